What follows belongs to an exercise in optimizing a design on an open flow for small area; a production flow would make more cautious choices.
The RTL was checked by simulation tests, not by an equivalence proof against the original design.
Runs are listed by start time; runs that overlapped did not see each other's results, and the first one shown may already differ from the original design.
Some runs may be left out. An edit can pass the tests and still lose a function that they never use.
No activity file was given, so power comes from the tool's default toggle rates.

`flow/config.mk`:
```
export PLATFORM = sky130hd
export DESIGN_NAME = fbga_pl
export DESIGN_NICKNAME = fbga_pl
export VERILOG_FILES = /design/flow/design.v
export SDC_FILE = /design/flow/constraint.sdc
export NUM_CORES = 4
export LEC_CHECK = 0
export CAP_MARGIN = 20
export CORE_AREA = 2.3 2.72 221.26 220.32
export CTS_BUF_LIST = sky130_fd_sc_hd__clkbuf_8
export DIE_AREA = 0 0 223.465 223.465
export SLEW_MARGIN = 20
```
`flow/constraint.sdc`:
```
create_clock -name core_clock -period 10.0 [get_ports {clk}]
set_input_delay 2.0000 -clock core_clock [delete_from_list [all_inputs] [get_ports {clk}]]
set_output_delay 2.0000 -clock core_clock [all_outputs]
set_load 0.01 [all_outputs]
```
`flow/design.v`:
```
`timescale 1ns/1ps
module adc9826_cfg (
    input             clk,
    input             rst_n,
    output            cfg_done_o,
    input             cfg_start_in,
    input      [8:0]  cfg_data_in,
    input             cfg_wr_in,
    input      [2:0]  cfg_addr_in,
    input             cfg_rd_in,
    output reg [8:0]  cfg_rd_data_o,
    output reg        cfg_rd_valid_o,
    input             sdata_i,
    output            sdata_o,
    output            tri_en,
    output            sload_o
);
reg [8:0] ram [0:7];
always @(posedge clk) begin
    if (cfg_wr_in) ram[cfg_addr_in] <= cfg_data_in;
    cfg_rd_data_o  <= ram[cfg_addr_in];
    cfg_rd_valid_o <= cfg_rd_in;
end
reg  [3:0] cs;
reg        cfg_start;
wire       e_idle = ~cs[3];
wire       e_wr   = cs[3] & ~cs[2];
wire       e_rd   = cs[3] & cs[2];
wire [2:0] addr   = {cs[1] & cs[0], cs[1] & ~cs[0], cs[0]};
wire [8:0] entry  = cs[1] ? (cs[0] ? ram[5] : ram[2]) : (cs[0] ? ram[1] : ram[0]);
localparam S_IDLE  = 3'b000,    
           S_IDLEW = 3'b010,    
           S_IDLER = 3'b011,    
           S_WR    = 3'b100,
           S_RDC   = 3'b101,
           S_RDD   = 3'b110,
           S_END   = 3'b111;
reg  [2:0]  st;
reg  [3:0]  cnt;
reg  [1:0]  code;       
reg  [8:0]  sh;         
wire ready    = ~st[2];
wire done     = (st == S_IDLEW);
wire rd_valid = st[1] & st[0];
wire match    = (sh == entry);
wire step = e_idle ? (~cfg_start & cfg_start_in & ready) :
            e_wr   ? done : (rd_valid & match);
always @(posedge clk) begin
    cfg_start <= cfg_start_in;
    if (~rst_n) cs <= 4'd0;
    else if (step) cs <= e_idle ? 4'b1000 : cs + 1'b1;
end
assign cfg_done_o = &cs;
wire cnt_nz = |cnt;
wire cnt9   = (st == S_RDD) & cnt[3] & cnt[0];
wire cmd    = (st == S_WR || st == S_RDC);
wire cmd_sh = cmd & cnt_nz;
always @(posedge clk) begin
    if (~rst_n) begin
        st <= S_IDLE;
    end else begin
        case (st)
            S_WR:    if (cnt == 4'hf) st <= S_IDLEW;
            S_RDC:   if (cnt == 4'h7) st <= S_RDD;
            S_RDD:   if (cnt9) st <= S_END;
            S_END:   st <= S_IDLER;
            default: st <= e_wr ? S_WR : e_rd ? S_RDC : S_IDLE;
        endcase
    end
end
always @(posedge clk) begin
    if (ready | (st == S_RDC && cnt == 4'h7) | cnt9) cnt <= 4'd0;
    else cnt <= cnt + 1'b1;
end
always @(posedge clk) begin
    if (ready) begin
        code <= cs[1:0];
        sh   <= {entry[8] & e_wr, entry[7:0]};
    end else if ((st == S_WR & cnt[3]) | ((st == S_RDD) & ~cnt9)) begin
        sh   <= {sh[7:0], sdata_i};
    end
end
reg hdr;
always @* begin
    case (cnt[2:0])
        3'd1:    hdr = st[0];                  
        3'd2:    hdr = code[1] & code[0];
        3'd3:    hdr = code[1] & ~code[0];
        3'd4:    hdr = code[0];
        default: hdr = 1'b0;
    endcase
end
assign sdata_o = (cmd & ~cnt[3]) ? hdr : sh[8];
assign tri_en  = ~(cmd_sh | (st == S_IDLEW) | ((st == S_RDD) & ~cnt_nz));
assign sload_o = ~(cmd_sh | (st == S_IDLEW) | ((st == S_RDD) & ~cnt9));
endmodule
`timescale 1ns/1ps
module adc9826 (
    input             clk,
    input             rst_n,
    input      [7:0]  adc_data_in,       
    input      [7:0]  adc_data_fall_in,  
    output            adc_oeb,
    input             adc_start_in,
    output reg        adc_done_out,
    output     [12:0] ram_addr_o,
    output     [31:0] ram_data_o,        
    output            ram_wr_o
);
reg  [9:0]  cnt;
reg         tail;           
reg  [10:0] waddr;          
reg  [7:0]  r1, r2, r3;     
reg  [7:0]  f1, f2, f3, f4; 
wire idle = (cnt == 10'd0);
wire last = &cnt;
always @(posedge clk) begin
    if (~rst_n) cnt <= 10'd0;
    else if (idle) cnt <= adc_start_in ? 10'd506 : 10'd0;
    else cnt <= cnt + 1'b1;
    adc_done_out <= last;
    tail <= adc_done_out;
end
assign ram_wr_o = (cnt[9] & cnt[0] & (|cnt[8:1])) | tail;
always @(posedge clk) begin
    if (~rst_n) waddr <= 11'd0;
    else if (ram_wr_o) waddr <= waddr + 1'b1;
end
always @(posedge clk) begin
    r1 <= adc_data_in;
    if (~adc_done_out) r2 <= r1;
    r3 <= r2;
    f1 <= cnt[9] ? adc_data_fall_in : 8'h00;
    f2 <= f1;
    f3 <= f2;
    f4 <= f3;
end
assign adc_oeb    = 1'b0;
assign ram_addr_o = {waddr, 2'b00};
assign ram_data_o = {f4, r3, f3, r2};
endmodule
`timescale 1ns/1ps
module g11620 (
    input             clk,
    input             rst_n,
    output reg        reset_o,
    input             ad_sp,
    input             start_in,
    input             soft_reset_in,
    output reg        done_o,
    output            cfg_ram_rd_o,
    output [7:0]      cfg_ram_addr_o,
    input  [31:0]     cfg_ram_din
);
localparam IDLE  = 3'd0,
           GET_I = 3'd1,
           GET_C = 3'd2,
           INTEG = 3'd3,
           NOP   = 3'd4,
           DATA  = 3'd5,
           BLANK = 3'd6,
           DONE  = 3'd7;
reg [2:0]  state;
reg        start_r;
reg [31:0] integ;     
reg [31:0] frames;    
reg        borrow;    
reg        nz;        
reg [31:0] cnt;
wire s_idle  = (state == IDLE);
wire s_integ = (state == INTEG);
wire s_data  = (state == DATA);
wire s_blank = (state == BLANK);
wire s_done  = (state == DONE);
wire integ_end = (&cnt[31:1]) & ~cnt[0];
wire data_end  = cnt[9];
wire blank_end = cnt[4] & cnt[3];
wire done_end  = cnt[5] & cnt[0];
wire last_frame = ~nz;
wire fbit = frames[0] ^ borrow;
wire enter_integ = (state == GET_C) | (s_blank & blank_end & ~last_frame);
wire cnt_run = (s_integ & ~integ_end) | (s_data & ~data_end) |
               (s_blank & ~blank_end) | s_done;
always @(posedge clk) begin
    start_r <= start_in;
    if (enter_integ) cnt <= ~integ;
    else cnt <= cnt_run ? cnt + 1'b1 : 32'd1;
    if (state == GET_I) integ <= cfg_ram_din;
    if (state == GET_C) frames <= cfg_ram_din;
    else if (s_data) frames <= {fbit, frames[31:1]};
    borrow <= ~s_data | (borrow & ~frames[0] & ~cnt[5]);
    nz <= (s_data & fbit) | ((s_data | s_blank) & nz);
    done_o <= s_done;
end
always @(posedge clk) begin
    if (~rst_n) begin
        state <= IDLE;
        reset_o <= 1'b0;
    end else begin
        reset_o <= s_integ;
        case (state)
            IDLE:  if (start_in & ~start_r) state <= GET_I;
            GET_I: state <= GET_C;
            GET_C: state <= INTEG;
            INTEG: if (soft_reset_in) state <= IDLE;
                   else if (integ_end) state <= NOP;
            NOP:   if (ad_sp) state <= DATA;
                   else if (soft_reset_in) state <= IDLE;
            DATA:  if (soft_reset_in) state <= IDLE;
                   else if (data_end) state <= BLANK;
            BLANK: if (soft_reset_in) state <= IDLE;
                   else if (blank_end) state <= last_frame ? DONE : INTEG;
            DONE:  if (done_end) state <= IDLE;
        endcase
    end
end
assign cfg_ram_rd_o   = (state[2:1] == 2'b00);
assign cfg_ram_addr_o = {4'b0000, state[0], ~state[0], 2'b00};
endmodule
`timescale 1ns/1ps
module data_gen (
    input             clk,
    input             rst_n,
    input             data_gen_in,
    input      [7:0]  data_gen_num_in,
    output     [31:0] data_gen_o,
    output            data_gen_valid_o
);
reg        data_gen_r, data_gen_p;
reg [7:0]  num;
reg        run;
reg        valid;
reg [29:0] word;      
wire [7:0] steps = {~word[7], word[6], word[5:0]};
always @(posedge clk) begin
    data_gen_r <= data_gen_in;
    data_gen_p <= ~data_gen_r & data_gen_in;
    if (data_gen_p) num <= data_gen_num_in;
end
always @(posedge clk) begin
    if (~rst_n) begin
        run <= 1'b0;
        valid <= 1'b0;
    end else begin
        valid <= run;
        if (run) begin
            if (steps == num) run <= 1'b0;
        end else begin
            run <= data_gen_p;
        end
    end
    if (run) word <= word + 30'h01010101;
    else word <= 30'h00004080;    
end
assign data_gen_o       = {word, 2'b11};
assign data_gen_valid_o = valid;
endmodule
`timescale 1ns/1ps
module fbga_pl (
    input           clk,
    input           rst_n,
    input           g11620_start_in,
    input           g11620_soft_reset_in,
    input           ad_sp_in,
    output          g11620_reset_o,
    output          g11620_done_o,
    output          param_ram_rd_o,
    output [7:0]    param_ram_addr_o,
    input  [31:0]   param_ram_din,
    input           adc_start_in,
    input  [7:0]    adc_data_rise_in,
    input  [7:0]    adc_data_fall_in,
    output          adc_oeb_o,
    output          adc_done_o,
    input           data_source_in,
    input           pldata_gen_in,
    input  [7:0]    pldata_gen_num_in,
    output [12:0]   pldata_ram_addr_o,
    output [31:0]   pldata_ram_din_o,
    output          pldata_ram_wr_o,
    input           cfg_start_in,
    input  [8:0]    cfg_data_in,
    input           cfg_wr_in,
    input  [2:0]    cfg_addr_in,
    input           cfg_rd_in,
    output [8:0]    cfg_rd_data_o,
    output          cfg_rd_valid_o,
    output          cfg_done_o,
    input           sdata_i,
    output          sdata_o,
    output          tri_en_o,
    output          sload_o
);
wire [12:0]  ad9826_ram_addr;
wire [31:0]  ad9826_ram_dout;
wire         ad9826_ram_wr;
wire [31:0]  pldata_gen;
wire         pldata_gen_valid;
reg  [7:0]   pldata_gen_addr;    
g11620 g11620_inst (
    .clk            (clk),
    .rst_n          (rst_n),
    .reset_o        (g11620_reset_o),
    .ad_sp          (ad_sp_in),
    .start_in       (g11620_start_in),
    .soft_reset_in  (g11620_soft_reset_in),
    .done_o         (g11620_done_o),
    .cfg_ram_rd_o   (param_ram_rd_o),
    .cfg_ram_addr_o (param_ram_addr_o),
    .cfg_ram_din    (param_ram_din)
);
adc9826 adc9826_inst (
    .clk             (clk),
    .rst_n           (rst_n),
    .adc_data_in     (adc_data_rise_in),
    .adc_data_fall_in(adc_data_fall_in),
    .adc_oeb         (adc_oeb_o),
    .adc_start_in    (ad_sp_in | adc_start_in),
    .adc_done_out    (adc_done_o),
    .ram_addr_o      (ad9826_ram_addr),
    .ram_data_o      (ad9826_ram_dout),
    .ram_wr_o        (ad9826_ram_wr)
);
adc9826_cfg adc9826_cfg_inst (
    .clk           (clk),
    .rst_n         (rst_n),
    .cfg_done_o    (cfg_done_o),
    .cfg_start_in  (cfg_start_in),
    .cfg_data_in   (cfg_data_in),
    .cfg_wr_in     (cfg_wr_in),
    .cfg_addr_in   (cfg_addr_in),
    .cfg_rd_in     (cfg_rd_in),
    .cfg_rd_data_o (cfg_rd_data_o),
    .cfg_rd_valid_o(cfg_rd_valid_o),
    .sdata_i       (sdata_i),
    .sdata_o       (sdata_o),
    .tri_en        (tri_en_o),
    .sload_o       (sload_o)
);
data_gen pldata_gen_inst (
    .clk             (clk),
    .rst_n           (rst_n),
    .data_gen_in     (pldata_gen_in),
    .data_gen_num_in (pldata_gen_num_in),
    .data_gen_o      (pldata_gen),
    .data_gen_valid_o(pldata_gen_valid)
);
always @(posedge clk) begin
    if (~rst_n) pldata_gen_addr <= 8'h0;
    else if (pldata_gen_valid) pldata_gen_addr <= pldata_gen_addr + 1'b1;
end
assign pldata_ram_din_o  = data_source_in ? pldata_gen : ad9826_ram_dout;
assign pldata_ram_wr_o   = data_source_in ? pldata_gen_valid : ad9826_ram_wr;
assign pldata_ram_addr_o = data_source_in ? {3'h0, pldata_gen_addr, 2'b00} : ad9826_ram_addr;
endmodule
```
`flow/run.sh`:
```
#!/bin/bash
# synth_recipe.tcl (not shown) runs the flow's synth.tcl, then flattens the netlist and writes it again
# the make line also repeats each setting of config.mk as NAME=value (left out here)
make -C /OpenROAD-flow-scripts/flow DESIGN_CONFIG=/design/flow/config.mk WORK_HOME=/design/flow/orfs CLKGATE_MAP_FILE= SYNTH_SCRIPT=/design/flow/synth_recipe.tcl finish
```
==> results of run 1 <==
-- synth_stat cells, types with 2 or more instances --
cell type / instances
dfxtp_1: 175
edfxtp_1: 163
nor2_1: 75
nand2_1: 71
mux2_1: 66
xor2_1: 62
clkbuf_1: 37
o22ai_1: 33
xnor2_1: 32
nand3_1: 31
nand4_1: 26
mux4_2: 25
and2_1: 21
a21oi_1: 19
inv_1: 19
and3_1: 18
ha_1: 13
mux2_2: 13
o21ai_1: 13
o21ai_0: 12
buf_4: 10
and4_1: 9
nand2b_1: 8
nor3_1: 7
or3_1: 7
a31oi_1: 6
buf_2: 6
nor2b_1: 6
nor4_1: 6
mux2i_1: 5
a311oi_1: 3
buf_1: 3
or2_1: 3
a21o_1: 2
inv_2: 2
mux4_1: 2
nand3b_1: 2
nand4b_1: 2
nor3b_1: 2
o21ai_2: 2
-- power by group --
part           internal, W  switching (W)
Combinational     0.000133       0.000140
Sequential         0.00155      0.0000581
Clock             0.000736       0.000572
-- cells by family after synthesis --
kind of cell,after synthesis,synth area share
AO/OA/AOI/OAI,108,0.0524
XOR/XNOR,94,0.0611
adder cells (fa/ha/maj),13,0.0121
buffers and inverters,78,0.0256
flip-flops,338,0.623
multiplexers,111,0.115
other,1,0.000278
AND/OR/NAND/NOR,297,0.110
-- layer usage --
metal	vias to the layer above	part of all wire	GRT usage
li1	4117	-	-
met1	4177	0.46	0.158
met2	207	0.45	0.192
met3	80	0.061	0.0346
met4	2	0.027	0.0460
met5	-	0.00043	0
-- cell type report --
cell class              instances  area, sq um  area share
repair buffers                152         1490      0.0892
clock buffers                  66          908      0.0542
diodes                          2         5.00    0.000299
clock inverters                40          318      0.0190
inverters                      21         78.8     0.00471
well taps                     615          769      0.0459
multi-input cells             632         4780       0.285
flip-flops and latches        338         8400       0.501
-- final timing paths --
check                           endpoint                   start
setup / recovery     pldata_ram_din_o[2]          data_source_in
hold / removal        adc9826_inst.f2[0]      adc9826_inst.f1[0]
setup reg to reg  adc9826_cfg_inst.cs[3]  adc9826_cfg_inst.cs[0]
hold reg to reg       adc9826_inst.f2[0]      adc9826_inst.f1[0]
-- registers in the layout, indices dropped and copies added (netlist names), 2 cells and up --
signal	count
adc9826_cfg_inst.cfg_rd_data_o	9
adc9826_cfg_inst.cnt	4
adc9826_cfg_inst.code	2
adc9826_cfg_inst.cs	4
adc9826_cfg_inst.ram	72
adc9826_cfg_inst.sh	9
adc9826_cfg_inst.st	3
adc9826_inst.cnt	10
adc9826_inst.f1	8
adc9826_inst.f2	8
adc9826_inst.f3	8
adc9826_inst.f4	8
adc9826_inst.r1	8
adc9826_inst.r2	8
adc9826_inst.r3	8
adc9826_inst.waddr	11
g11620_inst.cnt	32
g11620_inst.frames	32
g11620_inst.integ	32
g11620_inst.state	3
pldata_gen_addr	8
pldata_gen_inst.num	8
pldata_gen_inst.word	30
-- placed cells by master, fill, tap and decap left out, drive strengths merged, types with 13 or more instances in the layout --
| cell type | n |
|---|---|
| mux4 | 27 |
| dfxtp | 175 |
| o21ai | 27 |
| clkinv | 13 |
| nand4 | 26 |
| xnor2 | 32 |
| nor2 | 75 |
| and2 | 21 |
| clkbuf | 66 |
| a21oi | 19 |
| clkdlybuf4s50 | 142 |
| nand2 | 71 |
| o22ai | 33 |
| mux2 | 79 |
| edfxtp | 163 |
| xor2 | 62 |
| inv | 41 |
| and3 | 18 |
| nand3 | 31 |
| ha | 13 |
-- stage by stage --
| stage | util | hold slack (ns) | power (W) | cells | area, sq um |
|---|---|---|---|---|---|
| final | 0.352 | 0.321 | 0.00319 | 1866 | 16700 |
| after global routing | 0.351 | 0.325 | 0.00334 | 1864 | 16700 |
| after CTS | 0.351 | 0.323 | 0.00325 | 1864 | 16700 |
| after detailed placement | 0.326 | 0.313 | 0.00191 | 1758 | 15500 |
| after global placement | 0.326 | 0.317 | 0.00191 | 1758 | 15500 |
| after floorplan | - | 0.310 | 0.00179 | 1048 | 13500 |
==> run notes, run 1 <==
Run status:
- The flow ran to the end and the layout has no timing, DRC or antenna violations.

Power and ir drop:
- The maximum vdd ir drop is approximately 0.1 mV.
- The cell leakage power is 5.93 nW.
- In this run the power density over the cells is 190 nW/um^2.

Clocking:
- CTS saw ~340 sinks.
- The level count of the clock H-tree is 2.
- The clock passes through at most 3 buffers.
- After clock tree synthesis, the repair step resized 0 gates.
- The number of buffers inserted during clock tree synthesis is 57.
- The clock transition at the registers of the reported paths is ~0.060 ns.
- Post-CTS timing repair inserted 0 buffers for setup.
- TritonCTS built the clock tree.
- The root buffer cell is clkbuf_8.
- The count of hold buffers inserted by post-cts repair is 0.
- The clock reaches the later pin of the worst-skew pair after about 0.63 ns.

Yosys:
- The yosys synthesis warning count is 5.
- The distinct cell type count of the synthesized netlist is 63.
- After synthesis, the mean cell area works out to 13.0 sq um.
- The cell count after synthesis is 1040.
- Counting flops and latches in the post-synthesis netlist gives 338.
- Sorting the synthesized cells by area gives the leading types as edfxtp_1, dfxtp_1, mux2_1.
- Of all cell types, the one taking the most synthesized area is edfxtp_1.
- In the synthesized netlist the dominant register cell turns out to be dfxtp_1.
- The cell area after technology mapping is 13500 sq um.
- The share of the synthesized area in the top cell type is 0.363.
- After synthesis, the share of flip-flops with an asynchronous set or reset is 0.
- The register area share after synthesis is 0.623.
- The number of synthesized flops with an enable pin is 163.

Placement:
- Routability-driven placement finished with a final weighted congestion of 0.771.
- The estimated wirelength of the detail-placed design is 20.8 mm.
- The count of buffers added on input and output ports is between 100 and 150.
- OpenSTA, run right after detailed placement, puts the worst setup slack at 4.33 ns.

Setup path:
- Among cell families on the critical path, the largest total delay comes from buffers and inverters.
- In this run the register-to-register setup slack is 7.19 ns.
- Data arrives at the worst endpoint at roughly 3.7 ns.
- STA classifies the critical path endpoint as a primary output.
- The delay of the slowest cell on the worst path is 0.73 ns.
- The critical path data required time is 8.00 ns.
- The depth of the critical timing path with buffers and inverters included is 3.
- In this run the worst path has a maximum fanout of 44.
- The sort of element at the start of the critical path is an input port.
- The setup path with the least slack is of type in -> out.
- Traced cell by cell, the critical path runs through buf_2 > mux2_2 > clkdlybuf4s50_1.
- Together, buffers and inverters on the worst path number 2.
- The library cell contributing the largest single delay on the critical path is buf_2.
- The number of cells traversed by the worst register-to-register path is 6.

STA:
- Setup violations remaining at the end of the flow were counted as 0.
- In the finished design, the share of the clock period the worst path needs comes to 0.569.
- The number of slew-limit violations in the final report is 0.
- The final critical-path setup slack is 4.31 ns.
- The clock period could shrink to 5.69 ns.
- Timing would allow up to 176 MHz.
- Setup repair after global routing left no endpoint under its margin.
- Setup total negative slack on the finished layout was measured at 0 ns.
- The final number of hold-violating endpoints is 0.
- Headroom to the max-slew limit came out at 0.248.
- The final worst clock skew is 0.0326 ns.
- For the pin with the worst max-slew slack, the measured transition is between 1 and 1.5 ns.

Route:
- The detailed router placed 8583 vias in this run.
- Dividing the detail-routed via count by the number of cells gives 4.60.
- After detailed routing, the total wire length is around 30 mm.
- After detailed routing, the average wire length per cell comes to 16.3 microns.
- In the routed design, unresolved DRC markers number 0.
- Before antenna repair, the detailed router went through 4 iterations.
- The number of nets still failing antenna checks after routing is 0.
- For this block, the initial DRC count from the detailed router was 353.

Floorplan:
- The initial utilization of the core area, before any placement, comes to 0.283.
- The die is 223 microns wide.
- The floorplan step defined a die boundary enclosing 49900 sq um.
- The placeable core area is 47600 sq um.
- The number of placed I/O pins is 153.
- The chip height is between 200 and 250 microns.
- The floorplan has 80 rows.

Cells and area:
- The number of fillers in the final layout is 4675.
- In the final layout, the share of cells above drive strength 1 is 0.115.
- For this run, the post-layout net count is 1295.
- Compared with the post-synthesis result, the final layout area differs by 24.2%.

Hold path:
- The path class of the lowest-slack min-delay path is reg -> reg.
- The worst hold path passes through 0 cells.

Global routing:
- The total global routing track utilization is 0.122.
- The first global-routing pass estimated 47.8 mm of wire.
- The total global routing overflow is 0.
- The pin count of the biggest net entering global routing is 45.
- The via count of the first global-routing pass is 8562.
- The initial antenna violation count is 2.

Flow run:
- The max-cap violation count is 0.
==> inputs of run 2 (changes only) <==
--- a/flow/config.mk
+++ b/flow/config.mk
@@ -9,3 +9,2 @@
 export CORE_AREA = 2.3 2.72 221.26 220.32
-export CTS_BUF_LIST = sky130_fd_sc_hd__clkbuf_8
 export DIE_AREA = 0 0 223.465 223.465
==> run 2 against run 1 <==
Effect of this change:
- setup slack got worse by 0.0039 ns
- worst hold slack better by 0.0060 ns
- non-clock buffer count increased by 1
- via count shrank 1.8%
- largest cell class unchanged
- highest routed layer unchanged
==> run notes, run 2 <==
Setup path:
- The setup slack of the worst register-to-register path is 7.19 ns (about the same).
- STA classifies the critical path endpoint as a primary output.
- Among all stages on the critical path, the largest delay is contributed by buf_2.
- Walking the worst path, the cells encountered are buf_2 > mux2_2 > clkdlybuf4s50_1.
- The maximum net fanout on the critical path is 44 (unchanged).
- STA classifies the critical path startpoint as an input port.
- The startpoint of the most critical register-to-register path is adc9826_cfg_inst.cs[0].
- The number of cells traversed by the worst register-to-register path came to 6 (unchanged).
- The buffers plus inverters on the worst setup path is 2 (unchanged).
- The critical path data required time was 8.00 ns (about the same).
- The dominant delay contributor by cell family on the critical path is buffers and inverters.
- The delay of the slowest cell on the worst path came to 0.73 ns (about the same).
- The data arrival at the endpoint of the critical path is 3.69 ns (about the same).
- The endpoint identified for the worst register-to-register timing path is adc9826_cfg_inst.cs[3].
- The worst setup path is of the in -> out kind.

Yosys:
- By count the netlist is led by dfxtp_1, edfxtp_1, nor2_1.
- The cell count after synthesis is 1040 (unchanged).
- The share of the synthesized area in the top cell type came to 0.363 (unchanged).
- The cell taking the most area after synthesis is edfxtp_1.
- The mean instance size in the synthesized netlist is 13.0 sq um (unchanged).
- The cell area after technology mapping is 13500 sq um (unchanged).
- The most used flip-flop cell after synthesis is dfxtp_1.
- The distinct cell type count of the synthesized netlist is 63 (unchanged).
- After synthesis, the cell types taking the most area are edfxtp_1, dfxtp_1, mux2_1.
- The share of flip-flops with an asynchronous set or reset after synthesis is 0 (unchanged).
- The most common cell in the synthesized netlist is dfxtp_1.
- The number of synthesized flops with an enable pin is 163 (unchanged).
- The yosys synthesis warning count is 5 (unchanged).
- The register area share after synthesis is 0.623 (unchanged).
- The synthesized flop and latch total is 338 (unchanged).

STA:
- The number of slew-limit violations in the final report was 0 (unchanged).
- The summed negative setup slack over all endpoints was 0 ns (unchanged).
- The max-slew headroom at the worst pin came to 0.318 (+0.0695).
- Setup repair after global routing left no endpoint under its margin.
- The upper clock frequency limit is 176 MHz (about the same).
- The time the worst path needs with I/O delays and setup was 5.69 ns (+0.00388 ns).
- The number of endpoints failing setup at the final stage is 0 (unchanged).
- The final critical-path share of the clock period is 0.569 (about the same).
- The final number of hold-violating endpoints was 0 (unchanged).
- The final worst clock skew is 0.0275 ns (-0.00506 ns).
- The transition time of the tightest slew-check pin came to 1.02 ns (-0.108 ns).

Clocking:
- The count of hold buffers inserted by post-cts repair is 0 (unchanged).
- The number of buffers inserted during clock tree synthesis is 39 (-32%).
- The number of cells upsized or downsized after cts is 0 (unchanged).
- The post-CTS setup repair buffer count is 0 (unchanged).
- The latest clock arrival within the worst-skew pair came to 0.56 ns (-0.07 ns).
- The clock transition at the registers of the reported paths came to 0.06 ns (about the same).
- The root buffer cell is clkbuf_16.
- The level count of the clock H-tree is 2 (unchanged).
- The deepest clock path buffer count is 3 (unchanged).
- TritonCTS built the clock tree.
- The clock sink count is 338 (unchanged).

Hold path:
- In this run the most critical hold path is launched from adc9826_inst.f1[0].
- The hold-critical path depth is 0 (unchanged).
- The path class of the lowest-slack min-delay path is reg -> reg.
- The worst hold path terminates at adc9826_inst.f2[0].

Floorplan:
- The starting density of the core was 0.283 (unchanged).
- The chip height is 223 microns (unchanged).
- The placeable core area was 47600 sq um (unchanged).
- The width of the die was 223 microns (unchanged).
- The floorplan row count is 80 (unchanged).
- The number of placed I/O pins is 153 (unchanged).
- The full die area was 49900 sq um (unchanged).

Cells and area:
- The multi-input logic area is 4780 sq um (unchanged).
- The most common library cell in the layout ignoring fill and taps is dfxtp_1.
- The number of fillers in the final layout is 4665 (-0.21%).
- In the layout the commonest cells are dfxtp_1, edfxtp_1, clkdlybuf4s50_1.
- The final net count was 1278 (-1.3%).
- The share of cells above drive strength 1 is 0.101 (-0.0141).
- The area growth from synthesis to layout is 24.8%.
- The sequential cell area in the final layout came to 8400 sq um (unchanged).
- The flip-flop count of the largest register, all copies and words added came to 72 (unchanged).
- The register containing the most flip-flops in the final layout is adc9826_cfg_inst.ram.
- The final design utilization came to 0.353 (+0.00168).

Route:
- The count of unresolved DRC violations after routing is 0 (unchanged).
- The routed length on met1 was 13.9 mm (about the same).
- The via-per-instance ratio is 4.60 (about the same).
- The top routing layer in use is met5.
- The total routed wirelength was 30.0 mm (-1.0%).
- The length of the first detailed-routing pass in iterations is 4 (unchanged).
- The number of nets still failing antenna checks after routing is 0 (unchanged).
- The routed wire length on met3 was 1.87 mm (+0.92%).
- The via total after detailed routing is 8432 (-1.8%).
- The total met2 wirelength after detailed routing is 13.6 mm (-1.4%).
- The starting DRC count in detailed routing is 388 (+9.9%).
- The routed length per placed instance is 16.4 microns (+0.74%).

Power and ir drop:
- The maximum vdd ir drop is 0.124 mV (+24%).
- The cell area power density came to 195 nW/um^2 (+2.7%).
- The cell leakage power came to 5.86 nW (-1.2%).

Placement:
- The final estimated routing congestion in global placement is 0.771 (unchanged).
- The port buffer count is 143 (unchanged).
- The estimated wirelength of the detail-placed design is 20.8 mm (unchanged).

Run status:
- The run finished with no timing, DRC or antenna violations.

Global routing:
- The initial antenna violation count came to 2 (unchanged).
- The via count of the first global-routing pass is 8424 (-1.6%).
- The global-route wire length before repair is 47.5 mm (-0.58%).
- The pin count of the biggest net entering global routing is 45 (unchanged).
- The total global routing overflow came to 0 (unchanged).
- The total global routing track utilization is 0.121 (-0.00100).

Flow run:
- The max-cap violation count is 0 (unchanged).
## run 2: cell counts after synthesis
Identical to the previous run, type by type.
## run 2: worst max path at each step
stage / from / slack [ns] / end / cells past startpoint
after floorplan: data_source_in / 4.99 / pldata_ram_addr_o[2] / 3
after global placement: data_source_in / 4.40 / pldata_ram_din_o[2] / 3
after detailed placement: data_source_in / 4.33 / pldata_ram_din_o[2] / 3
after CTS: data_source_in / 4.33 / pldata_ram_din_o[3] / 3
after global routing: data_source_in / 4.24 / pldata_ram_din_o[2] / 3
final: data_source_in / 4.31 / pldata_ram_din_o[2] / 3
## run 2: cells by family after synthesis
group,after synthesis,synth area share
simple gates,297,0.110
fa+ha+maj,13,0.0121
xor+xnor,94,0.0611
mux,111,0.115
flops,338,0.623
other cells,1,0.000278
compound gates,108,0.0524
buf+inv,78,0.0256
## run 2: cell type report
class,count,share of cell area
inverters,21,0.00468
diodes,2,0.000297
multi-input cells,632,0.284
flip-flops and latches,338,0.499
repair buffers,153,0.0897
clock buffers,52,0.0651
clock inverters,20,0.0117
well taps,615,0.0457
## run 2: layer usage
| layer | track usage | vias to the layer above |
|---|---|---|
| met1 | 0.161 | 4100 |
| li1 | - | 4069 |
| met5 | 0 | - |
| met4 | 0.0387 | 2 |
| met2 | 0.191 | 206 |
| met3 | 0.0313 | 55 |
## run 2: per-stage QoR
step | total power, W | setup WS (ns) | instances | cell area [sq um] | hold slack [ns]
detailed placement | 0.00191 | 4.33 | 1758 | 15500 | 0.313
global placement | 0.00191 | 4.40 | 1758 | 15500 | 0.317
finish | 0.00329 | 4.31 | 1833 | 16800 | 0.327
floorplan | 0.00179 | 4.99 | 1048 | 13500 | 0.310
CTS | 0.00334 | 4.33 | 1830 | 16800 | 0.327
global route | 0.00343 | 4.24 | 1831 | 16800 | 0.328
## run 2: where the power goes
| part | switching, W | internal [W] |
|---|---|---|
| logic | 0.000141 | 0.000135 |
| registers | 0.0000581 | 0.00155 |
| clock network | 0.000595 | 0.000811 |
| total | 0.000794 | 0.00250 |
==> inputs of run 3 (changes only) <==
--- a/flow/config.mk
+++ b/flow/config.mk
@@ -9,2 +9,4 @@
 export CORE_AREA = 2.3 2.72 221.26 220.32
+export CTS_CLUSTER_DIAMETER = 100
+export CTS_CLUSTER_SIZE = 25
 export DIE_AREA = 0 0 223.465 223.465
==> run 3 against run 2 <==
Effect of this change:
- setup slack gained 0.0050 ns
- non-clock buffer count is 1 lower
- clock-buffer cell count down 25
- register-to-register slack barely moved
- core utilization down 1.6 points
- critical path depth did not move
- routed wire length shrank 2.0%
- final cell count decreased by 2.3%
- sequential share of layout area rose by 2.4 points
- via count down 1.8%
- die area unchanged
- largest power group unchanged
- highest routed layer unchanged
==> run notes, run 3 <==
STA:
- The final critical-path setup slack came to 4.32 ns (+0.00497 ns).
- The number of slew-limit violations in the final report is 0 (unchanged).
- The upper clock frequency limit is 176 MHz (about the same).
- The max-slew headroom at the worst pin is 0.266 (-0.0521).
- Setup repair after global routing left no endpoint under its margin.
- The final number of hold-violating endpoints is 0 (unchanged).
- The final worst clock skew is 0.0208 ns (-0.00673 ns).
- The transition time of the tightest slew-check pin is 1.10 ns (+0.0819 ns).
- The final critical-path share of the clock period was 0.568 (about the same).
- The number of endpoints failing setup at the final stage is 0 (unchanged).
- The time the worst path needs with I/O delays and setup came to 5.68 ns (-0.00497 ns).
- The summed negative setup slack over all endpoints is 0 ns (unchanged).

Clocking:
- The clock transition at the registers of the reported paths is 0.10 ns (+0.04 ns).
- The clock sink count came to 338 (unchanged).
- The TritonCTS clock tree is built.
- The latest clock arrival within the worst-skew pair is 0.55 ns (about the same).
- The deepest clock path buffer count is 3 (unchanged).
- In this run the clock root is driven by a clkbuf_16.
- The number of cells upsized or downsized after cts is 0 (unchanged).
- The post-CTS setup repair buffer count is 0 (unchanged).
- The level count of the clock H-tree is 1 (-1).
- The number of buffers inserted during clock tree synthesis is 18 (-54%).
- The count of hold buffers inserted by post-cts repair is 0 (unchanged).

Yosys:
- The yosys synthesis warning count was 5 (unchanged).
- The cell count after synthesis is 1040 (unchanged).
- The most used flip-flop cell after synthesis is dfxtp_1.
- The synthesized flop and latch total is 338 (unchanged).
- The mean instance size in the synthesized netlist is 13.0 sq um (unchanged).
- The cell taking the most area after synthesis is edfxtp_1.
- The register area share after synthesis is 0.623 (unchanged).
- By instance count, the leading cell after synthesis is dfxtp_1.
- The number of synthesized flops with an enable pin was 163 (unchanged).
- The cell area after technology mapping is 13500 sq um (unchanged).
- The share of flip-flops with an asynchronous set or reset after synthesis is 0 (unchanged).
- After synthesis, the cell types taking the most area are edfxtp_1, dfxtp_1, mux2_1.
- By count the netlist is led by dfxtp_1, edfxtp_1, nor2_1.
- The share of the synthesized area in the top cell type was 0.363 (unchanged).
- The distinct cell type count of the synthesized netlist was 63 (unchanged).

Setup path:
- The critical path starts at data_source_in.
- The critical path data required time is 8.00 ns (about the same).
- The setup slack of the worst register-to-register path was 7.19 ns (about the same).
- The data arrival at the endpoint of the critical path came to 3.68 ns (about the same).
- The most critical setup path has its endpoint at pldata_ram_din_o[2].
- The capturing element type of the critical path is a primary output.
- The number of cells traversed by the worst register-to-register path is 6 (unchanged).
- The sort of element at the start of the critical path is an input port.
- The maximum net fanout on the critical path is 44 (unchanged).
- The startpoint identified for the worst register-to-register timing path is adc9826_cfg_inst.cs[0].
- The endpoint of the lowest-slack register-to-register path is adc9826_cfg_inst.cs[3].
- The class of the most critical setup path is in -> out.

Power and ir drop:
- The cell area power density is 168 nW/um^2 (-14%).
- The maximum vdd ir drop is 0.121 mV (-2.1%).
- The cell leakage power came to 5.50 nW (-6.3%).
- The sum of internal, switching and leakage power is 0.00269 W (-18%).

Hold path:
- The hold-critical path depth is 0 (unchanged).
- The path class of the lowest-slack min-delay path is reg -> reg.

Global routing:
- The total global routing track utilization is 0.116 (-0.00450).
- The pin count of the biggest net entering global routing is 45 (unchanged).
- The initial antenna violation count came to 3 (+1).
- The global-route wire length before repair is 46.2 mm (-2.7%).
- The total global routing overflow was 0 (unchanged).
- The via count of the first global-routing pass is 8168 (-3.0%).

Floorplan:
- The starting density of the core is 0.283 (unchanged).
- The placeable core area is 47600 sq um (unchanged).
- The floorplan row count is 80 (unchanged).
- The chip height came to 223 microns (unchanged).
- The full die area is 49900 sq um (unchanged).
- The width of the die was 223 microns (unchanged).
- The number of placed I/O pins is 153 (unchanged).

Run status:
- The run finished with no timing, DRC or antenna violations.

Route:
- The via-per-instance ratio was 4.62 (+0.51%).
- The count of unresolved DRC violations after routing is 0 (unchanged).
- The total routed wirelength came to 29.5 mm (-2.0%).
- The starting DRC count in detailed routing is 378 (-2.6%).
- The via total after detailed routing was 8281 (-1.8%).
- The routed length per placed instance is 16.4 microns (+0.33%).
- The length of the first detailed-routing pass in iterations is 7 (+3).
- The number of nets still failing antenna checks after routing is 0 (unchanged).

Cells and area:
- The flip-flop count of the largest register, all copies and words added is 72 (unchanged).
- The library cell used most frequently in the layout, excluding fill and tap cells, is dfxtp_1.
- The total non-filler cell area in the finished layout is 16100 sq um (-4.5%).
- In the layout the commonest cells are dfxtp_1, edfxtp_1, clkdlybuf4s50_1.
- The final cell count without fillers is 1791 (-2.3%).
- The area growth from synthesis to final layout is 19.2%.
- The share of cells above drive strength 1 is 0.0690 (-0.0322).
- The final net count is 1256 (-1.7%).
- The number of fillers in the final layout was 4717 (+1.1%).
- The register with the most flip-flops in the final layout is adc9826_cfg_inst.ram.

Placement:
- The port buffer count came to 143 (unchanged).
- The area of placed instances is 15500 sq um (unchanged).
- The placed instance count is 1758 (unchanged).
- The final estimated routing congestion in global placement is 0.771 (unchanged).
- The placement-stage worst setup slack is 4.33 ns (unchanged).
- The estimated wirelength of the detail-placed design came to 20.8 mm (unchanged).

Flow run:
- The max-cap violation count is 0 (unchanged).
-- run 3: per-layer routing --
layer  wire length [microns]  share of wire  up-vias  track usage
met5                      13        0.00044        -            0
met4                     582          0.020        2       0.0258
met3                    1530          0.052       34       0.0266
met2                   13500           0.46      179        0.190
met1                   13800           0.47     4057        0.156
li1                        -              -     4009            -
-- run 3: kinds of logic after synthesis --
| group | share of synthesized area |
|---|---|
| AND/OR/NAND/NOR | 0.110 |
| XOR/XNOR | 0.0611 |
| AO/OA/AOI/OAI | 0.0524 |
| buffers and inverters | 0.0256 |
| adder cells (fa/ha/maj) | 0.0121 |
| other | 0.000278 |
| multiplexers | 0.115 |
| flip-flops | 0.623 |
-- run 3: stage by stage --
stage / hold slack, ns / utilization
floorplan: 0.310 / -
global placement: 0.317 / 0.326
detailed placement: 0.313 / 0.326
CTS: 0.328 / 0.337
global route: 0.337 / 0.337
finish: 0.322 / 0.337
-- run 3: report_power, final --
part,switching (W),total [W],internal [W]
logic,0.000140,0.000273,0.000133
clock network,0.000462,0.000815,0.000353
registers,0.0000581,0.00160,0.00155
total,0.000659,0.00269,0.00203
-- run 3: critical path, cell delays in order --
cell and delay, ns:
buf_2 0.72, mux2_2 0.42, clkdlybuf4s50_1 0.49
-- run 3: final cells by class --
class,instances,area (sq um),share of cell area
multi-input cells,632,4780,0.297
diodes,2,5.00,0.000311
clock inverters,4,61.3,0.00382
clock buffers,27,485,0.0302
flip-flops and latches,338,8400,0.523
inverters,21,78.8,0.00491
repair buffers,152,1490,0.0930
well taps,615,769,0.0479
-- run 3: worst min-delay path by stage --
stage / from / slack, ns / end
final: adc9826_inst.f2[5] / 0.32 / adc9826_inst.f3[5]
after global routing: adc9826_inst.f2[4] / 0.34 / adc9826_inst.f3[4]
after detailed placement: adc9826_inst.f1[0] / 0.31 / adc9826_inst.f2[0]
after CTS: adc9826_inst.f2[5] / 0.33 / adc9826_inst.f3[5]
after floorplan: adc9826_inst.f1[0] / 0.31 / adc9826_inst.f2[0]
after global placement: adc9826_inst.f1[1] / 0.32 / adc9826_inst.f2[1]
==> inputs of run 4 (changes only) <==
--- a/flow/config.mk
+++ b/flow/config.mk
@@ -9,4 +9,5 @@
 export CORE_AREA = 2.3 2.72 221.26 220.32
-export CTS_CLUSTER_DIAMETER = 100
-export CTS_CLUSTER_SIZE = 25
+export CTS_BUF_LIST = sky130_fd_sc_hd__clkbuf_8
+export CTS_CLUSTER_DIAMETER = 80
+export CTS_CLUSTER_SIZE = 15
 export DIE_AREA = 0 0 223.465 223.465
==> run 4 against run 3 <==
Effect of this change:
- worst hold slack improved by 0.0044 ns
- still clean on timing, DRC and antenna
- clock power shrank 7.6%
- highest routed layer unchanged
- register-to-register slack gained 0.02 ns
- global-route usage up 0.086 points
- via count rose by 0.33%
- synthesized cell count did not move
- clock-buffer cell count is 2 higher
- first-iteration DRC count shrank 2.4%
==> run notes, run 4 <==
Global routing:
- The via count of the first global-routing pass was 8271 (+1.3%).
- The most crowded layer after global routing is met2.
- The global-route met2 utilization is 0.189 (-0.00111).
- The global-route wire length before repair was 46.6 mm (+0.85%).
- The routing usage on met3 came to 0.0291 (+0.00250).
- The total global routing overflow is 0 (unchanged).
- The met1 capacity usage during global routing is 0.159 (+0.00211).
- The total global routing track utilization is 0.117 (+0.000857).
- The pin count of the biggest net entering global routing is 45 (unchanged).
- The initial antenna violation count is 3 (unchanged).

Setup path:
- The critical path is of the in -> out type.
- The end point of the critical path is pldata_ram_din_o[2].
- The number of cells traversed by the worst register-to-register path is 6 (unchanged).
- For this design, the slowest cell found on the critical path is buf_2.
- The delay of the slowest cell on the worst path is 0.73 ns (about the same).
- The capturing element type of the critical path is a primary output.
- STA classifies the critical path startpoint as an input port.
- The critical path goes through buf_2 > mux2_2 > clkdlybuf4s50_1.
- The critical path data required time came to 8.00 ns (about the same).
- The data arrival at the endpoint of the critical path was 3.69 ns (about the same).
- The origin of the worst setup path is data_source_in.
- The maximum net fanout on the critical path is 44 (unchanged).
- The endpoint of the lowest-slack register-to-register path is adc9826_cfg_inst.cs[3].
- The setup slack of the worst register-to-register path is 7.21 ns (+0.02 ns).
- The worst register-to-register path begins at adc9826_cfg_inst.cs[0].

Placement:
- The port buffer count came to 143 (unchanged).
- The placement-stage worst setup slack is 4.33 ns (unchanged).
- The final estimated routing congestion in global placement was 0.771 (unchanged).
- The estimated wirelength of the detail-placed design is 20.8 mm (unchanged).

Cells and area:
- The final net count was 1267 (+0.88%).
- The number of fillers in the final layout is 4719 (+0.042%).
- The register containing the most flip-flops in the final layout is adc9826_cfg_inst.ram.
- The final design utilization is 0.337 (-0.000421).
- The flip-flop count of the largest register, all copies and words added came to 72 (unchanged).
- Leaving out fill and tap cells, the most frequent cell in the layout is dfxtp_1.
- Leaving out fill and tap cells, the most frequent cells in the layout are dfxtp_1, edfxtp_1, clkdlybuf4s50_1.
- The share of cells above drive strength 1 is 0.0787 (+0.00973).
- The area growth from synthesis to final layout is 19.1%.

STA:
- The final number of hold-violating endpoints is 0 (unchanged).
- The number of slew-limit violations in the final report is 0 (unchanged).
- Setup repair after global routing left no endpoint under its margin.
- The final critical-path setup slack is 4.31 ns (-0.00170 ns).
- The final worst clock skew is 0.0303 ns (+0.00953 ns).
- The summed negative setup slack over all endpoints is 0 ns (unchanged).
- The max-slew headroom at the worst pin is 0.265 (-0.00131).
- The number of endpoints failing setup at the final stage is 0 (unchanged).
- The time the worst path needs with I/O delays and setup is 5.69 ns (+0.00170 ns).
- The smallest hold slack is 0.327 ns (+0.00445 ns).
- The final critical-path share of the clock period is 0.569 (about the same).
- The transition time of the tightest slew-check pin was 1.10 ns (+0.00196 ns).
- The upper clock frequency limit is 176 MHz (about the same).

Power and ir drop:
- The clock share of power came to 0.286 (-0.017).
- The switching share of power is 0.254 (+0.00907).
- The total internal power came to 0.00196 W (-3.5%).
- The portion of total power attributed to combinational logic is 0.104 (+0.003).
- The cell leakage power is 5.56 nW (+1.1%).
- The maximum vdd ir drop was 0.104 mV (-14%).
- The cell area power density came to 164 nW/um^2 (-2.2%).
- The switching power summed over all nets is 0.000668 W (+1.3%).
- The share of power burned in registers is 0.610 (+0.014).
- The sum of internal, switching and leakage power came to 0.00263 W (-2.3%).

Yosys:
- The cell area after technology mapping is 13500 sq um (unchanged).
- The share of the synthesized area in the top cell type is 0.363 (unchanged).
- The number of synthesized flops with an enable pin was 163 (unchanged).
- The yosys synthesis warning count is 5 (unchanged).
- The cell taking the most area after synthesis is edfxtp_1.
- In the post-synthesis netlist, the biggest area contributors are edfxtp_1, dfxtp_1, mux2_1.
- The distinct cell type count of the synthesized netlist is 63 (unchanged).
- The share of flip-flops with an asynchronous set or reset after synthesis was 0 (unchanged).
- The register area share after synthesis was 0.623 (unchanged).
- The synthesized flop and latch total came to 338 (unchanged).
- Among all cell types in the netlist, the one instantiated most often is dfxtp_1.
- Among all flip-flop cells after synthesis, the most frequent one is dfxtp_1.
- The cell count after synthesis was 1040 (unchanged).
- The commonest cells after synthesis are dfxtp_1, edfxtp_1, nor2_1.
- The mean instance size in the synthesized netlist is 13.0 sq um (unchanged).

Floorplan:
- The floorplan row count is 80 (unchanged).
- The full die area is 49900 sq um (unchanged).
- The starting density of the core is 0.283 (unchanged).
- The width of the die is 223 microns (unchanged).
- The number of placed I/O pins came to 153 (unchanged).
- The placeable core area is 47600 sq um (unchanged).
- The chip height is 223 microns (unchanged).

Hold path:
- In this run the worst hold path is classified as reg -> reg.

Clocking:
- The deepest clock path buffer count was 3 (unchanged).
- The level count of the clock H-tree is 1 (unchanged).
- The root buffer cell is clkbuf_8.
- The TritonCTS clock tree is built.
- The clock transition at the registers of the reported paths is 0.09 ns (about the same).
- The number of buffers inserted during clock tree synthesis is 29 (+11).
- The clock sink count is 338 (unchanged).
- The post-CTS setup repair buffer count came to 0 (unchanged).
- The latest clock arrival within the worst-skew pair is 0.62 ns (+0.07 ns).
- The count of hold buffers inserted by post-cts repair is 0 (unchanged).
- The number of cells upsized or downsized after cts is 0 (unchanged).

Run status:
- The flow ran to the end and the layout has no timing, DRC or antenna violations.

Route:
- The via total after detailed routing is 8308 (+0.33%).
- The starting DRC count in detailed routing is 369 (-2.4%).
- The via-per-instance ratio is 4.59 (-0.78%).
- The number of nets still failing antenna checks after routing came to 0 (unchanged).
- The total routed wirelength is 29.5 mm (+0.25%).
- The count of unresolved DRC violations after routing is 0 (unchanged).
- The routed length per placed instance came to 16.3 microns (-0.86%).
- The length of the first detailed-routing pass in iterations is 6 (-1).

Flow run:
- The max-cap violation count is 0 (unchanged).
[run 4: logic make-up after synthesis]
| family | synth area share |
|---|---|
| mux | 0.115 |
| xor+xnor | 0.0611 |
| compound gates | 0.0524 |
| other cells | 0.000278 |
| simple gates | 0.110 |
| buf+inv | 0.0256 |
| fa+ha+maj | 0.0121 |
| flops | 0.623 |
[run 4: worst min-delay path by stage]
stage | startpoint | endpoint | slack [ns] | depth (start not counted)
5_1_grt | adc9826_inst.f2[4] | adc9826_inst.f3[4] | 0.33 | 0
3_5_place_dp | adc9826_inst.f1[0] | adc9826_inst.f2[0] | 0.31 | 0
4_1_cts | adc9826_inst.f2[5] | adc9826_inst.f3[5] | 0.33 | 0
6_report | adc9826_inst.f2[5] | adc9826_inst.f3[5] | 0.33 | 0
2_1_floorplan | adc9826_inst.f1[0] | adc9826_inst.f2[0] | 0.31 | 0
3_3_place_gp | adc9826_inst.f1[1] | adc9826_inst.f2[1] | 0.32 | 0
[run 4: area by class of cell]
cell class | count | area, sq um | area share
well taps | 615 | 769 | 0.0479
clock buffers | 29 | 399 | 0.0249
clock inverters | 22 | 128 | 0.00795
repair buffers | 152 | 1490 | 0.0931
inverters | 21 | 78.8 | 0.00491
diodes | 2 | 5.00 | 0.000312
multi-input cells | 632 | 4780 | 0.298
flip-flops and latches | 338 | 8400 | 0.523
[run 4: worst max-delay path, delay by kind of cell]
family | cells | cell delay, ns
mux | 1 | 0.41
buf+inv | 2 | 1.22
[run 4: per-layer routing]
| layer | routed length, microns | vias to the layer above | part of all wire |
|---|---|---|---|
| met3 | 1650 | 38 | 0.056 |
| met4 | 539 | 2 | 0.018 |
| li1 | - | 4034 | - |
| met1 | 13800 | 4063 | 0.47 |
| met2 | 13500 | 171 | 0.46 |
| met5 | 13 | - | 0.00044 |
[run 4: power by group through the flow]
stage	registers [W]	clock network (W)	logic, W
floorplan	0.00162	0	0.000177
global placement	0.00163	0	0.000272
detailed placement	0.00164	0	0.000277
CTS	0.00161	0.000786	0.000279
global route	0.00162	0.000839	0.000302
finish	0.00160	0.000753	0.000273
[run 4: through the flow]
stage	cells	area, sq um
after floorplan	1048	13500
after global placement	1758	15500
after detailed placement	1758	15500
after CTS	1809	16000
after global routing	1809	16000
final	1811	16000
==> inputs of run 5 (changes only) <==
==> flow/flow/run.sh (new file) <==
#!/bin/bash
# Layout flow: the standard flow (standard.sh), with the standard
# synthesis unchanged, and these changes to the later steps:
#  - port buffers are sky130_fd_sc_hd__buf_1 instead of the flow's default
#  - clock tree synthesis without dummy loads
#  - power recovery (downsizing of gates off the critical paths) after
#    global routing
# Each step's full output goes to a log file of its own in this folder.
set -euo pipefail

bash standard.sh synth > synth.log 2>&1

export BUFFER_PORTS_ARGS="-buffer_cell sky130_fd_sc_hd__buf_1"
export CTS_ARGS="-sink_clustering_enable -repair_clock_nets -dont_use_dummy_load -buf_list sky130_fd_sc_hd__clkbuf_8 -sink_clustering_size 15 -sink_clustering_max_diameter 80"
export RECOVER_POWER=100

bash standard.sh floorplan > floorplan.log 2>&1
bash standard.sh place > place.log 2>&1
bash standard.sh cts > cts.log 2>&1
bash standard.sh route > route.log 2>&1
bash standard.sh finish > finish.log 2>&1
==> flow/standard.sh (new file) <==
#!/bin/bash
# synth_recipe.tcl (not shown) runs the flow's synth.tcl, then flattens the netlist and writes it again
# the make line also repeats each setting of config.mk as NAME=value (left out here)
make -C /OpenROAD-flow-scripts/flow DESIGN_CONFIG=/design/flow/config.mk WORK_HOME=/design/flow/orfs CLKGATE_MAP_FILE= SYNTH_SCRIPT=/design/flow/synth_recipe.tcl "${@:-finish}"
removed: flow/run.sh
==> run 5 against run 4 <==
Effect of this change:
- now fails the layout checks on capacitance limit, slew limit
- clock skew grew 0.0021 ns
- critical path depth is the same
- register-to-register slack lost 2.1 ns
- critical path type unchanged
- largest power group unchanged
==> run notes, run 5 <==
Cells and area:
- The final design utilization came to 0.314 (-0.0232).
- The flip-flop count of the largest register, all copies and words added was 72 (unchanged).
- The final net count was 1266 (-0.079%).
- adc9826_cfg_inst.ram holds more flip-flops than any other register.
- The total non-filler cell area in the finished layout came to 14900 sq um (-6.9%).
- The sequential cell area in the final layout is 8400 sq um (unchanged).
- Compared with the post-synthesis result, the final layout area differs by 10.8%.
- The number of fillers in the final layout is 4799 (+1.7%).
- The share of cells above drive strength 1 is 0.0581 (-0.0207).
- In the layout the commonest cells are dfxtp_1, edfxtp_1, buf_1.
- The final cell count without fillers is 1787 (-1.3%).
- The library cell used most frequently in the layout, excluding fill and tap cells, is dfxtp_1.
- The multi-input logic area came to 4730 sq um (-0.92%).

Clocking:
- TritonCTS built the clock tree.
- The number of buffers inserted during clock tree synthesis is 28 (-3.4%).
- The latest clock arrival within the worst-skew pair is 0.61 ns (about the same).
- The post-CTS setup repair buffer count is 0 (unchanged).
- The deepest clock path buffer count was 3 (unchanged).
- The number of cells upsized or downsized after cts is 0 (unchanged).
- The clock sink count was 338 (unchanged).
- The count of hold buffers inserted by post-cts repair was 0 (unchanged).
- The level count of the clock H-tree is 1 (unchanged).
- The clock transition at the registers of the reported paths is 0.09 ns (about the same).
- The cell sitting at the root of the clock tree is a clkbuf_8.

Yosys:
- Ranked by total cell area, the synthesized netlist is headed by edfxtp_1, dfxtp_1, mux2_1.
- The most common flop cell mapped by yosys is dfxtp_1.
- The share of flip-flops with an asynchronous set or reset after synthesis is 0 (unchanged).
- The cell count after synthesis is 1040 (unchanged).
- The largest total area in the synthesized netlist belongs to edfxtp_1.
- The cell area after technology mapping is 13500 sq um (unchanged).
- The distinct cell type count of the synthesized netlist was 63 (unchanged).
- The number of synthesized flops with an enable pin came to 163 (unchanged).
- The commonest cells after synthesis are dfxtp_1, edfxtp_1, nor2_1.
- The mean instance size in the synthesized netlist was 13.0 sq um (unchanged).
- The yosys synthesis warning count was 5 (unchanged).
- The share of the synthesized area in the top cell type is 0.363 (unchanged).
- The synthesized flop and latch total was 338 (unchanged).
- The register area share after synthesis is 0.623 (unchanged).
- The most common cell in the netlist is dfxtp_1.

Floorplan:
- The full die area is 49900 sq um (unchanged).
- The width of the die was 223 microns (unchanged).
- The floorplan row count is 80 (unchanged).
- The number of placed I/O pins was 153 (unchanged).
- The chip height is 223 microns (unchanged).
- The placeable core area is 47600 sq um (unchanged).
- The starting density of the core came to 0.283 (unchanged).

Setup path:
- The maximum net fanout on the critical path came to 44 (unchanged).
- The class of the most critical setup path is in -> out.
- The worst setup path is launched from an input port.
- The library cell contributing the largest single delay on the critical path is clkbuf_1.
- The buffers plus inverters on the worst setup path is 2 (unchanged).
- On the critical path the largest part of the delay comes from buffers and inverters.
- The delay of the slowest cell on the worst path is 1.59 ns (+0.86 ns).
- Traced cell by cell, the critical path runs through clkbuf_1 > mux2_2 > buf_1.
- The data arrival at the endpoint of the critical path is 4.22 ns (+0.53 ns).
- The critical path data required time came to 8.00 ns (about the same).
- The capturing element type of the critical path is a primary output.

STA:
- The time the worst path needs with I/O delays and setup is 6.22 ns (+0.530 ns).
- The transition time of the tightest slew-check pin is 2.92 ns (+1.82 ns).
- The max-slew headroom at the worst pin is -0.953 (-1.22).
- The final worst clock skew is 0.0324 ns (+0.00207 ns).
- The number of endpoints failing setup at the final stage came to 0 (unchanged).
- The final number of hold-violating endpoints is 0 (unchanged).
- The summed negative setup slack over all endpoints is 0 ns (unchanged).
- The upper clock frequency limit is 161 MHz (-8.5%).
- Setup repair after global routing left no endpoint under its margin.
- The final critical-path share of the clock period came to 0.622 (+0.0530).
- The number of slew-limit violations in the final report came to 142 (+142).

Placement:
- The port buffer count is 143 (unchanged).
- The area of placed instances came to 14600 sq um (-5.7%).
- The placed instance count was 1758 (unchanged).
- The final estimated routing congestion in global placement was 0.781 (+1.3%).
- The estimated wirelength of the detail-placed design is 20.5 mm (-1.4%).

Run status:
- A clean result was blocked by capacitance limit, slew limit.
- The run finished, with violations left.

Route:
- The via total after detailed routing is 8285 (-0.28%).
- The length of the first detailed-routing pass in iterations is 4 (-2).
- The via-per-instance ratio came to 4.64 (+1.1%).
- The starting DRC count in detailed routing was 491 (+33%).
- The count of unresolved DRC violations after routing is 0 (unchanged).
- The number of nets still failing antenna checks after routing was 0 (unchanged).
- The routed length per placed instance is 16.2 microns (-0.83%).
- The total routed wirelength is 28.9 mm (-2.1%).

Global routing:
- The pin count of the biggest net entering global routing is 45 (unchanged).
- The initial antenna violation count is 2 (-1).
- The total global routing track utilization was 0.114 (-0.00295).
- The via count of the first global-routing pass is 8351 (+0.97%).
- The total global routing overflow is 0 (unchanged).
- The global-route wire length before repair is 45.7 mm (-1.9%).

Power and ir drop:
- The maximum vdd ir drop is 0.122 mV (+18%).
- The cell leakage power was 5.02 nW (-9.7%).
- The cell area power density is 168 nW/um^2 (+2.4%).

Hold path:
- The path class of the tightest hold or removal check is reg -> reg.

Flow run:
- The max-cap violation count is 4 (+4).
## run 5: cell types whose count changed in the layout (fill, tap and decap cells not counted), moves of 2 or more
cell	delta
inv_6	-4
buf_1	+129
o21ai_0	+10
clkdlybuf4s50_1	-142
and2_0	+11
clkbuf_1	+22
and2_1	-11
nor2_1	+2
inv_1	-13
buf_4	-8
inv_2	-2
o21ai_1	-8
o21ai_2	-2
## run 5: kinds of logic after synthesis
kind of cell | synth area share
AO/OA/AOI/OAI | 0.0524
XOR/XNOR | 0.0611
adder cells (fa/ha/maj) | 0.0121
buffers and inverters | 0.0256
flip-flops | 0.623
multiplexers | 0.115
other | 0.000278
AND/OR/NAND/NOR | 0.110
## run 5: worst paths after layout
path / from / endpoint / slack, ns / cells past startpoint
setup / recovery: data_source_in / pldata_ram_din_o[2] / 3.78 / 3
hold / removal: adc9826_inst.f2[2] / adc9826_inst.f3[2] / 0.33 / 0
setup reg to reg: g11620_inst.state[1] / g11620_inst.frames[21] / 5.11 / 4
hold reg to reg: adc9826_inst.f2[2] / adc9826_inst.f3[2] / 0.33 / 0
## run 5: metrics by stage
stage / hold slack [ns] / power, W / worst slack (ns)
final: 0.331 / 0.00251 / 3.78
after global routing: 0.348 / 0.00263 / 3.49
after CTS: 0.337 / 0.00256 / 4.63
after detailed placement: 0.314 / 0.00188 / 4.63
after global placement: 0.318 / 0.00187 / 4.71
after floorplan: 0.310 / 0.00179 / 4.99
## run 5: area by class of cell
cell class                      instances  area share
Sequential cell                       338       0.562
Inverter                               21     0.00528
Timing Repair Buffer                  152      0.0384
Clock buffer                           28      0.0258
Tap cell                              615      0.0515
Multi-Input combinational cell        632       0.317
Antenna cell                            1    0.000167
## run 5: power by group
part	internal, W	switching (W)	total (W)
sequential	0.00155	0.0000571	0.00161
combinational	0.0000958	0.000138	0.000234
clock	0.000249	0.000419	0.000668
total	0.00189	0.000614	0.00251
## run 5: routing by layer
metal | wire length, microns | track usage
met5 | 13 | 0
met4 | 632 | 0.0260
met3 | 1590 | 0.0284
met1 | 13400 | 0.150
met2 | 13200 | 0.189
==> inputs of run 6 (changes only) <==
--- a/flow/flow/run.sh
+++ b/flow/flow/run.sh
@@ -5,4 +5,2 @@
 #  - clock tree synthesis without dummy loads
-#  - power recovery (downsizing of gates off the critical paths) after
-#    global routing
 # Each step's full output goes to a log file of its own in this folder.
@@ -14,3 +12,2 @@
 export CTS_ARGS="-sink_clustering_enable -repair_clock_nets -dont_use_dummy_load -buf_list sky130_fd_sc_hd__clkbuf_8 -sink_clustering_size 15 -sink_clustering_max_diameter 80"
-export RECOVER_POWER=100
 
==> run 6 against run 5 <==
Effect of this change:
- the run now finishes clean
- core utilization is 0.16 points higher
- die area unchanged
- setup slack improved by 0.93 ns
- area after synthesis did not move
- clock power barely moved
- register-to-register slack improved by 2.1 ns
- global-route usage is the same
- sequential power about the same
- routed wire length up 0.33%
- first-iteration DRC count decreased by 2.0%
- critical path depth stayed put
- clock skew fell by 0.0018 ns
- largest cell class unchanged
- largest power group unchanged
==> run notes, run 6 <==
Yosys:
- Ranked by instance count, the synthesized netlist is headed by dfxtp_1, edfxtp_1, nor2_1.
- In the post-synthesis netlist, the cell with the most instances is dfxtp_1.
- The most used flip-flop cell after synthesis is dfxtp_1.
- The distinct cell type count of the synthesized netlist came to 63 (unchanged).
- The register area share after synthesis was 0.623 (unchanged).
- The cell count after synthesis was 1040 (unchanged).
- The share of the synthesized area in the top cell type is 0.363 (unchanged).
- The synthesized flop and latch total is 338 (unchanged).
- The share of flip-flops with an asynchronous set or reset after synthesis is 0 (unchanged).
- The number of synthesized flops with an enable pin is 163 (unchanged).
- The yosys synthesis warning count is 5 (unchanged).
- The cell area after technology mapping was 13500 sq um (unchanged).
- In the post-synthesis netlist, the biggest area contributors are edfxtp_1, dfxtp_1, mux2_1.
- edfxtp_1 takes more of the synthesized area than any other cell.
- The mean instance size in the synthesized netlist is 13.0 sq um (unchanged).

Power and ir drop:
- The total internal power is 0.00189 W (about the same).
- The maximum vdd ir drop is 0.122 mV (-0.64%).
- The switching share of power is 0.245 (about the same).
- The cell leakage power is 5.06 nW (+0.94%).
- The portion of total power attributed to combinational logic is 0.095 (+0.002).
- The cell area power density came to 167 nW/um^2 (-0.42%).
- The sum of internal, switching and leakage power is 0.00251 W (about the same).
- The clock share of power came to 0.266 (about the same).
- The share of power burned in registers was 0.639 (about the same).
- The switching power summed over all nets was 0.000615 W (+0.11%).

Route:
- The total routed wirelength was 29.0 mm (+0.33%).
- The starting DRC count in detailed routing is 481 (-2.0%).
- The routed length per placed instance is 16.2 microns (+0.33%).
- The number of nets still failing antenna checks after routing is 0 (unchanged).
- The length of the first detailed-routing pass in iterations is 4 (unchanged).
- The via-per-instance ratio was 4.64 (about the same).
- The via total after detailed routing is 8283 (-0.024%).
- The count of unresolved DRC violations after routing was 0 (unchanged).

Floorplan:
- The width of the die is 223 microns (unchanged).
- The starting density of the core is 0.283 (unchanged).
- The chip height was 223 microns (unchanged).
- The number of placed I/O pins came to 153 (unchanged).
- The full die area came to 49900 sq um (unchanged).
- The placeable core area came to 47600 sq um (unchanged).
- The floorplan row count was 80 (unchanged).

Setup path:
- The critical path data required time is 8.00 ns (about the same).
- The data arrival at the endpoint of the critical path is 3.29 ns (-0.93 ns).
- The library cell contributing the largest single delay on the critical path is buf_2.
- The delay of the slowest cell on the worst path is 0.71 ns (-0.88 ns).
- The worst setup path is of the in -> out kind.
- Walking the worst path, the cells encountered are buf_2 > mux2_1 > buf_1.
- The most critical setup path has its startpoint at data_source_in.
- The maximum net fanout on the critical path came to 44 (unchanged).
- The startpoint of the most critical register-to-register path is adc9826_cfg_inst.cs[0].
- The worst setup path is launched from an input port.
- The capturing element type of the critical path is a primary output.

Clocking:
- The root buffer cell is clkbuf_8.
- The number of buffers inserted during clock tree synthesis is 28 (unchanged).
- The latest clock arrival within the worst-skew pair is 0.61 ns (about the same).
- The number of cells upsized or downsized after cts is 0 (unchanged).
- The post-CTS setup repair buffer count is 0 (unchanged).
- The count of hold buffers inserted by post-cts repair is 0 (unchanged).
- TritonCTS built the clock tree.
- The clock sink count was 338 (unchanged).
- The level count of the clock H-tree came to 1 (unchanged).
- The deepest clock path buffer count came to 3 (unchanged).
- The clock transition at the registers of the reported paths came to 0.09 ns (about the same).

Global routing:
- The global-route wire length before repair came to 45.7 mm (unchanged).
- The total global routing track utilization came to 0.114 (unchanged).
- The initial antenna violation count came to 2 (unchanged).
- The via count of the first global-routing pass is 8351 (unchanged).
- The total global routing overflow is 0 (unchanged).
- The pin count of the biggest net entering global routing is 45 (unchanged).

Placement:
- The placed instance count is 1758 (unchanged).
- The port buffer count is 143 (unchanged).
- The final estimated routing congestion in global placement is 0.781 (unchanged).
- The estimated wirelength of the detail-placed design is 20.5 mm (unchanged).

Cells and area:
- The library cell used most frequently in the layout, excluding fill and tap cells, is dfxtp_1.
- The final net count is 1266 (unchanged).
- The share of cells above drive strength 1 was 0.0734 (+0.0154).
- The flip-flop count of the largest register, all copies and words added is 72 (unchanged).
- Leaving out fill and tap cells, the most frequent cells in the layout are dfxtp_1, edfxtp_1, buf_1.
- Counting flops per register, the top entry is adc9826_cfg_inst.ram.
- The area growth from synthesis to final layout is 11.4%.
- The final cell count without fillers is 1787 (unchanged).
- The final design utilization came to 0.315 (+0.00158).

STA:
- The time the worst path needs with I/O delays and setup was 5.29 ns (-0.926 ns).
- The number of endpoints failing setup at the final stage is 0 (unchanged).
- The final critical-path share of the clock period came to 0.529 (-0.0926).
- The upper clock frequency limit is 189 MHz (+18%).
- The max-slew headroom at the worst pin is 0.267 (+1.22).
- The transition time of the tightest slew-check pin is 1.10 ns (-1.82 ns).
- The summed negative setup slack over all endpoints is 0 ns (unchanged).
- The smallest hold slack was 0.329 ns (-0.00259 ns).
- Setup repair after global routing left no endpoint under its margin.
- The final worst clock skew is 0.0306 ns (-0.00176 ns).
- The number of slew-limit violations in the final report is 0 (-100%).
- The final number of hold-violating endpoints is 0 (unchanged).

Hold path:
- The worst hold path begins at adc9826_inst.f2[2].
- In this run the worst hold path is classified as reg -> reg.

Flow run:
- The max-cap violation count was 0 (-4).

Run status:
- The run finished with no timing, DRC or antenna violations.
## run 6: cell counts after synthesis
Identical to the previous run, type by type.
## run 6: path summary, 6_finish.rpt
path,endpoint,slack (ns),cells after the start
worst max-delay path,pldata_ram_addr_o[9],4.71,3
worst max register to register,adc9826_cfg_inst.cs[0],7.22,6
worst min register to register,adc9826_inst.f3[2],0.33,0
worst min-delay path,adc9826_inst.f3[2],0.33,0
## run 6: metrics by stage
stage / area [sq um] / setup slack (ns)
finish: 15000 / 4.71
global route: 15000 / 4.59
CTS: 15000 / 4.63
detailed placement: 14600 / 4.63
global placement: 14600 / 4.71
floorplan: 13500 / 4.99
## run 6: layout make-up
type                    instances  area [sq um]
diodes                          1          2.50
clock buffers                  28           385
fillers                      4782         32600
inverters                      21          78.8
multi-input cells             632          4780
flip-flops and latches        338          8400
well taps                     615           769
repair buffers                152           606
## run 6: per-layer routing
metal	track usage	vias to the layer above	wire length, microns
met5	0	-	13
met4	0.0260	2	623
met2	0.189	158	13300
met3	0.0284	45	1550
met1	0.150	4071	13500
li1	-	4007	-
## run 6: cell families (layout without fill, tap and decap cells)
group,count (synthesis),count (layout),share of synthesized area
flops,338,338,0.623
simple gates,297,297,0.110
mux,111,111,0.115
compound gates,108,108,0.0524
xor+xnor,94,94,0.0611
buf+inv,78,201,0.0256
fa+ha+maj,13,13,0.0121
other cells,1,10,0.000278
## run 6: power by group through the flow
stage | Combinational, W | Clock, W | Sequential, W
global route | 0.000270 | 0.000750 | 0.00162
global placement | 0.000236 | 0 | 0.00163
floorplan | 0.000177 | 0 | 0.00162
finish | 0.000238 | 0.000667 | 0.00160
CTS | 0.000243 | 0.000708 | 0.00160
detailed placement | 0.000242 | 0 | 0.00164
## run 6: worst max-delay path, delay by kind of cell
kind / cells / cell delay, ns
buffers and inverters: 2 / 0.85
muxes: 1 / 0.41
==> inputs of run 7 (changes only) <==
--- a/flow/design.v
+++ b/flow/design.v
@@ -111,3 +111,3 @@
 reg         tail;           
-reg  [10:0] waddr;          
+reg  [2:0]  caps;           
 reg  [7:0]  r1, r2, r3;     
@@ -125,5 +125,6 @@
 always @(posedge clk) begin
-    if (~rst_n) waddr <= 11'd0;
-    else if (ram_wr_o) waddr <= waddr + 1'b1;
+    if (~rst_n) caps <= 3'd0;
+    else if (tail) caps <= caps + 1'b1;
 end
+wire [7:0] idx = tail ? 8'hff : cnt[8:1] - 1'b1;
 always @(posedge clk) begin
@@ -138,3 +139,3 @@
 assign adc_oeb    = 1'b0;
-assign ram_addr_o = {waddr, 2'b00};
+assign ram_addr_o = {caps, idx, 2'b00};
 assign ram_data_o = {f4, r3, f3, r2};
==> run 7 against run 6 <==
Effect of this change:
- clock skew grew 0.082 ns
- critical path type unchanged
- via count shrank 1.5%
- clock power is essentially flat
- setup slack lost 0.12 ns
- largest cell class unchanged
- core utilization shrank 0.22 points
- die area is the same
- first-iteration DRC count shrank 26%
- synthesized cell count shrank 0.77%
==> run notes, run 7 <==
Run status:
- The run finished with no timing, DRC or antenna violations.

STA:
- The number of slew-limit violations in the final report is 0 (unchanged).
- The final critical-path share of the clock period is 0.541 (+0.0120).
- The final worst clock skew is 0.112 ns (+0.0819 ns).
- The transition time of the tightest slew-check pin is 1.11 ns (+0.0117 ns).
- The upper clock frequency limit is 185 MHz (-2.2%).
- The final critical-path setup slack is 4.59 ns (-0.120 ns).
- The summed negative setup slack over all endpoints is 0 ns (unchanged).
- The final number of hold-violating endpoints is 0 (unchanged).
- The number of endpoints failing setup at the final stage is 0 (unchanged).
- Setup repair after global routing left no endpoint under its margin.
- The max-slew headroom at the worst pin is 0.257 (-0.0106).
- The smallest hold slack came to 0.327 ns (-0.00230 ns).
- The time the worst path needs with I/O delays and setup is 5.41 ns (+0.120 ns).

Clocking:
- The deepest clock path buffer count came to 3 (unchanged).
- The level count of the clock H-tree is 1 (unchanged).
- The TritonCTS clock tree is built.
- The clock sink count is 330 (-2.4%).
- The clock transition at the registers of the reported paths is 0.09 ns (about the same).
- The post-CTS setup repair buffer count is 0 (unchanged).
- CTS placed an instance of clkbuf_8 at the clock tree root.
- The number of cells upsized or downsized after cts is 0 (unchanged).
- The latest clock arrival within the worst-skew pair is 0.64 ns (+0.03 ns).
- The count of hold buffers inserted by post-cts repair came to 0 (unchanged).
- The number of buffers inserted during clock tree synthesis came to 28 (unchanged).

Cells and area:
- The flip-flop count of the largest register, all copies and words added is 72 (unchanged).
- The antenna diode count is 0 (-1).
- The most common library cell in the layout ignoring fill and taps is dfxtp_1.
- The register containing the most flip-flops in the final layout is adc9826_cfg_inst.ram.
- The final net count is 1266 (unchanged).
- The library cells used most frequently in the layout, excluding fill and tap cells, are dfxtp_1, edfxtp_1, buf_1.
- Relative to the synthesized area, the layout overhead comes to 11.8%.
- The final cell count without fillers is 1783 (-0.22%).
- The share of cells above drive strength 1 was 0.122 (+0.0490).

Floorplan:
- The number of placed I/O pins is 153 (unchanged).
- The width of the die was 223 microns (unchanged).
- The chip height is 223 microns (unchanged).
- The full die area is 49900 sq um (unchanged).
- The starting density of the core is 0.280 (-0.00305).
- The placeable core area was 47600 sq um (unchanged).
- The floorplan row count is 80 (unchanged).

Yosys:
- The share of flip-flops with an asynchronous set or reset after synthesis is 0 (unchanged).
- The dominant combinational cell family by area after synthesis is simple AND/OR/NAND/NOR gates.
- The distinct cell type count of the synthesized netlist is 55 (-13%).
- The area share of xor/xnor cells in the synthesized design is 0.0624 (+0.00132).
- The basic-gate share of the synthesized area counting and, or, nand and nor cells is 0.116 (+0.00552).
- The number of synthesized flops with an enable pin is 163 (unchanged).
- The yosys synthesis warning count is 5 (unchanged).
- The portion of netlist area occupied by mux cells is 0.109 (-0.00597).
- The share of the synthesized area in the top cell type was 0.367 (+0.00395).
- The share of synthesized cell area in full adder, half adder and majority cells is 0.0150 (+0.00295).
- The cell area after technology mapping is 13300 sq um (-1.1%).
- The mean instance size in the synthesized netlist was 12.9 sq um (-0.31%).
- The register area share after synthesis was 0.618 (-0.00523).
- The synthesized flop and latch total is 330 (-2.4%).
- The cell count after synthesis was 1032 (-0.77%).
- The most common cell in the netlist is dfxtp_1.
- By area the synthesized netlist is led by edfxtp_1, dfxtp_1, mux2_2.
- The cell taking the most area after synthesis is edfxtp_1.
- The compound-gate portion of the synthesized area was 0.0547 (+0.00226).
- The most used flip-flop cell after synthesis is dfxtp_1.
- Counting instances in the post-synthesis netlist gives the leading cell types as dfxtp_1, edfxtp_1, nand2_1.

Setup path:
- The data arrival at the endpoint of the critical path is 3.41 ns (+0.12 ns).
- The critical path data required time was 8.00 ns (about the same).
- The worst setup path is of the in -> out kind.
- The sort of element at the start of the critical path is an input port.
- The worst register-to-register path ends at adc9826_cfg_inst.cs[3].
- The setup slack of the worst register-to-register path is 7.21 ns (about the same).
- The worst register-to-register path begins at adc9826_cfg_inst.cs[0].
- The maximum net fanout on the critical path is 47 (+6.8%).
- The number of cells traversed by the worst register-to-register path is 6 (unchanged).
- The worst setup path is captured at a primary output.

Global routing:
- The via count of the first global-routing pass is 8130 (-2.6%).
- The total global routing overflow came to 0 (unchanged).
- The initial antenna violation count came to 1 (-1).
- The pin count of the biggest net entering global routing was 48 (+6.7%).
- The total global routing track utilization came to 0.113 (-0.00119).
- The global-route wire length before repair was 45.0 mm (-1.5%).

Placement:
- The final estimated routing congestion in global placement is 0.779 (-0.27%).
- The placement-stage worst setup slack is 4.59 ns (-0.0412 ns).
- The placed instance count is 1755 (-0.17%).
- The port buffer count came to 143 (unchanged).
- The estimated wirelength of the detail-placed design is 19.6 mm (-4.1%).

Route:
- The starting DRC count in detailed routing is 358 (-26%).
- The routed length per placed instance came to 16.0 microns (-1.6%).
- The via-per-instance ratio is 4.58 (-1.3%).
- The count of unresolved DRC violations after routing is 0 (unchanged).
- The total routed wirelength is 28.5 mm (-1.8%).
- The via total after detailed routing is 8159 (-1.5%).
- The number of nets still failing antenna checks after routing was 0 (unchanged).
- The length of the first detailed-routing pass in iterations is 5 (+1).

Power and ir drop:
- The cell leakage power is 5.02 nW (-0.94%).
- The maximum vdd ir drop is 0.104 mV (-14%).
- The cell area power density was 170 nW/um^2 (+1.7%).

Hold path:
- The worst min-delay path startpoint is adc9826_inst.f2[4].
- The hold-critical path depth is 0 (unchanged).
- The capture endpoint of the worst hold path is adc9826_inst.f3[4].
- The tightest min-delay check is of the reg -> reg type.

Flow run:
- The max-cap violation count is 0 (unchanged).
[run 7: cell types whose count changed in the layout (fill, tap and decap cells not counted), moves of 7 or more]
cell	previous run	this run
mux2_1	66	0
mux2_2	13	70
nor2_1	73	44
and2_1	21	45
o21ai_0	12	30
xnor2_1	32	50
xor2_1	62	45
nor2b_1	6	19
o21ai_1	13	0
dfxtp_1	175	167
nand4_1	26	19
[run 7: area by class of cell]
cell class	instances	area, sq um
Sequential cell	330	8240
Multi-Input combinational cell	634	4820
Inverter	23	86.3
Clock buffer	28	385
Tap cell	615	769
Fill cell	4858	32700
Timing Repair Buffer	153	613
[run 7: per-layer routing]
| metal | global-route usage | up-vias | share of wire |
|---|---|---|---|
| met3 | 0.0292 | 38 | 0.057 |
| li1 | - | 3966 | - |
| met2 | 0.178 | 188 | 0.45 |
| met1 | 0.155 | 3965 | 0.48 |
| met4 | 0.0245 | 2 | 0.018 |
| met5 | 0 | - | 0.00025 |
[run 7: per-stage QoR]
step	utilization	area, sq um	total power [W]
finish	0.313	14900	0.00253
global placement	0.305	14500	0.00190
global route	0.313	14900	0.00266
detailed placement	0.305	14500	0.00190
CTS	0.313	14900	0.00257
floorplan	-	13400	0.00179
[run 7: critical path, stage by stage]
cell and delay [ns]:
clkbuf_2 0.68, nor2_1 0.29, a21oi_1 0.26, buf_1 0.17
[run 7: kinds of logic (layout without fill, tap and decap cells)]
logic type | count (synthesis) | after routing
flops | 330 | 330
buf+inv | 76 | 204
other cells | 1 | 9
xor+xnor | 95 | 95
mux | 101 | 101
simple gates | 300 | 300
fa+ha+maj | 16 | 16
compound gates | 113 | 113
[run 7: worst max path at each step]
stage,start,endpoint,slack (ns)
finish,data_source_in,pldata_ram_addr_o[3],4.59
global route,data_source_in,pldata_ram_addr_o[3],4.40
CTS,data_source_in,pldata_ram_addr_o[8],4.57
detailed placement,data_source_in,pldata_ram_addr_o[8],4.59
global placement,data_source_in,pldata_ram_addr_o[3],4.76
floorplan,data_source_in,pldata_ram_din_o[16],4.95
[run 7: power by group]
part,internal [W],switching [W]
logic,0.000125,0.000177
registers,0.00151,0.0000577
clock network,0.000249,0.000418
==> inputs of run 8 (changes only) <==
==> flow/run.sh (new file) <==
#!/bin/bash
# synth_recipe.tcl (not shown) runs the flow's synth.tcl, then flattens the netlist and writes it again
# the make line also repeats each setting of config.mk as NAME=value (left out here)
make -C /OpenROAD-flow-scripts/flow DESIGN_CONFIG=/design/flow/config.mk WORK_HOME=/design/flow/orfs CLKGATE_MAP_FILE= SYNTH_SCRIPT=/design/flow/synth_recipe.tcl finish
removed: flow/flow/run.sh
removed: flow/standard.sh
==> run 8 against run 7 <==
Effect of this change:
- still clean
- synthesized cell count unchanged
- sequential share of layout area fell by 3.6 points
- die area unchanged
- non-clock buffer count down 1
- critical path depth grew 1
- register-to-register slack gained 0.03 ns
- clock skew decreased by 0.046 ns
- total power grew 5.2%
- flip-flop and latch count stayed put
- design area rose by 7.0%
- clock power grew 13%
==> run notes, run 8 <==
Floorplan:
- The placeable core area is 47600 sq um (unchanged).
- The floorplan row count is 80 (unchanged).
- The starting density of the core is 0.280 (unchanged).
- The number of placed I/O pins is 153 (unchanged).
- The width of the die came to 223 microns (unchanged).
- The chip height is 223 microns (unchanged).
- The full die area is 49900 sq um (unchanged).

STA:
- The final critical-path setup slack is 4.12 ns (-0.465 ns).
- The max-slew headroom at the worst pin came to 0.296 (+0.0388).
- The transition time of the tightest slew-check pin is 1.05 ns (-0.0580 ns).
- The upper clock frequency limit was 170 MHz (-7.9%).
- The final critical-path share of the clock period is 0.588 (+0.0465).
- Setup repair after global routing left no endpoint under its margin.
- The summed negative setup slack over all endpoints came to 0 ns (unchanged).
- The time the worst path needs with I/O delays and setup was 5.88 ns (+0.465 ns).
- The number of slew-limit violations in the final report is 0 (unchanged).
- The number of endpoints failing setup at the final stage is 0 (unchanged).
- The final number of hold-violating endpoints came to 0 (unchanged).
- The final worst clock skew came to 0.0669 ns (-0.0456 ns).

Power and ir drop:
- The maximum vdd ir drop is 0.106 mV (+1.7%).
- The portion of total power attributed to combinational logic is 0.130 (+0.011).
- The clock share of power is 0.283 (+0.020).
- The switching share of power is 0.260 (+0.00186).
- The total internal power is 0.00198 W (+5.0%).
- The share of power burned in registers is 0.587 (-0.031).
- The cell area power density is 167 nW/um^2 (-1.6%).
- The switching power summed over all nets is 0.000692 W (+6.0%).
- The cell leakage power is 5.51 nW (+9.8%).

Cells and area:
- The register containing the most flip-flops in the final layout is adc9826_cfg_inst.ram.
- The total non-filler cell area in the finished layout is 16000 sq um (+7.0%).
- The final net count is 1265 (-0.079%).
- The flip-flop count of the largest register, all copies and words added was 72 (unchanged).
- The library cells used most frequently in the layout, excluding fill and tap cells, are dfxtp_1, edfxtp_1, clkdlybuf4s50_1.
- The most common library cell in the layout ignoring fill and taps is dfxtp_1.
- The final design utilization is 0.335 (+0.0219).
- The multi-input logic area came to 4820 sq um (about the same).
- The final cell count without fillers is 1804 (+1.2%).
- The share of cells above drive strength 1 came to 0.124 (+0.00131).
- The number of fillers in the final layout is 4737 (-2.5%).
- The area growth from synthesis to final layout is 19.6%.
- The sequential cell area in the final layout is 8240 sq um (unchanged).

Clocking:
- The number of buffers inserted during clock tree synthesis is 28 (unchanged).
- The TritonCTS clock tree is built.
- The clock transition at the registers of the reported paths came to 0.10 ns (about the same).
- The latest clock arrival within the worst-skew pair is 0.64 ns (about the same).
- The post-CTS setup repair buffer count is 0 (unchanged).
- The count of hold buffers inserted by post-cts repair is 0 (unchanged).
- The clock sink count came to 330 (unchanged).
- The number of cells upsized or downsized after cts was 0 (unchanged).
- The level count of the clock H-tree came to 1 (unchanged).
- The deepest clock path buffer count is 3 (unchanged).
- The root buffer cell is clkbuf_8.

Yosys:
- The portion of netlist area occupied by mux cells is 0.109 (unchanged).
- The distinct cell type count of the synthesized netlist is 55 (unchanged).
- The share of flip-flops with an asynchronous set or reset after synthesis is 0 (unchanged).
- After synthesis, the largest family of logic cells by area is simple AND/OR/NAND/NOR gates.
- The cell count after synthesis is 1032 (unchanged).
- The synthesized flop and latch total came to 330 (unchanged).
- The number of synthesized flops with an enable pin is 163 (unchanged).
- The yosys synthesis warning count was 5 (unchanged).
- Yosys attributes the largest share of cell area to edfxtp_1, dfxtp_1, mux2_2.
- The compound-gate portion of the synthesized area is 0.0547 (unchanged).
- Ranked by instance count, the synthesized netlist is headed by dfxtp_1, edfxtp_1, nand2_1.
- The most common flop cell mapped by yosys is dfxtp_1.
- The share of synthesized cell area in full adder, half adder and majority cells was 0.0150 (unchanged).
- The mean instance size in the synthesized netlist was 12.9 sq um (unchanged).
- The basic-gate share of the synthesized area counting and, or, nand and nor cells came to 0.116 (unchanged).
- The area share of xor/xnor cells in the synthesized design is 0.0624 (unchanged).
- The register area share after synthesis is 0.618 (unchanged).
- The share of the synthesized area in the top cell type is 0.367 (unchanged).
- The cell area after technology mapping was 13300 sq um (unchanged).
- Among all cell types in the netlist, the one instantiated most often is dfxtp_1.
- Summed over all instances, the cell type with the most area after synthesis is edfxtp_1.

Placement:
- The port buffer count came to 143 (unchanged).
- The placed instance count was 1753 (-0.11%).
- The placement-stage worst setup slack is 4.13 ns (-0.458 ns).
- The final estimated routing congestion in global placement is 0.798 (+2.4%).
- The estimated wirelength of the detail-placed design is 19.7 mm (+0.17%).
- The area of placed instances was 15400 sq um (+6.0%).

Setup path:
- The maximum net fanout on the critical path is 47 (unchanged).
- The worst setup path is launched from an input port.
- The delay of the slowest cell on the worst path is 0.57 ns (-0.11 ns).
- The data arrival at the endpoint of the critical path is 3.88 ns (+0.47 ns).
- The largest individual stage delay along the critical path comes from the cell clkdlybuf4s50_1.
- The worst setup path is captured at a primary output.
- The signal on the critical path passes through clkdlybuf4s50_1 > buf_4 > nor2_1 > a21oi_1 > clkdlybuf4s50_1.
- The critical path is of the in -> out type.
- The critical path data required time came to 8.00 ns (about the same).
- The cell seen most often among critical-path stages is clkdlybuf4s50_1.

Route:
- The number of nets still failing antenna checks after routing came to 0 (unchanged).
- The total routed wirelength was 28.6 mm (+0.64%).
- The via total after detailed routing is 8187 (+0.34%).
- The count of unresolved DRC violations after routing is 0 (unchanged).
- The via-per-instance ratio came to 4.54 (-0.82%).
- The routed length per placed instance is 15.9 microns (-0.54%).
- The length of the first detailed-routing pass in iterations is 5 (unchanged).
- The starting DRC count in detailed routing is 462 (+29%).

Global routing:
- The global-route met2 utilization is 0.181 (+0.00291).
- The global-route wire length before repair was 45.3 mm (+0.51%).
- The via count of the first global-routing pass is 8142 (+0.15%).
- The layer flagged by global routing as most heavily used is met2.
- The total global routing overflow was 0 (unchanged).
- The routing usage on met3 was 0.0308 (+0.00158).
- The pin count of the biggest net entering global routing is 48 (unchanged).
- The total global routing track utilization was 0.114 (+0.00123).
- The met1 capacity usage during global routing is 0.155 (about the same).
- The initial antenna violation count is 3 (+2).

Flow run:
- The max-cap violation count is 0 (unchanged).

Hold path:
- The path class of the lowest-slack min-delay path is reg -> reg.

Run status:
- The flow ran to the end and the layout has no timing, DRC or antenna violations.
[run 8: cell counts after synthesis]
Identical to the previous run, type by type.
[run 8: kinds of logic (layout without fill, tap and decap cells)]
group                      count (synthesis)  in the layout
muxes                                    101            101
other                                      1             10
and+or+nand+nor                          300            300
xor gates and xnor gates                  95             95
adders and majority gates                 16             16
AOI/OAI and AO/OA                        113            113
buffers and inverters                     76            224
DFF                                      330            330
[run 8: metal layers]
layer | vias up | wire length (microns)
met5 | - | 27
met4 | 4 | 558
met3 | 41 | 1830
met2 | 208 | 12700
met1 | 3951 | 13500
li1 | 3983 | -
[run 8: area by class of cell]
cell class              instances  share of cell area
diodes                          1            0.000157
clock buffers                  28              0.0242
clock inverters                21             0.00965
inverters                      23             0.00541
multi-input cells             634               0.302
flip-flops and latches        330               0.516
well taps                     615              0.0482
repair buffers                152              0.0941
[run 8: worst paths after layout]
path         slack, ns                     end              startpoint  cells past startpoint
max               4.12    pldata_ram_addr_o[6]          data_source_in                      5
min               0.32      adc9826_inst.f3[7]      adc9826_inst.f2[7]                      0
max reg2reg       7.24  adc9826_cfg_inst.cs[3]  adc9826_cfg_inst.cs[0]                      6
min reg2reg       0.32      adc9826_inst.f3[7]      adc9826_inst.f2[7]                      0
[run 8: worst max-delay path: cells and delay by family]
family	cells	cell delay, ns
compound gates	1	0.23
buf+inv	3	1.43
simple gates	1	0.21
[run 8: through the flow]
stage	hold WS (ns)	power (W)
2_1_floorplan	0.310	0.00179
3_3_place_gp	0.310	0.00194
3_5_place_dp	0.312	0.00194
4_1_cts	0.325	0.00271
5_1_grt	0.334	0.00280
6_report	0.325	0.00267
[run 8: power groups by stage]
stage	Clock (W)	Sequential [W]	Combinational [W]
floorplan	0	0.00158	0.000215
global placement	0	0.00160	0.000343
detailed placement	0	0.00160	0.000346
CTS	0.000791	0.00157	0.000349
global route	0.000844	0.00158	0.000383
finish	0.000756	0.00157	0.000346

separate check: timing with driven ports:
In the flow no input, the clock included, has a driving cell. The finished layouts below were timed again as built, in two steps.
Step 1 (the two cells are an assumption about what drives the block):
set clk [get_ports {clk}]
set_driving_cell -lib_cell sky130_fd_sc_hd__clkbuf_16 $clk
set_driving_cell -lib_cell sky130_fd_sc_hd__buf_2 [delete_from_list [all_inputs] $clk]
Step 2 times the ports against the registers' clock, not the clock port: input delays grow and output delays shrink by t, the midpoint of the rising clock arrivals with the driver on.
Three values: ideal, step 1, step 2; two values: the first two.
run	t, ns	slack for setup (ns)	hold WS [ns]	clock arrival spread, ns
run 1	0.663	4.315 / 4.289 / 4.289	0.321 / 0.321 / 0.321	0.037 / 0.037
run 2	0.595	4.311 / 4.285 / 4.285	0.327 / 0.327 / 0.327	0.029 / 0.030
run 3	0.585	4.316 / 4.290 / 4.290	0.322 / 0.322 / 0.322	0.025 / 0.024
run 4	0.651	4.314 / 4.288 / 4.288	0.327 / 0.327 / 0.327	0.032 / 0.032
run 5	0.636	3.784 / 3.741 / 3.741	0.331 / 0.331 / 0.331	0.046 / 0.046
run 6	0.633	4.709 / 4.682 / 4.682	0.329 / 0.329 / 0.329	0.053 / 0.053
run 7	0.627	4.589 / 4.568 / 4.568	0.327 / 0.327 / 0.327	0.138 / 0.138
run 8	0.649	4.125 / 4.094 / 4.094	0.325 / 0.325 / 0.325	0.080 / 0.081
For run 5, which loses most, drivers alone change the setup slack by -0.043 ns; drivers and shift together by -0.043 ns.
